Context: an optimization exercise on an open-source flow, tuned for a short achievable clock period and few clock cycles. The choices shown serve that exercise and are no tape-out recipe. In this exercise RTL edits were held to simulation tests only and were not proved equivalent to the original. Order is by start time. A run may have started before the one above it ended, and the first run may already hold edits. Not every run is shown, and edits may drop behaviour that the tests do not exercise. Power and IR drop assume default switching activity.

<file path="design/flow/run.sh">
#!/bin/bash
# synth_recipe.tcl (not shown) runs the flow's synth.tcl, then flattens the netlist and writes it again
# the make line also repeats each setting of config.mk as NAME=value (left out here)
make -C /OpenROAD-flow-scripts/flow DESIGN_CONFIG=/design/flow/config.mk WORK_HOME=/design/flow/orfs CLKGATE_MAP_FILE= SYNTH_SCRIPT=/design/flow/synth_recipe.tcl finish
</file>
<file path="design/flow/config.mk">
export PLATFORM = sky130hd
export DESIGN_NAME = CPU
export DESIGN_NICKNAME = CPU
export VERILOG_FILES = /design/flow/design.v
export SDC_FILE = /design/flow/constraint.sdc
export NUM_CORES = 4
export LEC_CHECK = 0
export CAP_MARGIN = 20
export CORE_MARGIN = 2
export CORE_UTILIZATION = 30
export SETUP_SLACK_MARGIN = 0.2
export SLEW_MARGIN = 20
</file>
<file path="design/flow/constraint.sdc">
create_clock -name core_clock -period 14.0 [get_ports {clk}]
set_input_delay 2.8000 -clock core_clock [delete_from_list [all_inputs] [get_ports {clk}]]
set_output_delay 2.8000 -clock core_clock [all_outputs]
set_load 0.01 [all_outputs]
</file>
<file path="design/flow/design.v">
`timescale 1ns / 1ps
module Build_imm(
input[31:0] instruction,
output[31:0] imm32
    );
wire [11:0] imm12_I, imm12_S, imm12_SB;
wire [19:0] imm20_U, imm20_UJ;
wire [31:0] imm_I, imm_S, imm_SB, imm_U, imm_UJ;
assign imm12_I = instruction[31:20];
assign imm_I = {{20{imm12_I[11]}}, imm12_I};
assign imm12_S = {instruction[31:25], instruction[11:7]};
assign imm_S = {{20{imm12_S[11]}}, imm12_S};
assign imm12_SB = {instruction[31], instruction[7], instruction[30:25], instruction[11:8]};
assign imm_SB = {{19{imm12_SB[11]}}, imm12_SB, 1'b0};
assign imm20_U = instruction[31:12];
assign imm_U = {imm20_U, 12'b0};
assign imm20_UJ = {instruction[31], instruction[19:12], instruction[20], instruction[30:21]};
assign imm_UJ = {{11{imm20_UJ[19]}}, imm20_UJ, 1'b0};
assign imm32 = (instruction[6:0] == 7'b0000011 ||  
                instruction[6:0] == 7'b0010011) ? imm_I :
               (instruction[6:0] == 7'b0100011) ? imm_S :
               (instruction[6:0] == 7'b1100011) ? imm_SB :
               (instruction[6:0] == 7'b0010111) ? imm_U :
               (instruction[6:0] == 7'b1101111) ? imm_UJ :
               32'h0000_0000;
endmodule
`timescale 1ns / 1ps
module Controller(
    input[21:0] Alu_resultHigh,  
    input [6:0] opcode,
    output Branch,
    output MemRead,
    output MemtoReg,
    output[1:0] ALUOp,
    output MemWrite,
    output ALUSrc,
    output RegWrite,
    output MemOrIOtoReg,  
    output IORead_singal,  
    output IOWrite_singal  
    );
    parameter LW_OP = 7'b000_0011;
    parameter SW_OP = 7'b010_0011;
    parameter BR_OP = 7'b110_0011;
    parameter JAL_OP = 7'b110_1111;
    parameter JALR_OP = 7'b110_0111;
    parameter R_TYPE_OP = 7'b011_0011;
    parameter I_TYPE_OP = 7'b001_0011;
    parameter HIGH_ADDR = 22'h3fffff;
    assign IORead_singal = (opcode == LW_OP && Alu_resultHigh == HIGH_ADDR) ? 1'b1 : 1'b0; 
    assign IOWrite_singal = (opcode == SW_OP && Alu_resultHigh == HIGH_ADDR) ? 1'b1 : 1'b0;
    assign MemOrIOtoReg = IORead_singal || IOWrite_singal;
    assign Branch = (opcode == BR_OP || opcode == JAL_OP || opcode == JALR_OP) ? 1'b1 : 1'b0;
    assign MemWrite = (opcode == SW_OP && IOWrite_singal == 1'b0) ? 1'b1 : 1'b0;
    assign MemRead = (opcode == LW_OP && IORead_singal == 1'b0) ? 1'b1 : 1'b0;
    assign MemtoReg = (opcode == LW_OP) ? 1'b1 : 1'b0;
    assign RegWrite = (opcode == R_TYPE_OP || opcode == LW_OP || opcode == I_TYPE_OP) ? 1'b1 : 1'b0;
    assign ALUOp = (opcode == R_TYPE_OP || opcode == I_TYPE_OP) ? 2'b10 :
                   (opcode == LW_OP || opcode == SW_OP || opcode == JALR_OP) ? 2'b00 :
                   (opcode == BR_OP) ? 2'b01 : 2'b11;
    assign ALUSrc = (opcode == LW_OP || opcode == I_TYPE_OP || opcode == SW_OP || opcode == JAL_OP || opcode == JALR_OP) ? 1'b1 : 1'b0;
endmodule
`timescale 1ns / 1ps
module Decoder(
    input clk,
    input reset,
    input[31:0] Instruction,
    input RegWrite,
    input[31:0] data_to_reg,
    input[31:0]next_PC_plus_4,
    output[31:0] imm32,
    output[2:0] funct3,
    output[6:0] funct7,
    output[31:0] read_data1,
    output[31:0] read_data2
    );
    integer i;
    parameter SW_OP = 7'b010_0011;
    parameter BR_OP = 7'b110_0011;
    parameter JAL_OP = 7'b110_1111;
    parameter JALR_OP = 7'b110_0111;
    wire [6:0] opcode;
    wire [4:0] register_address1;
    wire [4:0] register_address2;
    wire [4:0] return_address;
    wire [31:0] load_data;
    reg [31:0] register[0:31];
    assign opcode = Instruction[6:0];
    assign return_address = Instruction[11:7];
    assign register_address1 = Instruction[19:15];
    assign register_address2 = Instruction[24:20];
    assign funct3 = Instruction[14:12];
    assign funct7 = Instruction[31:25];
    Build_imm imm(.instruction(Instruction), .imm32(imm32));
    assign read_data1 = register[register_address1];
    assign read_data2 = register[register_address2];
    assign load_data = (opcode == 7'b000_0011 && funct3 == 3'b100) ? {24'h00_0000,data_to_reg[7:0]} :
                        (opcode == 7'b000_0011 && funct3 == 3'b000) ? {{24{data_to_reg[7]}},data_to_reg[7:0]} :
                        (opcode == JAL_OP) ? next_PC_plus_4 : data_to_reg;
    always@(posedge clk, negedge reset)begin
        if(reset == 1'b0) begin
            for(i=0;i<32;i=i+1) register[i] <= 32'h0000_0000;
        end else if(RegWrite == 1'b1) begin
            register[return_address] <= load_data;
        end else if(opcode == JAL_OP && return_address == 5'b00001)begin
            register[return_address] <= load_data;
        end
    end
endmodule
`timescale 1ns / 1ps
module ALU(
input[31:0] read_data1,
input[31:0] read_data2,
input[31:0] imm32,
input[1:0] ALUOp,
input[2:0] funct3,
input[6:0] funct7,
input ALUSrc,
input[6:0] opcode,
output[31:0] ALU_result,
output zero,
output check
    );
    wire func7;
    wire[3:0] ALUControl;
    wire[31:0] operand2;
    wire blt;
    wire bge;
    wire bltu;
    wire bgeu;
    wire signed [31:0] signed_data1;
    wire signed [31:0] signed_data2;
    wire [31:0]ALU_mux;
    assign func7 = funct7[5];
    assign operand2 = (ALUSrc == 1'b1)? imm32 : read_data2;
    assign ALUControl = (ALUOp == 2'b01 || (ALUOp == 2'b10 && funct3 == 3'b000 && func7 == 1'b1)) ? 4'b0110 :
                        (ALUOp == 2'b00 || (ALUOp == 2'b10 && funct3 == 3'b000)) ? 4'b0010 :
                        (ALUOp == 2'b10 && funct3 == 3'b111) ? 4'b0000 : 
                        (ALUOp == 2'b10 && funct3 == 3'b110) ? 4'b0001 : 
                        4'b1111;
     assign ALU_mux = (ALUControl == 4'b0010) ? read_data1 + operand2 :
                    (ALUControl == 4'b0110) ? read_data1 - operand2 :
                    (ALUControl == 4'b0000) ? read_data1 & operand2 :
                    (ALUControl == 4'b0001) ? read_data1 | operand2 :
                    (opcode == 7'b0010011 && funct3 == 3'b001) ? read_data1 << operand2 :
                    (opcode == 7'b0010011 && funct3 == 3'b101) ? read_data1 >> operand2 :
                    32'h00000000;
     assign signed_data1 = $signed(read_data1);
     assign signed_data2 = $signed(read_data2);
     assign blt  = signed_data1 < signed_data2;
     assign bge  = signed_data1 >= signed_data2;
     assign bltu = read_data1 < read_data2;
     assign bgeu = read_data1 >= read_data2;
     assign check = blt || bge || bltu || bgeu;
     assign zero = ((ALUOp == 2'b01 && ((funct3 == 3'b000 && ALU_mux == 32'h0000_0000) ||  
                (funct3 == 3'b001 && ALU_mux != 32'h0000_0000) ||  
                (funct3 == 3'b100 && blt == 1'b1) ||  
                (funct3 == 3'b101 && bge == 1'b1) ||  
                (funct3 == 3'b110 && bltu == 1'b1) ||  
                (funct3 == 3'b111 && bgeu == 1'b1)))) || 
                opcode == 7'b110_1111 || opcode == 7'b110_0111 ? 1'b1 : 1'b0; 
     assign ALU_result = ((ALUOp == 2'b01 && ((funct3 == 3'b000 && ALU_mux == 32'h0000_0000) || 
                        (funct3 == 3'b001 && ALU_mux != 32'h0000_0000) ||  
                        (funct3 == 3'b100 && blt == 1'b1) ||  
                        (funct3 == 3'b101 && bge == 1'b1) ||  
                        (funct3 == 3'b110 && bltu == 1'b1) ||  
                        (funct3 == 3'b111 && bgeu == 1'b1)))) ||  
                        opcode == 7'b110_1111 ? imm32 : ALU_mux;
endmodule
`timescale 1ns / 1ps
module MemOrIO(
    input button_a,
    input button_b,
    input button_model,
    input MemRead,
    input MemWrite,
    input IORead_singal,
    input IOWrite_singal,
    input[31:0] addr_in,  
    output[31:0] addr_out,  
    input[31:0] mem_read_data,  
    input[15:0] io_read_data,  
    output[31:0] rdata,  
    input[31:0] register_read_data,  
    output [31:0] write_data,
    output LEDCtrl,
    output SwitchCtrl,
    output DigitalCtrl,
    output[15:0] led_data,
    output[1:0] ledaddr
    );
    wire[31:0] WD;
    assign rdata = (IORead_singal && addr_in != 32'hffff_fc74 && addr_in != 32'hffff_fc78 && addr_in != 32'hffff_fc88) ? {16'h0000 ,io_read_data} :  
                    (IORead_singal && addr_in == 32'hffff_fc74) ? {31'b0,button_a} : 
                    (IORead_singal && addr_in == 32'hffff_fc78) ? {31'b0,button_b} :
                    (IORead_singal && addr_in == 32'hffff_fc88) ? {31'b0,button_model} : mem_read_data;
    assign WD = (MemWrite == 1'b1 || IOWrite_singal == 1'b1) ? register_read_data : 32'h0000_0000; 
    assign write_data = WD;
    assign led_data = (IOWrite_singal == 1'b1) ? WD[15:0] : 16'h0000;
    assign LEDCtrl = (IOWrite_singal == 1'b1) ? 1'b1 : 1'b0;
    assign SwitchCtrl = (IORead_singal == 1'b1) ? 1'b1 : 1'b0;
    assign DigitalCtrl = (IOWrite_singal == 1'b1) ? 1'b1 : 1'b0;
    assign addr_out = addr_in;
    assign ledaddr = (addr_in == 32'hffff_fc7c) ? 2'b10 :
                    (addr_in == 32'hffff_fc80) ? 2'b01 :
                    (addr_in == 32'hffff_fc84) ? 2'b11 :
                    2'b00;
endmodule
`timescale 1ns / 1ps
module IOread (
    input           reset,               
    input           ior,                 
    input           switchctrl,          
    input   [15:0]  ioread_data_switch,  
    output  [15:0]  ioread_data          
);
    assign ioread_data = (reset == 1'b0) ? 16'h0 : ioread_data_switch;
endmodule
`timescale 1ns / 1ps
module Leds (
    input			ledrst,
    input			led_clk,
    input			ledcs,
    input	[1:0]	ledaddr,	 
    input	[15:0]	ledwdata,	 
    output	[15:0]	ledout		 
);
    reg [15:0] ledout_design;
    assign ledout = ledout_design;
    always @ (posedge led_clk or negedge ledrst) begin
        if (ledrst == 1'b0)begin
            ledout_design <= 16'h0000;
        end
		else if(ledcs == 1'b1) begin
		    case(ledaddr)
		      2'b10: ledout_design[15:0] <= {ledwdata[7:0], ledout_design[7:0]};
		      2'b01: ledout_design[15:0] <= {ledout_design[15:8],ledwdata[7:0]};
		      2'b11: ledout_design[15:0] <= ledwdata[15:0];
		      default : ledout_design <= ledout_design;
		      endcase
		end else begin
		    ledout_design <= ledout_design;
		end
	end
endmodule
`timescale 1ns / 1ps
module DigitalOut(
input IOWrite_singal,
input clk,
input rst,
input[31:0] digital,
output reg [31:0] digital_tube
);
always@(posedge clk, negedge rst) begin
    if (rst == 1'b0) begin
        digital_tube <= 32'h0000_0000;
    end else if(IOWrite_singal == 1'b1) begin 
        digital_tube <= digital;
    end
end
endmodule
`timescale 1ns / 1ps
module Ana_Instruction(
input clk,
input reset,
input Branch,
input zero,
input[6:0] opcode,
input[31:0] ALU_result,
input[31:0] imem_data,
output[13:0] imem_addr,
output[31:0] Instruction,
output[31:0] next_PC_plus_4
    );
    reg[31:0] PC;
    assign next_PC_plus_4 = PC + 32'h0000_0004;
    assign imem_addr = PC[15:2];
    assign Instruction = imem_data;
    always@(posedge clk, negedge reset)begin
        if(reset == 1'b0)begin
            PC <= 32'h0000_0000;
        end else begin
            if(opcode == 7'b110_0111)begin 
                PC <= (Branch && zero) ? ALU_result : 32'h0000_0000;
            end else begin
                PC <= (Branch && zero) ? PC + ALU_result : PC + 32'h0000_0004;
            end
        end
    end
endmodule
`timescale 1ns / 1ps
module CPU(
input clk,
input reset,                     
input[15:0] io_read_dataP5R1,    
input button_a,
input button_b,
input button_model,
output[15:0] ledF6K2,            
output[31:0] digit,              
output[13:0] imem_addr,          
input[31:0] imem_data,           
output[13:0] dmem_addr,          
output[31:0] dmem_wdata,         
output dmem_we,                  
input[31:0] dmem_rdata           
    );
    wire[1:0] ledaddr;
    wire[15:0] led_input;
    wire[31:0] dagital;
    wire[15:0] io_read_data;
    wire[31:0] Instruction;
    wire[31:0] next_PC_plus_4;
    wire[6:0] opcode;
    wire[1:0] ALUOp;
    wire Branch;
    wire MemRead;
    wire MemtoReg;
    wire MemWrite;
    wire ALUSrc;
    wire RegWrite;
    wire MemOrIOtoReg;
    wire IORead_singal;
    wire IOWrite_singal;
    wire[31:0] data_to_reg;
    wire[31:0] imm32;
    wire[2:0] funct3;
    wire[6:0] funct7;
    wire[31:0] read_data1;
    wire[31:0] read_data2;
    wire zero;
    wire check;
    wire[31:0] ALU_result;
    wire[31:0] mem_addr;
    wire[31:0] mem_data_out;
    wire[31:0] rdata;
    wire[31:0] write_data;
    wire LEDCtrl;
    wire SwitchCtrl;
    wire DigitalCtrl;
    wire[15:0] led_data;
    assign dagital = write_data;
    assign led_input = led_data;
    assign opcode = Instruction[6:0];
    assign data_to_reg = (MemRead == 1'b1 || IORead_singal == 1'b1) ? rdata :
                        (opcode == 7'b0110011 || opcode == 7'b0010011) ? ALU_result : 
                        32'h0000_0000;
    Leds leds(.ledrst(reset),.led_clk(clk),
            .ledcs(LEDCtrl),.ledaddr(ledaddr),
            .ledwdata(led_input),.ledout(ledF6K2));
    DigitalOut digital_out(.IOWrite_singal(IOWrite_singal),
                .clk(clk),.rst(reset),
                .digital(dagital),.digital_tube(digit));
    IOread io_read(.reset(reset),.ior(IORead_singal),
                .switchctrl(SwitchCtrl),.ioread_data_switch(io_read_dataP5R1),
                .ioread_data(io_read_data));
    Ana_Instruction instruction(.clk(clk),.reset(reset),.Branch(Branch),
                        .zero(zero),.opcode(opcode),.ALU_result(ALU_result),
                        .imem_data(imem_data),.imem_addr(imem_addr),
                        .Instruction(Instruction),.next_PC_plus_4(next_PC_plus_4));
    Controller con(.Alu_resultHigh({ALU_result[31:10]}),.opcode(opcode),
                    .Branch(Branch),.MemRead(MemRead),
                    .MemtoReg(MemtoReg),.ALUOp(ALUOp),
                    .MemWrite(MemWrite),.ALUSrc(ALUSrc),
                    .RegWrite(RegWrite),.MemOrIOtoReg(MemOrIOtoReg),
                    .IORead_singal(IORead_singal),.IOWrite_singal(IOWrite_singal));
    Decoder decoder(.clk(clk),.reset(reset),.Instruction(Instruction),
                    .RegWrite(RegWrite),.data_to_reg(data_to_reg),.next_PC_plus_4(next_PC_plus_4),
                    .imm32(imm32),.funct3(funct3),.funct7(funct7),
                    .read_data1(read_data1),.read_data2(read_data2));
    ALU alu(.read_data1(read_data1),.read_data2(read_data2),
            .imm32(imm32),.ALUOp(ALUOp),.funct3(funct3),
            .funct7(funct7), .ALUSrc(ALUSrc),.opcode(opcode),
            .ALU_result(ALU_result),.zero(zero),.check(check));
    MemOrIO mem_or_io(.button_a(button_a),.button_b(button_b),.button_model(button_model),.MemRead(MemRead),.MemWrite(MemWrite),
                    .IORead_singal(IORead_singal),.IOWrite_singal(IOWrite_singal),
                    .addr_in(ALU_result),.addr_out(mem_addr),
                    .mem_read_data(mem_data_out),.io_read_data(io_read_data),
                    .rdata(rdata),.register_read_data(read_data2),
                    .write_data(write_data),.LEDCtrl(LEDCtrl),
                    .SwitchCtrl(SwitchCtrl),.DigitalCtrl(DigitalCtrl),.led_data(led_data),.ledaddr(ledaddr));
    assign dmem_addr = mem_addr[13:0];
    assign dmem_wdata = write_data;
    assign dmem_we = MemWrite;
    assign mem_data_out = dmem_rdata;
endmodule
</file>
==> results.py, run 1 <==
metrics = {
    "sta": {
        "period_minus_slack_ns": 13.71,
        "rsz0062_at_grt": "true",
        "worst_pin_slew_ns": 1.21,
        "max_slew_margin": 0.187,
        "fin_ws_ns": 0.294,
        "drv_slew": 0,
        "clock_skew_ns": 0.0710,
        "setup-violations-final": 0,
        "finalHoldViolations": 0,
        "fmax_ghz": 0.0730,
        "post-route-period-util": 0.979,
    },
    "setup_path": {
        "slowest_stage": "clkdlybuf4s50_1",
        "crit_top_cell": "buf_4",
        "cp.arrival_ns": 10.91,
        "crit_fanout": 18,
        "startpoint_type": "input pin",
        "cp-end-kind": "primary output",
        "max_stage_delay_ns": 0.55,
        "required_ns": 11.20,
        "rrSetupSlack_ns": 2.58,
        "critPathKind": "input pin to primary output",
    },
    "clock_network": {
        "cts.sinks": 1104,
        "clk_path_buf_depth": 3,
        "cts_made_buffers": 138,
        "h-tree-depth": 4,
        "clockRootBuffer": "clkbuf_16",
        "clk_latency_ns": 0.88,
        "cts_tree": "done",
        "clk_pin_slew_ns": 0.06,
    },
    "layout": {
        "syn2layout_area_growth_pct": 32.1,
        "layout_common_cells": "1,564 x buf_4, 1,265 x nand2_1, 1,104 x dfrtp_1",
        "finish.instance_area_um2": 95400,
        "finalNetCount": 10300,
        "final_common_cell": "buf_4",
        "drive_gt1_frac": 0.228,
    },
    "synth": {
        "ys_top_cells_by_area": "dfrtp_1 38%, nand2_1 6.7%, nand3_1 5.3%",
        "synth-async-reset-ratio": 1.00,
        "syn-mean-instance-area_um2": 8.13,
        "synth-main-ff-cell": "dfrtp_1",
        "synth_top_area_frac": 0.383,
        "ys_seq_area_frac": 0.383,
        "synthesis.area_um2": 72200,
        "synth-seq-cells": 1104,
        "ys_warn_count": 5,
        "yosysTopAreaCell": "dfrtp_1",
        "syn-num-nets": 9129,
        "syn-instance-count": 8882,
        "synth_edf_count": 0,
        "yosysUniqueCellTypes": 109,
    },
    "routing": {
        "drt_iter0_markers": 13900,
        "wl_per_cell_um": 37.8,
        "drt-pass1-iter-count": 6,
        "drt-vias-per-instance": 6.49,
        "finalWirelength_um": 506000,
        "drc": 0,
        "ant_nets": 0,
        "num_vias": 86800,
    },
    "power": {
        "powerDensity_nw_per_um2": 89.4,
        "totalPowerFinal_w": 0.00853,
        "leakage_nw": 43.1,
        "ir_drop_v": 0.0000970,
    },
    "global_routing": {
        "track_usage": 0.401,
        "antenna_found_initial": 55,
        "grt_max_degree": 139,
        "grt_overflow_total": 0,
        "grt_pass1_vias": 80900,
        "grt_pass1_wl_um": 687000,
    },
    "worst_hold_path": {
        "hold_class": "flip-flop to flip-flop",
    },
    "floorplan": {
        "core_um2": 240000,
        "rows": 180,
        "die_y_um": 495,
        "dieArea_um2": 245000,
        "start_util": 0.301,
        "io_pins": 194,
        "die_x_um": 495,
    },
    "run_status": {
        "outcome": "complete, no violations",
    },
    "placed_design": {
        "io_buffers": 193,
        "placed_area_um2": 89300,
        "hpwlAfterDp_um": 368000,
        "gp_congestion": 1.07,
        "post-place-ws_ns": -1.95,
    },
    "run": {
        "cap_violations": 0,
    },
}
-- worst paths after layout --
kind	start	end	cells past startpoint
worst max-delay path	imem_data[17]	dmem_addr[6]	38
worst min-delay path	digital_out.digital_tube[7]	digital_out.digital_tube[7]	1
worst max register to register	decoder.register[3][0]	instruction.PC[30]	56
worst min register to register	digital_out.digital_tube[7]	digital_out.digital_tube[7]	1
max in group asynchronous	reset	decoder.register[23][22]	4
min in group asynchronous	reset	decoder.register[1][21]	1
-- through the flow --
step | TNS (ns) | cells | hold slack, ns | utilization
2_1_floorplan | 0 | 8882 | 0.449 | -
3_3_place_gp | -43.84 | 13100 | 0.464 | 0.372
3_5_place_dp | -29.94 | 13100 | 0.466 | 0.372
4_1_cts | 0 | 13300 | 0.479 | 0.394
5_1_grt | 0 | 13300 | 0.492 | 0.397
6_report | 0 | 13400 | 0.473 | 0.398
-- where the power goes --
group | switching [W] | internal, W
registers | 0.0000909 | 0.00323
clock network | 0.00160 | 0.00216
logic | 0.000908 | 0.000527
-- repair_timing --
item / CTS / global route
resized for setup: 109 / 164
hold buffers: 0 / 0
cloned: 3 / 0
setup endpoints to repair: 31 / 25
buffers inserted: 17 / 22
pin swaps: 16 / 37
-- layer usage --
layer,GRT usage,up-vias,share of wire
met5,0.00176,-,0.00041
met4,0.268,30,0.083
met3,0.120,1848,0.12
met2,0.569,6758,0.41
met1,0.523,42700,0.40
li1,-,35400,-
-- layout make-up --
class                           count  area [um2]
Timing Repair Buffer             1929       17000
Tap cell                         3185        3990
Multi-Input combinational cell   6729       41500
Clock inverter                     63         788
Inverter                          147         552
Antenna cell                       41         103
Clock buffer                      182        3830
Sequential cell                  1104       27600
Fill cell                       24400      144000
-- registers in the layout (all words and copies together), names as in the netlist --
name	flops
decoder.register	1024
instruction.PC	32
digital_out.digital_tube	32
leds.ledout_design	16
-- cell families after synthesis --
| group | synth area share |
|---|---|
| AND/OR/NAND/NOR | 0.261 |
| AO/OA/AOI/OAI | 0.243 |
| flip-flops | 0.383 |
| buffers and inverters | 0.0650 |
| adder cells (fa/ha/maj) | 0.0284 |
| multiplexers | 0.0133 |
| XOR/XNOR | 0.00752 |
-- critical path, delay by kind of cell --
kind / cells / cell delay (ns)
AND/OR/NAND/NOR: 10 / 1.62
adder cells (fa/ha/maj): 1 / 0.28
AO/OA/AOI/OAI: 15 / 3.41
buffers and inverters: 12 / 2.75
-- synth_stat cells (88+ instances only) --
cell,n
a22oi_1,187
nor2_1,492
clkbuf_1,587
dfrtp_1,1104
nor3_1,92
a2111oi_0,160
nand2_1,1292
nand4_1,286
buf_2,187
ha_1,159
o31ai_1,487
a21oi_1,306
a221oi_1,88
nand3_1,759
o21ai_0,641
and3_1,544
inv_1,137
Testbench counts, summed over its fixed seeds: cycles 130,013.
==> run 2: changes to the inputs <==
==> design/flow/design.v (replaced) <==
`timescale 1ns / 1ps
module CPU(
input clk,
input reset,                     
input[15:0] io_read_dataP5R1,    
input button_a,
input button_b,
input button_model,
output[15:0] ledF6K2,            
output[31:0] digit,              
output[13:0] imem_addr,          
input[31:0] imem_data,           
output[13:0] dmem_addr,          
output[31:0] dmem_wdata,         
output dmem_we,                  
input[31:0] dmem_rdata           
    );
    localparam OP_LOAD  = 7'b000_0011;
    localparam OP_STORE = 7'b010_0011;
    localparam OP_BR    = 7'b110_0011;
    localparam OP_JAL   = 7'b110_1111;
    localparam OP_JALR  = 7'b110_0111;
    localparam OP_R     = 7'b011_0011;
    localparam OP_I     = 7'b001_0011;
    integer i;
    reg [31:0] pcF;              
    reg        vX;               
    reg [31:0] irX, pcX;
    reg [31:0] linkX;            
    reg [31:0] altX;             
    reg        predTX;           
    reg        hzX;              
    reg [31:0] oh1X, oh2X;       
    reg [31:0] ras;              
    reg [1023:0] rf;             
    reg        mLoad;
    reg [4:0]  mRd;
    reg [2:0]  mF3;
    reg        mIo;
    reg [31:0] mIoVal;
    reg [13:0] dAddr;
    reg [31:0] dWdata;
    reg        dWe;
    reg        ioW;
    reg [1:0]  ioLed;            
    reg [31:0] ioData;
    reg [15:0] led;
    reg [31:0] dig;
    assign imem_addr  = pcF[15:2];
    assign dmem_addr  = dAddr;
    assign dmem_wdata = dWdata;
    assign dmem_we    = dWe;
    assign ledF6K2    = led;
    assign digit      = dig;
    wire [31:0] insF  = imem_data;
    wire [6:0]  opF   = insF[6:0];
    wire isJalF  = opF == OP_JAL;
    wire isJalrF = opF == OP_JALR;
    wire isBrF   = opF == OP_BR;
    wire [31:0] immJF = {{12{insF[31]}}, insF[19:12], insF[20], insF[30:21], 1'b0};
    wire [31:0] immBF = {{20{insF[31]}}, insF[7], insF[30:25], insF[11:8], 1'b0};
    wire [31:0] pc4F  = pcF + 32'd4;
    wire [31:0] tgtJF = pcF + immJF;
    wire [31:0] tgtBF = pcF + immBF;
    wire brTakeF = isBrF & insF[31];
    wire [31:0] predF = isJalF ? tgtJF : brTakeF ? tgtBF : isJalrF ? ras : pc4F;
    wire use1F = opF != OP_JAL;
    wire use2F = (opF == OP_R) | (opF == OP_STORE) | (opF == OP_BR);
    wire [6:0] opX = irX[6:0];
    wire [4:0] rdX = irX[11:7];
    wire [2:0] f3X = irX[14:12];
    wire isLoadX  = opX == OP_LOAD;
    wire isStoreX = opX == OP_STORE;
    wire isBrX    = opX == OP_BR;
    wire isJalX   = opX == OP_JAL;
    wire isJalrX  = opX == OP_JALR;
    wire isRX     = opX == OP_R;
    wire isIX     = opX == OP_I;
    wire stallX = vX & hzX;
    wire exX    = vX & ~hzX;
    reg [31:0] a, b;
    always @* begin
        a = 32'd0;
        b = 32'd0;
        for (i = 0; i < 32; i = i + 1) begin
            a = a | (rf[i*32 +: 32] & {32{oh1X[i]}});
            b = b | (rf[i*32 +: 32] & {32{oh2X[i]}});
        end
    end
    wire [31:0] immIX = {{20{irX[31]}}, irX[31:20]};
    wire [31:0] immSX = {{20{irX[31]}}, irX[31:25], irX[11:7]};
    wire [31:0] op2X = isRX ? b : immIX;
    wire        subX = irX[30];
    wire [31:0] addX = subX ? a - op2X : a + op2X;
    wire        shBig = |irX[31:25];
    wire [31:0] sllX = shBig ? 32'd0 : a << irX[24:20];
    wire [31:0] srlX = shBig ? 32'd0 : a >> irX[24:20];
    reg  [31:0] aluX;
    always @* begin
        case (f3X)
            3'b000: aluX = addX;
            3'b111: aluX = a & op2X;
            3'b110: aluX = a | op2X;
            3'b001: aluX = isIX ? sllX : 32'd0;
            3'b101: aluX = isIX ? srlX : 32'd0;
            default: aluX = 32'd0;
        endcase
    end
    wire [31:0] resX = isJalX ? linkX : aluX;
    wire weX = exX & (isRX | isIX | (isJalX & rdX == 5'd1));
    wire eqX  = a == b;
    wire ltuX = a < b;
    wire ltX  = (a[31] ^ b[31]) ? a[31] : ltuX;
    reg takeX;
    always @* begin
        case (f3X)
            3'b000: takeX = eqX;
            3'b001: takeX = ~eqX;
            3'b100: takeX = ltX;
            3'b101: takeX = ~ltX;
            3'b110: takeX = ltuX;
            3'b111: takeX = ~ltuX;
            default: takeX = 1'b0;
        endcase
    end
    wire redirX = exX & ((isBrX & (takeX ^ predTX)) | (isJalrX & (a != pcF)));
    wire [31:0] redirTgt = isJalrX ? a : altX;
    wire [31:0] memA = a + (isStoreX ? immSX : immIX);
    wire ioA = &memA[31:10];
    wire [31:0] rdM = mIo ? mIoVal : dmem_rdata;
    wire [31:0] ldM = (mF3 == 3'b100) ? {24'd0, rdM[7:0]} :
                      (mF3 == 3'b000) ? {{24{rdM[7]}}, rdM[7:0]} : rdM;
    always @(posedge clk or negedge reset) begin
        if (reset == 1'b0) begin
            pcF <= 32'd0;
            vX <= 1'b0;
            irX <= 32'd0;
            pcX <= 32'd0;
            linkX <= 32'd0;
            altX <= 32'd0;
            predTX <= 1'b0;
            hzX <= 1'b0;
            oh1X <= 32'd0;
            oh2X <= 32'd0;
            ras <= 32'd0;
        end else begin
            if (redirX) begin
                pcF <= redirTgt;
                vX <= 1'b0;
                hzX <= 1'b0;
            end else if (stallX) begin
                hzX <= 1'b0;
            end else begin
                pcF <= predF;
                vX <= 1'b1;
                irX <= insF;
                pcX <= pcF;
                linkX <= pc4F;
                altX <= insF[31] ? pc4F : tgtBF;
                predTX <= insF[31];
                hzX <= exX & isLoadX &
                       ((use1F & insF[19:15] == rdX) | (use2F & insF[24:20] == rdX));
                for (i = 0; i < 32; i = i + 1) begin
                    oh1X[i] <= insF[19:15] == i;
                    oh2X[i] <= insF[24:20] == i;
                end
            end
            if (exX & isJalX & rdX == 5'd1) ras <= linkX;
        end
    end
    always @(posedge clk or negedge reset) begin
        if (reset == 1'b0) begin
            rf <= 1024'd0;
        end else begin
            for (i = 0; i < 32; i = i + 1) begin
                if (weX && rdX == i)
                    rf[i*32 +: 32] <= resX;
                else if (mLoad && mRd == i)
                    rf[i*32 +: 32] <= ldM;
            end
        end
    end
    always @(posedge clk or negedge reset) begin
        if (reset == 1'b0) begin
            mLoad <= 1'b0;
            mRd <= 5'd0;
            mF3 <= 3'd0;
            mIo <= 1'b0;
            mIoVal <= 32'd0;
            dAddr <= 14'd0;
            dWdata <= 32'd0;
            dWe <= 1'b0;
            ioW <= 1'b0;
            ioLed <= 2'd0;
            ioData <= 32'd0;
        end else begin
            mLoad <= exX & isLoadX;
            mRd <= rdX;
            mF3 <= f3X;
            mIo <= ioA;
            mIoVal <= (memA == 32'hffff_fc74) ? {31'd0, button_a} :
                      (memA == 32'hffff_fc78) ? {31'd0, button_b} :
                      (memA == 32'hffff_fc88) ? {31'd0, button_model} :
                      {16'd0, io_read_dataP5R1};
            dAddr <= memA[13:0];
            dWdata <= b;
            dWe <= exX & isStoreX & ~ioA;
            ioW <= exX & isStoreX & ioA;
            ioLed <= (memA == 32'hffff_fc7c) ? 2'b10 :
                     (memA == 32'hffff_fc80) ? 2'b01 :
                     (memA == 32'hffff_fc84) ? 2'b11 : 2'b00;
            ioData <= b;
        end
    end
    always @(posedge clk or negedge reset) begin
        if (reset == 1'b0) begin
            led <= 16'd0;
            dig <= 32'd0;
        end else if (ioW) begin
            dig <= ioData;
            case (ioLed)
                2'b10: led <= {ioData[7:0], led[7:0]};
                2'b01: led <= {led[15:8], ioData[7:0]};
                2'b11: led <= ioData[15:0];
                default: led <= led;
            endcase
        end
    end
endmodule
==> run 2 against run 1 <==
Largest cell class unchanged. Flip-flop and latch count grew 264. Area after synthesis up 18%. Die area increased by 17%. Critical path depth is 19 lower. Total power is 52% higher. Wire length grew 9.6%. Worst hold slack got worse by 0.00072 ns. Global-route usage shrank 3.0 points. Largest power group is now sequential cells. Combinational power rose by 150%. Register-to-register slack better by 2.5 ns.
==> results.py, run 2 <==
metrics = {
    "global_routing": {
        "grt_pass1_vias": 85000,
        "grt_overflow_total": 0,
        "track_usage": 0.371,
        "antenna_found_initial": 40,
        "grt_pass1_wl_um": 743000,
        "grt_max_degree": 175,
    },
    "layout": {
        "largest_register": "rf",
        "finalNetCount": 9744,
        "layout_common_cells": "1,504 x nand2_1, 1,316 x o21ai_0, 1,302 x dfrtp_1",
        "syn2layout_area_growth_pct": 14.7,
        "final_common_cell": "nand2_1",
        "largest_reg_flops": 1024,
        "drive_gt1_frac": 0.123,
    },
    "run_status": {
        "outcome": "complete, no violations",
    },
    "clock_network": {
        "h-tree-depth": 4,
        "cts_resized": 0,
        "clk_pin_slew_ns": 0.07,
        "clockRootBuffer": "clkbuf_16",
        "clk_latency_ns": 0.92,
        "cts_made_buffers": 170,
        "post_cts_buffers": 0,
        "cts_tree": "done",
        "cts.sinks": 1368,
        "clk_path_buf_depth": 4,
        "cts_hold_buf": 0,
    },
    "synth": {
        "ys_warn_count": 1,
        "synth_commonest_cells": "1,527 x nand2_1, 1,368 x dfrtp_1, 1,319 x o21ai_0, 960 x a22oi_1, 858 x o211ai_1",
        "synth-seq-cells": 1368,
        "synthesis.area_um2": 84900,
        "syn-mean-instance-area_um2": 8.67,
        "ys_seq_area_frac": 0.403,
        "yosysUniqueCellTypes": 96,
        "yosysTopAreaCell": "dfrtp_1",
        "syn-num-nets": 10000,
        "synth-async-reset-ratio": 1.00,
        "syn-instance-count": 9788,
        "synth_top_area_frac": 0.403,
        "ys_top_cells_by_area": "dfrtp_1 40%, a22oi_1 8.5%, o21ai_0 7.8%",
        "synth_edf_count": 0,
        "synth_most_common_cell": "nand2_1",
        "synth-main-ff-cell": "dfrtp_1",
    },
    "setup_path": {
        "reg2reg_depth": 19,
        "startpoint_type": "flip-flop",
        "worstReg2RegStart": "oh1X[2]",
        "rrSetupSlack_ns": 5.10,
        "worst-path-buf-inv": 5,
        "reg2reg_to": "linkX[4]",
        "critPathKind": "flip-flop to flip-flop",
        "max_stage_delay_ns": 0.92,
        "crit_top_cell": "buf_4",
        "cpLargestDelayFamily": "simple AND/OR/NAND/NOR gates",
        "cp-end-kind": "flip-flop",
        "crit_fanout": 73,
        "required_ns": 14.72,
        "path_cells": "buf_4 -> a22oi_1 -> nand4_1 -> nor2_1 -> and2_1 -> inv_1 -> ha_1 -> nand4_1 -> nor2_1 -> o211ai_1 -> a41oi_1 -> nor4_1 -> nor3b_2 -> buf_4 -> mux2i_1 -> o221ai_4 -> buf_4 -> buf_4 -> mux2_2",
        "cp.arrival_ns": 9.61,
        "slowest_stage": "nor2_1",
    },
    "floorplan": {
        "rows": 195,
        "core_um2": 282000,
        "die_y_um": 536,
        "io_pins": 194,
        "dieArea_um2": 287000,
        "die_x_um": 536,
        "start_util": 0.301,
    },
    "sta": {
        "post-route-period-util": 0.635,
        "setup-violations-final": 0,
        "fin_ws_ns": 5.10,
        "max_slew_margin": 0.0398,
        "clock_skew_ns": 0.128,
        "period_minus_slack_ns": 8.90,
        "rsz0062_at_grt": "false",
        "finalSetupTns_ns": 0,
        "fmax_ghz": 0.112,
        "finalHoldViolations": 0,
        "drv_slew": 0,
        "worst_pin_slew_ns": 1.44,
    },
    "power": {
        "intPower_w": 0.00817,
        "p_sw_w": 0.00481,
        "powerDensity_nw_per_um2": 133,
        "leakage_nw": 32.5,
        "ir_drop_v": 0.000107,
        "p_seq_frac": 0.367,
        "share_comb_of_total_power": 0.276,
        "p_clk_frac": 0.357,
        "netSwitchingFraction": 0.371,
    },
    "routing": {
        "wl_per_cell_um": 41.3,
        "drt-vias-per-instance": 7.00,
        "ant_nets": 0,
        "drt_iter0_markers": 18900,
        "drc": 0,
        "finalWirelength_um": 554000,
        "drt-pass1-iter-count": 14,
        "num_vias": 94000,
    },
    "placed_design": {
        "post-place-ws_ns": 5.51,
        "io_buffers": 193,
        "gp_congestion": 1.04,
        "hpwlAfterDp_um": 355000,
    },
    "worst_hold_path": {
        "hold_start": "altX[9]",
        "hold_class": "flip-flop to flip-flop",
        "hold_end": "altX[9]",
        "whs_path_depth": 2,
    },
    "run": {
        "cap_violations": 0,
    },
}
run 2: cell types whose count changed in the layout (fill, tap and decap cells not counted), moves of 198 or more:
cell	previous run	this run
nand2_1	1265	1504
o21ai_0	618	1316
and3_1	542	27
nand3_1	756	95
buf_4	1564	337
a22oi_1	186	959
o211ai_1	40	858
dfrtp_1	1104	1302
o31ai_1	484	79
run 2: final cells by class:
| type | count | area, um2 |
|---|---|---|
| inverter | 123 | 462 |
| multi-input combinational | 7299 | 47200 |
| clock buffer | 232 | 4870 |
| clock inverter | 69 | 778 |
| sequential | 1368 | 34300 |
| antenna | 28 | 70.1 |
| timing repair buffer | 553 | 4940 |
| fill | 28500 | 184000 |
| tap | 3743 | 4680 |
run 2: worst max-delay path by stage:
stage / endpoint / start / cells after the start / slack [ns]
2_1_floorplan: rf[127] / irX[3] / 22 / 8.22
3_3_place_gp: altX[5] / oh1X[2] / 19 / 5.41
3_5_place_dp: irX[29] / oh1X[11] / 19 / 5.51
4_1_cts: irX[27] / oh1X[11] / 19 / 5.40
5_1_grt: irX[23] / oh1X[3] / 19 / 5.10
6_report: linkX[4] / oh1X[2] / 19 / 5.10
run 2: kinds of logic (layout without fill, tap and decap cells):
group | count (synthesis) | after routing | synth area share
other cells | 0 | 28 | 0
simple gates | 2610 | 2610 | 0.139
mux | 279 | 279 | 0.0428
compound gates | 4069 | 4069 | 0.318
buf+inv | 1121 | 977 | 0.0547
flops | 1368 | 1368 | 0.403
fa+ha+maj | 169 | 169 | 0.0245
xor+xnor | 172 | 172 | 0.0179
run 2: power by group through the flow:
stage | combinational (W) | clock (W) | sequential, W
after CTS | 0.00343 | 0.00464 | 0.00471
after global routing | 0.00376 | 0.00481 | 0.00475
after detailed placement | 0.00341 | 0 | 0.00478
after global placement | 0.00339 | 0 | 0.00478
final | 0.00358 | 0.00464 | 0.00476
after floorplan | 0.00207 | 0 | 0.00451
run 2: stage by stage:
step                instance area (um2)  hold slack, ns  total power (W)  utilization  cells
floorplan                         84900           0.352          0.00658            -   9788
global placement                  91200           0.456          0.00817        0.324  13100
detailed placement                91400           0.465          0.00819        0.324  13100
CTS                               97100           0.478           0.0128        0.344  13400
global route                      97300           0.501           0.0133        0.345  13400
finish                            97400           0.472           0.0130        0.345  13400
run 2: layer usage:
metal | vias to the layer above | global-route usage | share of wire
met3 | 2326 | 0.153 | 0.15
met5 | - | 0.000833 | 0.00033
met4 | 24 | 0.235 | 0.083
li1 | 36300 | - | -
met1 | 46300 | 0.484 | 0.38
met2 | 8979 | 0.503 | 0.39
run 2: worst reg2reg max path, delay by kind of cell (launching register included):
kind                     cells  cell delay (ns)
multiplexers                 2             0.65
adder cells (fa/ha/maj)      1             0.45
flip-flops                   1             0.74
buffers and inverters        5             2.68
AND/OR/NAND/NOR              7             2.73
AO/OA/AOI/OAI                4             1.46
Testbench counts for the RTL of run 2, summed over its fixed seeds: cycles 135,709.
==> run 3: changes to the inputs <==
--- a/design/flow/design.v
+++ b/design/flow/design.v
@@ -27,9 +27,9 @@
     reg        vX;               
     reg [31:0] irX, pcX;
+    reg [31:0] aX, bX;           
     reg [31:0] linkX;            
     reg [31:0] altX;             
     reg        predTX;           
-    reg        hzX;              
-    reg [31:0] oh1X, oh2X;       
+    reg        hz1X, hz2X;       
     reg [31:0] ras;              
     reg [1023:0] rf;             
@@ -53,18 +53,4 @@
     assign ledF6K2    = led;
     assign digit      = dig;
-    wire [31:0] insF  = imem_data;
-    wire [6:0]  opF   = insF[6:0];
-    wire isJalF  = opF == OP_JAL;
-    wire isJalrF = opF == OP_JALR;
-    wire isBrF   = opF == OP_BR;
-    wire [31:0] immJF = {{12{insF[31]}}, insF[19:12], insF[20], insF[30:21], 1'b0};
-    wire [31:0] immBF = {{20{insF[31]}}, insF[7], insF[30:25], insF[11:8], 1'b0};
-    wire [31:0] pc4F  = pcF + 32'd4;
-    wire [31:0] tgtJF = pcF + immJF;
-    wire [31:0] tgtBF = pcF + immBF;
-    wire brTakeF = isBrF & insF[31];
-    wire [31:0] predF = isJalF ? tgtJF : brTakeF ? tgtBF : isJalrF ? ras : pc4F;
-    wire use1F = opF != OP_JAL;
-    wire use2F = (opF == OP_R) | (opF == OP_STORE) | (opF == OP_BR);
     wire [6:0] opX = irX[6:0];
     wire [4:0] rdX = irX[11:7];
@@ -77,15 +63,8 @@
     wire isRX     = opX == OP_R;
     wire isIX     = opX == OP_I;
-    wire stallX = vX & hzX;
-    wire exX    = vX & ~hzX;
-    reg [31:0] a, b;
-    always @* begin
-        a = 32'd0;
-        b = 32'd0;
-        for (i = 0; i < 32; i = i + 1) begin
-            a = a | (rf[i*32 +: 32] & {32{oh1X[i]}});
-            b = b | (rf[i*32 +: 32] & {32{oh2X[i]}});
-        end
-    end
+    wire stallX = vX & (hz1X | hz2X);
+    wire exX    = vX & ~(hz1X | hz2X);
+    wire [31:0] a = aX;
+    wire [31:0] b = bX;
     wire [31:0] immIX = {{20{irX[31]}}, irX[31:20]};
     wire [31:0] immSX = {{20{irX[31]}}, irX[31:25], irX[11:7]};
@@ -131,4 +110,36 @@
     wire [31:0] ldM = (mF3 == 3'b100) ? {24'd0, rdM[7:0]} :
                       (mF3 == 3'b000) ? {{24{rdM[7]}}, rdM[7:0]} : rdM;
+    wire [31:0] insF  = imem_data;
+    wire [6:0]  opF   = insF[6:0];
+    wire [4:0]  rs1F  = insF[19:15];
+    wire [4:0]  rs2F  = insF[24:20];
+    wire isJalF  = opF == OP_JAL;
+    wire isJalrF = opF == OP_JALR;
+    wire isBrF   = opF == OP_BR;
+    wire [31:0] immJF = {{12{insF[31]}}, insF[19:12], insF[20], insF[30:21], 1'b0};
+    wire [31:0] immBF = {{20{insF[31]}}, insF[7], insF[30:25], insF[11:8], 1'b0};
+    wire [31:0] pc4F  = pcF + 32'd4;
+    wire [31:0] tgtJF = pcF + immJF;
+    wire [31:0] tgtBF = pcF + immBF;
+    wire brTakeF = isBrF & insF[31];
+    wire [31:0] predF = isJalF ? tgtJF : brTakeF ? tgtBF : isJalrF ? ras : pc4F;
+    wire use1F = opF != OP_JAL;
+    wire use2F = (opF == OP_R) | (opF == OP_STORE) | (opF == OP_BR);
+    reg [31:0] rf1F, rf2F;
+    always @* begin
+        rf1F = 32'd0;
+        rf2F = 32'd0;
+        for (i = 0; i < 32; i = i + 1) begin
+            rf1F = rf1F | (rf[i*32 +: 32] & {32{rs1F == i}});
+            rf2F = rf2F | (rf[i*32 +: 32] & {32{rs2F == i}});
+        end
+    end
+    wire fx1 = weX & (rdX == rs1F);
+    wire fx2 = weX & (rdX == rs2F);
+    wire fm1 = mLoad & (mRd == rs1F);
+    wire fm2 = mLoad & (mRd == rs2F);
+    wire [31:0] aF = fx1 ? resX : fm1 ? ldM : rf1F;
+    wire [31:0] bF = fx2 ? resX : fm2 ? ldM : rf2F;
+    wire ldX = exX & isLoadX;
     always @(posedge clk or negedge reset) begin
         if (reset == 1'b0) begin
@@ -137,32 +148,33 @@
             irX <= 32'd0;
             pcX <= 32'd0;
+            aX <= 32'd0;
+            bX <= 32'd0;
             linkX <= 32'd0;
             altX <= 32'd0;
             predTX <= 1'b0;
-            hzX <= 1'b0;
-            oh1X <= 32'd0;
-            oh2X <= 32'd0;
+            hz1X <= 1'b0;
+            hz2X <= 1'b0;
             ras <= 32'd0;
         end else begin
-            if (redirX) begin
+            if (redirX)
                 pcF <= redirTgt;
-                vX <= 1'b0;
-                hzX <= 1'b0;
-            end else if (stallX) begin
-                hzX <= 1'b0;
+            else if (!stallX)
+                pcF <= predF;
+            if (stallX) begin
+                if (hz1X) aX <= ldM;
+                if (hz2X) bX <= ldM;
+                hz1X <= 1'b0;
+                hz2X <= 1'b0;
             end else begin
-                pcF <= predF;
-                vX <= 1'b1;
+                vX <= ~redirX;
                 irX <= insF;
                 pcX <= pcF;
+                aX <= aF;
+                bX <= bF;
                 linkX <= pc4F;
                 altX <= insF[31] ? pc4F : tgtBF;
                 predTX <= insF[31];
-                hzX <= exX & isLoadX &
-                       ((use1F & insF[19:15] == rdX) | (use2F & insF[24:20] == rdX));
-                for (i = 0; i < 32; i = i + 1) begin
-                    oh1X[i] <= insF[19:15] == i;
-                    oh2X[i] <= insF[24:20] == i;
-                end
+                hz1X <= ldX & use1F & (rs1F == rdX);
+                hz2X <= ldX & use2F & (rs2F == rdX);
             end
             if (exX & isJalX & rdX == 5'd1) ras <= linkX;
@@ -195,5 +207,5 @@
             ioData <= 32'd0;
         end else begin
-            mLoad <= exX & isLoadX;
+            mLoad <= ldX;
             mRd <= rdX;
             mF3 <= f3X;
--- a/design/flow/config.mk
+++ b/design/flow/config.mk
@@ -6,7 +6,8 @@
 export NUM_CORES = 4
 export LEC_CHECK = 0
+export ABC_CLOCK_PERIOD_IN_PS = 3000
 export CAP_MARGIN = 20
 export CORE_MARGIN = 2
-export CORE_UTILIZATION = 30
-export SETUP_SLACK_MARGIN = 0.2
+export CORE_UTILIZATION = 40
+export SETUP_SLACK_MARGIN = 5
 export SLEW_MARGIN = 20
==> run 3 against run 2 <==
Setup slack better by 1.8 ns. Critical path depth increased by 4. Total power grew 1.7%. Utilization up 11 points. Worst hold slack got worse by 0.0053 ns. Sequential share of layout area shrank 0.60 points.
==> results.py, run 3 <==
metrics = {
    "clock_network": {
        "cts_hold_buf": 0,
        "post_cts_buffers": 0,
        "clockRootBuffer": "clkbuf_16",
        "cts_resized": 0,
        "clk_path_buf_depth": 3,
        "cts.sinks": 1369,
        "h-tree-depth": 4,
        "cts_tree": "done",
        "cts_made_buffers": 163,
        "clk_pin_slew_ns": 0.06,
        "clk_latency_ns": 0.92,
    },
    "synth": {
        "ys_top_cells_by_area": "dfrtp_1 39%, nand2_1 7.9%, o211ai_1 6.0%",
        "synth_commonest_cells": "1,829 x nand2_1, 1,369 x dfrtp_1, 990 x o21ai_0, 888 x clkbuf_1, 697 x o211ai_1",
        "synth_edf_count": 0,
        "ys_seq_area_frac": 0.393,
        "ys_warn_count": 1,
        "synth_top_area_frac": 0.393,
        "yosysTopAreaCell": "dfrtp_1",
        "synth-seq-cells": 1369,
        "synth-main-ff-cell": "dfrtp_1",
        "syn-instance-count": 10400,
        "synth-async-reset-ratio": 1.00,
        "syn-mean-instance-area_um2": 8.40,
        "syn-num-nets": 10600,
        "synth_most_common_cell": "nand2_1",
        "yosysUniqueCellTypes": 106,
        "synthesis.area_um2": 87100,
    },
    "routing": {
        "num_vias": 97500,
        "drt_iter0_markers": 21200,
        "drt-vias-per-instance": 7.46,
        "drt-pass1-iter-count": 14,
        "finalWirelength_um": 521000,
        "drc": 0,
        "ant_nets": 0,
        "wl_per_cell_um": 39.9,
    },
    "layout": {
        "largest_register": "rf",
        "syn2layout_area_growth_pct": 13.5,
        "final_common_cell": "nand2_1",
        "stdcell_count": 13100,
        "finalNetCount": 10300,
        "drive_gt1_frac": 0.114,
        "largest_reg_flops": 1024,
        "layout_common_cells": "1,806 x nand2_1, 1,363 x dfrtp_1, 989 x o21ai_0",
    },
    "global_routing": {
        "grt_pass1_wl_um": 718000,
        "antenna_found_initial": 52,
        "grt_pass1_vias": 88500,
        "grt_use_met1": 0.549,
        "grt_util_met2": 0.610,
        "grtUsageMet3": 0.235,
        "top_usage_layer": "met2",
        "grt_max_degree": 163,
        "track_usage": 0.456,
        "grt_overflow_total": 0,
    },
    "setup_path": {
        "cp.arrival_ns": 7.76,
        "worst-path-buf-inv": 1,
        "required_ns": 14.70,
        "path_cells": "and4b_1 -> and3_4 -> mux2i_1 -> ha_1 -> o2111a_2 -> and3_1 -> and2_1 -> nor3b_2 -> o21ai_1 -> nand2_1 -> a21boi_1 -> ha_1 -> nand2_1 -> nor2_1 -> a2111oi_0 -> o21ai_0 -> a211oi_1 -> o21bai_1 -> xnor2_1 -> o211ai_1 -> buf_4 -> nand2_1 -> o21ai_0",
        "max_stage_delay_ns": 0.65,
        "cp-end-kind": "flip-flop",
        "critPathKind": "flip-flop to flip-flop",
        "slowest_stage": "and3_4",
        "crit_fanout": 51,
        "cpLargestDelayFamily": "simple AND/OR/NAND/NOR gates",
        "startpoint_type": "flip-flop",
        "crit_top_cell": "nand2_1",
    },
    "sta": {
        "rsz0062_at_grt": "false",
        "max_slew_margin": 0.129,
        "hold_ws_ns": 0.467,
        "clock_skew_ns": 0.0803,
        "worst_pin_slew_ns": 1.31,
        "fin_ws_ns": 6.94,
        "setup-violations-final": 0,
        "drv_slew": 0,
        "finalSetupTns_ns": 0,
        "post-route-period-util": 0.504,
        "fmax_ghz": 0.142,
        "period_minus_slack_ns": 7.06,
        "finalHoldViolations": 0,
    },
    "placed_design": {
        "hpwlAfterDp_um": 320000,
        "io_buffers": 193,
        "post-place-ws_ns": 6.96,
        "gp_congestion": 1.06,
        "place_inst": 12700,
    },
    "floorplan": {
        "dieArea_um2": 222000,
        "die_x_um": 471,
        "start_util": 0.402,
        "io_pins": 194,
        "core_um2": 217000,
        "die_y_um": 471,
        "rows": 171,
    },
    "worst_hold_path": {
        "hold_class": "flip-flop to flip-flop",
    },
    "power": {
        "ir_drop_v": 0.000113,
        "p_sw_w": 0.00483,
        "netSwitchingFraction": 0.366,
        "totalPowerFinal_w": 0.0132,
        "intPower_w": 0.00837,
        "share_comb_of_total_power": 0.277,
        "powerDensity_nw_per_um2": 133,
        "p_clk_frac": 0.359,
        "p_seq_frac": 0.364,
        "leakage_nw": 34.2,
    },
    "run": {
        "cap_violations": 0,
    },
    "run_status": {
        "outcome": "complete, no violations",
    },
}
## run 3: cell types whose count changed after synthesis, sizes merged, moves of 42 or more
cell	before	now
nor3	64	111
o21ai	1356	1652
a22o	39	249
o211ai	858	697
clkbuf	794	888
a211oi	89	47
nand2	1528	1829
a22oi	977	575
nor2	345	443
mux2i	65	136
a21oi	240	336
nand4	270	207
a221oi	63	252
o31ai	82	24
## run 3: power by group through the flow
stage	registers, W	clock network [W]	logic [W]
6_report	0.00481	0.00474	0.00365
5_1_grt	0.00481	0.00488	0.00385
4_1_cts	0.00477	0.00472	0.00350
3_5_place_dp	0.00484	0	0.00348
3_3_place_gp	0.00484	0	0.00345
2_1_floorplan	0.00459	0	0.00223
## run 3: metal layers
layer  wire length, um  vias to the layer above  share of wire
li1                  -                    37800              -
met1            182000                    46500           0.35
met3             86100                     3231           0.17
met4             52100                       46           0.10
met5              1230                        -         0.0024
met2            200000                     9881           0.38
## run 3: worst reg2reg max path, delay by kind of cell (launching register included)
family                   cells  cell delay [ns]
flip-flops                   1             0.42
AND/OR/NAND/NOR              9             2.33
multiplexers                 1             0.42
AO/OA/AOI/OAI                9             2.16
XOR/XNOR                     1             0.61
adder cells (fa/ha/maj)      2             0.67
buffers and inverters        1             0.31
## run 3: path summary, 6_finish.rpt
| kind | startpoint | to | slack, ns | cells after the start |
|---|---|---|---|---|
| setup / recovery | irX[6] | rf[345] | 6.94 | 23 |
| hold / removal | altX[9] | altX[9] | 0.47 | 2 |
| setup reg to reg | irX[6] | rf[345] | 6.94 | 23 |
| hold reg to reg | altX[9] | altX[9] | 0.47 | 2 |
| max in group asynchronous | reset | rf[29] | 9.55 | 3 |
| min in group asynchronous | reset | irX[26] | 1.91 | 1 |
## run 3: area by class of cell
cell class | count | area (um2)
clock buffer | 229 | 4760
multi-input combinational | 7823 | 49700
antenna | 52 | 130
clock inverter | 65 | 1040
fill | 20800 | 118000
inverter | 94 | 353
sequential | 1369 | 34300
timing repair buffer | 576 | 5130
tap | 2854 | 3570
## run 3: kinds of logic (layout without fill, tap and decap cells)
kind of cell    Yosys count  count (layout)  share of synthesized area
simple gates           2953            2953                      0.145
buf+inv                1184             964                     0.0549
mux                     340             340                     0.0508
fa+ha+maj               161             161                     0.0230
flops                  1369            1369                      0.393
xor+xnor                204             204                     0.0206
compound gates         4165            4165                      0.313
other cells               0              52                          0
## run 3: through the flow
step,cell area [um2],utilization
floorplan,87100,-
global placement,92600,0.427
detailed placement,92800,0.428
CTS,98600,0.454
global route,98800,0.455
finish,98900,0.456
Testbench counts for the RTL of run 3, summed over its fixed seeds: cycles 135,709.
==> run 4: changes to the inputs <==
==> design/flow/design.v (replaced) <==
`timescale 1ns / 1ps
module CPU(
input clk,
input reset,                     
input[15:0] io_read_dataP5R1,    
input button_a,
input button_b,
input button_model,
output[15:0] ledF6K2,            
output[31:0] digit,              
output[13:0] imem_addr,          
input[31:0] imem_data,           
output[13:0] dmem_addr,          
output[31:0] dmem_wdata,         
output dmem_we,                  
input[31:0] dmem_rdata           
    );
    localparam OP_LOAD  = 7'b000_0011;
    localparam OP_STORE = 7'b010_0011;
    localparam OP_BR    = 7'b110_0011;
    localparam OP_JAL   = 7'b110_1111;
    localparam OP_JALR  = 7'b110_0111;
    localparam OP_R     = 7'b011_0011;
    localparam OP_I     = 7'b001_0011;
    integer i;
    reg [31:0] pcF;              
    reg [31:0] ras;              
    reg [1023:0] rf;             
    reg        vX;               
    reg [31:0] irX, pcX;
    reg [31:0] aX, bX;           
    reg [31:0] opbX;             
    reg        cinX;             
    reg        sAddX, sAndX, sOrX, sSllX, sSrlX, sLinkX;  
    reg        weXr;             
    reg [31:0] immMX;            
    reg        ldXr, stXr, brXr, jalXr, jalrXr;
    reg [31:0] linkX;            
    reg        hz1X, hz2X;       
    reg        mLoad;            
    reg        mAlu;             
    reg [31:0] mRes;
    reg [4:0]  mRd;
    reg [2:0]  mF3;
    reg        mIo;
    reg [31:0] mIoVal;
    reg [13:0] dAddr;
    reg [31:0] dWdata;
    reg        dWe;
    reg        ioW;
    reg [1:0]  ioLed;            
    reg [31:0] ioData;
    reg [15:0] led;
    reg [31:0] dig;
    assign imem_addr  = pcF[15:2];
    assign dmem_addr  = dAddr;
    assign dmem_wdata = dWdata;
    assign dmem_we    = dWe;
    assign ledF6K2    = led;
    assign digit      = dig;
    wire [4:0] rdX = irX[11:7];
    wire [2:0] f3X = irX[14:12];
    wire stallX = vX & (hz1X | hz2X);
    wire exX    = vX & ~(hz1X | hz2X);
    wire [31:0] a = aX;
    wire [31:0] b = bX;
    wire [31:0] addX = a + opbX + {31'd0, cinX};
    wire [31:0] sllX = a << irX[24:20];
    wire [31:0] srlX = a >> irX[24:20];
    wire [31:0] resX = ({32{sAddX}} & addX) | ({32{sAndX}} & (a & opbX)) |
                       ({32{sOrX}} & (a | opbX)) | ({32{sSllX}} & sllX) |
                       ({32{sSrlX}} & srlX) | ({32{sLinkX}} & linkX);
    wire weX = exX & weXr;
    wire eqX  = a == b;
    wire ltuX = a < b;
    wire ltX  = (a[31] ^ b[31]) ? a[31] : ltuX;
    reg takeX;
    always @* begin
        case (f3X)
            3'b000: takeX = eqX;
            3'b001: takeX = ~eqX;
            3'b100: takeX = ltX;
            3'b101: takeX = ~ltX;
            3'b110: takeX = ltuX;
            3'b111: takeX = ~ltuX;
            default: takeX = 1'b0;
        endcase
    end
    wire [31:0] immBX = {{20{irX[31]}}, irX[7], irX[30:25], irX[11:8], 1'b0};
    wire [31:0] immJX = {{12{irX[31]}}, irX[19:12], irX[20], irX[30:21], 1'b0};
    wire [31:0] tgtX  = pcX + (jalXr ? immJX : immBX);
    wire tgtOk  = tgtX == pcF;
    wire fallOk = linkX == pcF;
    wire jrOk   = a == pcF;
    wire nextOk = jalrXr ? jrOk :
                  jalXr  ? tgtOk :
                  brXr   ? (takeX ? tgtOk : fallOk) : fallOk;
    wire redirX = exX & ~nextOk;
    wire [31:0] redirTgt = jalrXr ? a : (jalXr | (brXr & takeX)) ? tgtX : linkX;
    wire [31:0] memA = a + immMX;
    wire [10:0] lowA = {1'b0, a[9:0]} + {1'b0, immMX[9:0]};
    wire [21:0] hx = a[31:10];
    wire [21:0] hy = immMX[31:10];
    wire [21:0] hk = 22'h3ffffe;     
    wire [21:0] hg = (hx & hy) | ((hx | hy) & ~hk);
    wire ioA0 = &(hx ^ hy);
    wire ioA1 = &((hx ^ hy ^ hk) ~^ {hg[20:0], 1'b0});
    wire ioA  = lowA[10] ? ioA1 : ioA0;
    wire [31:0] rdM = mIo ? mIoVal : dmem_rdata;
    wire [31:0] ldM = (mF3 == 3'b100) ? {24'd0, rdM[7:0]} :
                      (mF3 == 3'b000) ? {{24{rdM[7]}}, rdM[7:0]} : rdM;
    wire        weM = mLoad | mAlu;
    wire [31:0] valM = mLoad ? ldM : mRes;
    wire [31:0] insF  = imem_data;
    wire [6:0]  opF   = insF[6:0];
    wire [4:0]  rs1F  = insF[19:15];
    wire [4:0]  rs2F  = insF[24:20];
    wire [2:0]  f3F   = insF[14:12];
    wire isJalF  = opF == OP_JAL;
    wire isJalrF = opF == OP_JALR;
    wire isBrF   = opF == OP_BR;
    wire isRF    = opF == OP_R;
    wire isIF    = opF == OP_I;
    wire isLdF   = opF == OP_LOAD;
    wire isStF   = opF == OP_STORE;
    wire [15:0] immJF = {insF[15:12], insF[20], insF[30:21], 1'b0};
    wire [15:0] immBF = {{4{insF[31]}}, insF[7], insF[30:25], insF[11:8], 1'b0};
    wire [31:0] pc4F  = pcF + 32'd4;
    wire [15:0] tgtJF = pcF[15:0] + immJF;
    wire [15:0] tgtBF = pcF[15:0] + immBF;
    wire [31:0] predF = isJalF ? {pcF[31:16], tgtJF} :
                        (isBrF & insF[31]) ? {pcF[31:16], tgtBF} :
                        isJalrF ? ras : pc4F;
    wire use1F = opF != OP_JAL;
    wire use2F = isRF | isStF | isBrF;
    reg [31:0] rf1F, rf2F;
    always @* begin
        rf1F = 32'd0;
        rf2F = 32'd0;
        for (i = 0; i < 32; i = i + 1) begin
            rf1F = rf1F | (rf[i*32 +: 32] & {32{rs1F == i}});
            rf2F = rf2F | (rf[i*32 +: 32] & {32{rs2F == i}});
        end
    end
    wire fx1 = weX & (rdX == rs1F);
    wire fx2 = weX & (rdX == rs2F);
    wire fm1 = weM & (mRd == rs1F);
    wire fm2 = weM & (mRd == rs2F);
    wire [31:0] aF = fx1 ? resX : fm1 ? valM : rf1F;
    wire [31:0] bF = fx2 ? resX : fm2 ? valM : rf2F;
    wire subF = (isRF | isIF) & (f3F == 3'b000) & insF[30];
    wire [31:0] immIF = {{20{insF[31]}}, insF[31:20]};
    wire [31:0] immSF = {{20{insF[31]}}, insF[31:25], insF[11:7]};
    wire [31:0] sx = {32{subF}};
    wire [31:0] opbF = ~isRF ? (immIF ^ sx) :
                       fx2 ? (resX ^ sx) : fm2 ? (valM ^ sx) : (rf2F ^ sx);
    wire ldX = exX & ldXr;
    always @(posedge clk or negedge reset) begin
        if (reset == 1'b0) begin
            pcF <= 32'd0;
            ras <= 32'd0;
            vX <= 1'b0;
            irX <= 32'd0;
            pcX <= 32'd0;
            aX <= 32'd0;
            bX <= 32'd0;
            opbX <= 32'd0;
            cinX <= 1'b0;
            sAddX <= 1'b0;
            sAndX <= 1'b0;
            sOrX <= 1'b0;
            sSllX <= 1'b0;
            sSrlX <= 1'b0;
            sLinkX <= 1'b0;
            weXr <= 1'b0;
            immMX <= 32'd0;
            ldXr <= 1'b0;
            stXr <= 1'b0;
            brXr <= 1'b0;
            jalXr <= 1'b0;
            jalrXr <= 1'b0;
            linkX <= 32'd0;
            hz1X <= 1'b0;
            hz2X <= 1'b0;
        end else begin
            if (redirX)
                pcF <= redirTgt;
            else if (!stallX)
                pcF <= predF;
            if (exX & jalXr & rdX == 5'd1) ras <= linkX;
            if (stallX) begin
                if (hz1X) aX <= ldM;
                if (hz2X) bX <= ldM;
                if (hz2X) opbX <= cinX ? ~ldM : ldM;
                hz1X <= 1'b0;
                hz2X <= 1'b0;
            end else begin
                vX <= ~redirX;
                irX <= insF;
                pcX <= pcF;
                aX <= aF;
                bX <= bF;
                opbX <= opbF;
                cinX <= subF;
                sAddX <= (isRF | isIF) & (f3F == 3'b000);
                sAndX <= (isRF | isIF) & (f3F == 3'b111);
                sOrX <= (isRF | isIF) & (f3F == 3'b110);
                sSllX <= isIF & (f3F == 3'b001) & (insF[31:25] == 7'd0);
                sSrlX <= isIF & (f3F == 3'b101) & (insF[31:25] == 7'd0);
                sLinkX <= isJalF;
                weXr <= isRF | isIF | (isJalF & insF[11:7] == 5'd1);
                immMX <= isStF ? immSF : immIF;
                ldXr <= isLdF;
                stXr <= isStF;
                brXr <= isBrF;
                jalXr <= isJalF;
                jalrXr <= isJalrF;
                linkX <= pc4F;
                hz1X <= ldX & use1F & (rs1F == rdX);
                hz2X <= ldX & use2F & (rs2F == rdX);
            end
        end
    end
    always @(posedge clk or negedge reset) begin
        if (reset == 1'b0) begin
            rf <= 1024'd0;
        end else begin
            for (i = 0; i < 32; i = i + 1)
                if (weM && mRd == i)
                    rf[i*32 +: 32] <= valM;
        end
    end
    always @(posedge clk or negedge reset) begin
        if (reset == 1'b0) begin
            mLoad <= 1'b0;
            mAlu <= 1'b0;
            mRes <= 32'd0;
            mRd <= 5'd0;
            mF3 <= 3'd0;
            mIo <= 1'b0;
            mIoVal <= 32'd0;
            dAddr <= 14'd0;
            dWdata <= 32'd0;
            dWe <= 1'b0;
            ioW <= 1'b0;
            ioLed <= 2'd0;
            ioData <= 32'd0;
        end else begin
            mLoad <= ldX;
            mAlu <= weX;
            mRes <= resX;
            mRd <= rdX;
            mF3 <= f3X;
            mIo <= ioA;
            mIoVal <= (lowA[9:0] == 10'h074) ? {31'd0, button_a} :
                      (lowA[9:0] == 10'h078) ? {31'd0, button_b} :
                      (lowA[9:0] == 10'h088) ? {31'd0, button_model} :
                      {16'd0, io_read_dataP5R1};
            dAddr <= memA[13:0];
            dWdata <= b;
            dWe <= exX & stXr & ~ioA;
            ioW <= exX & stXr & ioA;
            ioLed <= (lowA[9:0] == 10'h07c) ? 2'b10 :
                     (lowA[9:0] == 10'h080) ? 2'b01 :
                     (lowA[9:0] == 10'h084) ? 2'b11 : 2'b00;
            ioData <= b;
        end
    end
    always @(posedge clk or negedge reset) begin
        if (reset == 1'b0) begin
            led <= 16'd0;
            dig <= 32'd0;
        end else if (ioW) begin
            dig <= ioData;
            case (ioLed)
                2'b10: led <= {ioData[7:0], led[7:0]};
                2'b01: led <= {led[15:8], ioData[7:0]};
                2'b11: led <= ioData[15:0];
                default: led <= led;
            endcase
        end
    end
endmodule
==> design/flow/flow/run.sh (new file) <==
#!/bin/bash
# Layout flow: the standard ORFS flow (standard.sh, with the standard
# synthesis unchanged), with timing repair asked to reach a 10 ns setup
# margin at the design's clock period, and without the footprint limit on
# resizing. Each step's output goes to its own log file here.
set -euo pipefail
cd "$(dirname "$0")/.."
bash standard.sh synth > flow_synth.log 2>&1
bash standard.sh SETUP_SLACK_MARGIN=10 MATCH_CELL_FOOTPRINT=0 finish > flow_layout.log 2>&1
==> design/flow/standard.sh (new file) <==
#!/bin/bash
# synth_recipe.tcl (not shown) runs the flow's synth.tcl, then flattens the netlist and writes it again
# the make line also repeats each setting of config.mk as NAME=value (left out here)
make -C /OpenROAD-flow-scripts/flow DESIGN_CONFIG=/design/flow/config.mk WORK_HOME=/design/flow/orfs CLKGATE_MAP_FILE= SYNTH_SCRIPT=/design/flow/synth_recipe.tcl "${@:-finish}"
--- a/design/flow/config.mk
+++ b/design/flow/config.mk
@@ -10,4 +10,3 @@
 export CORE_MARGIN = 2
 export CORE_UTILIZATION = 40
-export SETUP_SLACK_MARGIN = 5
 export SLEW_MARGIN = 20
removed: design/flow/run.sh
==> run 4 against run 3 <==
Critical path depth shrank 5. First-iteration DRC count shrank 25%. Global-route usage grew 0.75 points. Via count shrank 9.7%. Clock-buffer cell count grew 6. Critical path type is now input pin to flip-flop. Highest routed layer unchanged.
==> results.py, run 4 <==
metrics = {
    "layout": {
        "nFillCells": 17900,
        "largest_register": "rf",
        "finalNetCount": 10000,
        "utilization": 0.534,
        "drive_gt1_frac": 0.256,
        "layout_common_cells": "1,610 x nand2_1, 1,421 x dfrtp_1, 866 x o21ai_0",
        "syn2layout_area_growth_pct": 32.8,
        "final_common_cell": "nand2_1",
        "finish.instance_area_um2": 108000,
        "largest_reg_flops": 1024,
    },
    "clock_network": {
        "cts_made_buffers": 167,
        "clk_latency_ns": 0.88,
        "clk_path_buf_depth": 3,
        "clk_pin_slew_ns": 0.06,
        "cts_tree": "done",
        "clockRootBuffer": "clkbuf_16",
        "cts.sinks": 1448,
        "h-tree-depth": 4,
    },
    "synth": {
        "synth_commonest_cells": "1,675 x nand2_1, 1,448 x dfrtp_1, 1,311 x o21ai_0, 786 x a22oi_1, 706 x clkbuf_1",
        "ys_top_cells_by_area": "dfrtp_1 45%, o21ai_0 8.1%, nand2_1 7.7%",
        "synth_edf_count": 0,
        "syn-instance-count": 9204,
        "ys_warn_count": 1,
        "synth-seq-cells": 1448,
        "yosysTopAreaCell": "dfrtp_1",
        "synth-async-reset-ratio": 1.00,
        "yosysUniqueCellTypes": 112,
        "syn-num-nets": 9477,
        "synthesis.area_um2": 81300,
        "synth-main-ff-cell": "dfrtp_1",
        "synth_top_area_frac": 0.446,
        "synth_most_common_cell": "nand2_1",
        "syn-mean-instance-area_um2": 8.83,
        "ys_seq_area_frac": 0.446,
    },
    "sta": {
        "hold_ws_ns": 0.416,
        "finalHoldViolations": 0,
        "drv_slew": 0,
        "setup-violations-final": 0,
        "rsz0062_at_grt": "true",
        "fmax_ghz": 0.204,
        "period_minus_slack_ns": 4.91,
        "max_slew_margin": 0.101,
        "finalSetupTns_ns": 0,
        "post-route-period-util": 0.351,
        "worst_pin_slew_ns": 1.35,
        "clock_skew_ns": 0.0484,
    },
    "run_status": {
        "outcome": "complete, no violations",
    },
    "placed_design": {
        "hpwlAfterDp_um": 282000,
        "io_buffers": 193,
        "gp_congestion": 1.05,
        "placed_area_um2": 88200,
    },
    "worst_hold_path": {
        "whs_path_depth": 0,
        "hold_start": "bX[23]",
        "hold_end": "ioData[23]",
        "hold_class": "flip-flop to flip-flop",
    },
    "setup_path": {
        "cpLargestDelayFamily": "simple AND/OR/NAND/NOR gates",
        "required_ns": 14.68,
        "critPathKind": "input pin to flip-flop",
        "path_cells": "buf_6 -> buf_12 -> buf_12 -> or3b_4 -> buf_4 -> nor2_4 -> buf_12 -> buf_4 -> clkbuf_16 -> a22oi_2 -> nand2_2 -> nor4_4 -> nand3_4 -> nand3_4 -> nor2b_1 -> nand4_1 -> o2111ai_1 -> a21oi_1",
        "rrSetupSlack_ns": 9.36,
        "crit_fanout": 6,
        "worstReg2RegStart": "jalXr",
        "cp-end-kind": "flip-flop",
        "cp.arrival_ns": 5.59,
        "crit_cells": 18,
        "reg2reg_depth": 16,
        "slowest_stage": "or3b_4",
        "worst-path-buf-inv": 7,
        "crit_top_cell": "buf_12",
        "max_stage_delay_ns": 0.29,
        "startpoint_type": "input pin",
        "reg2reg_to": "pcF[2]",
    },
    "routing": {
        "drt-pass1-iter-count": 17,
        "wl_per_cell_um": 39.2,
        "num_vias": 88000,
        "drc": 0,
        "drt_iter0_markers": 15800,
        "drt-vias-per-instance": 6.99,
        "ant_nets": 0,
        "finalWirelength_um": 493000,
    },
    "floorplan": {
        "dieArea_um2": 207000,
        "io_pins": 194,
        "start_util": 0.402,
        "rows": 165,
        "die_x_um": 455,
        "die_y_um": 455,
        "core_um2": 202000,
    },
    "global_routing": {
        "grt_pass1_wl_um": 670000,
        "grt_overflow_total": 0,
        "antenna_found_initial": 33,
        "grt_pass1_vias": 81200,
        "grt_max_degree": 157,
        "track_usage": 0.464,
    },
    "run": {
        "cap_violations": 0,
    },
    "power": {
        "powerDensity_nw_per_um2": 129,
        "leakage_nw": 47.7,
        "ir_drop_v": 0.000146,
    },
}
==> run 4: how the worst max path moves through the flow <==
| stage | from | end | slack (ns) |
|---|---|---|---|
| after floorplan | imem_data[8] | pcF[15] | 8.94 |
| after global placement | imem_data[21] | opbX[1] | 6.06 |
| after detailed placement | imem_data[21] | opbX[1] | 6.13 |
| after CTS | dmem_rdata[1] | opbX[1] | 9.27 |
| after global routing | imem_data[23] | opbX[8] | 9.03 |
| final | imem_data[23] | opbX[15] | 9.09 |
==> run 4: worst register-to-register path, cell delays in order, from the launching register on <==
cell and delay, ns:
dfrtp_2 0.38, buf_12 0.15, mux2_2 0.40, ha_1 0.33, a211oi_2 0.28, o21bai_1 0.20, a211oi_2 0.34, o21a_2 0.27
a21oi_2 0.11, a22o_1 0.24, or4bb_1 0.56, nor4_4 0.27, buf_4 0.19, nand4_4 0.23, a21oi_4 0.28, buf_12 0.17
a221oi_2 0.06
==> run 4: cell families (layout without fill, tap and decap cells) <==
| logic type | after synthesis | after routing | share of synthesized area |
|---|---|---|---|
| compound gates | 3122 | 3141 | 0.244 |
| buf+inv | 1002 | 1663 | 0.0479 |
| flops | 1448 | 1448 | 0.446 |
| xor+xnor | 263 | 263 | 0.0297 |
| other cells | 0 | 31 | 0 |
| mux | 329 | 329 | 0.0510 |
| fa+ha+maj | 188 | 188 | 0.0296 |
| simple gates | 2852 | 2854 | 0.152 |
==> run 4: through the flow <==
stage | power [W] | cells | worst slack, ns
after floorplan | 0.00716 | 9204 | 8.94
after global placement | 0.00853 | 11500 | 6.06
after detailed placement | 0.00857 | 11500 | 6.13
after CTS | 0.0136 | 12400 | 9.27
after global routing | 0.0143 | 12600 | 9.03
final | 0.0139 | 12600 | 9.09
==> run 4: area by class of cell <==
type,instances,area [um2],share of cell area
diodes,31,77.6,0.000719
clock inverters,65,865,0.00801
repair buffers,1186,14300,0.132
clock buffers,235,4830,0.0448
well taps,2672,3340,0.0310
multi-input cells,6775,47600,0.441
inverters,177,688,0.00638
flip-flops and latches,1448,36300,0.336
==> run 4: metal layers <==
metal | GRT usage | routed length (um)
met5 | 0.0409 | 1710
met2 | 0.636 | 193000
met3 | 0.218 | 72100
met1 | 0.546 | 172000
met4 | 0.378 | 54300
==> run 4: where the power goes <==
group          internal [W]  switching [W]  leakage, nW
registers           0.00449       0.000508         14.2
logic               0.00168        0.00258         30.8
clock network       0.00266        0.00198         2.76
==> run 4: repair_timing <==
item,CTS,global route
setup endpoints to repair,1671,1172
gates cloned,65,11
gates resized for setup,1441,392
hold buffers,0,0
pin swaps,373,333
setup buffers,532,133
Testbench counts for the RTL of run 4, summed over its fixed seeds: cycles 135,709.
==> run 5: changes to the inputs <==
--- a/design/flow/design.v
+++ b/design/flow/design.v
@@ -37,4 +37,5 @@
     reg        ldXr, stXr, brXr, jalXr, jalrXr;
     reg [31:0] linkX;            
+    reg [31:0] immX;             
     reg        hz1X, hz2X;       
     reg        mLoad;            
@@ -87,8 +88,7 @@
         endcase
     end
-    wire [31:0] immBX = {{20{irX[31]}}, irX[7], irX[30:25], irX[11:8], 1'b0};
-    wire [31:0] immJX = {{12{irX[31]}}, irX[19:12], irX[20], irX[30:21], 1'b0};
-    wire [31:0] tgtX  = pcX + (jalXr ? immJX : immBX);
-    wire tgtOk  = tgtX == pcF;
+    wire [31:0] tgtX  = pcX + immX;
+    wire [31:0] tg = (pcX & immX) | ((pcX | immX) & ~pcF);
+    wire tgtOk  = &((pcX ^ immX ^ pcF) ~^ {tg[30:0], 1'b0});
     wire fallOk = linkX == pcF;
     wire jrOk   = a == pcF;
@@ -127,4 +127,6 @@
     wire [15:0] immBF = {{4{insF[31]}}, insF[7], insF[30:25], insF[11:8], 1'b0};
     wire [31:0] pc4F  = pcF + 32'd4;
+    wire [31:0] immJ32 = {{12{insF[31]}}, insF[19:12], insF[20], insF[30:21], 1'b0};
+    wire [31:0] immB32 = {{20{insF[31]}}, insF[7], insF[30:25], insF[11:8], 1'b0};
     wire [15:0] tgtJF = pcF[15:0] + immJF;
     wire [15:0] tgtBF = pcF[15:0] + immBF;
@@ -147,12 +149,13 @@
     wire fm1 = weM & (mRd == rs1F);
     wire fm2 = weM & (mRd == rs2F);
-    wire [31:0] aF = fx1 ? resX : fm1 ? valM : rf1F;
-    wire [31:0] bF = fx2 ? resX : fm2 ? valM : rf2F;
+    wire [31:0] aF = (fx1 | fm1) ? (fx1 ? resX : valM) : rf1F;
+    wire [31:0] bF = (fx2 | fm2) ? (fx2 ? resX : valM) : rf2F;
     wire subF = (isRF | isIF) & (f3F == 3'b000) & insF[30];
     wire [31:0] immIF = {{20{insF[31]}}, insF[31:20]};
     wire [31:0] immSF = {{20{insF[31]}}, insF[31:25], insF[11:7]};
     wire [31:0] sx = {32{subF}};
-    wire [31:0] opbF = ~isRF ? (immIF ^ sx) :
-                       fx2 ? (resX ^ sx) : fm2 ? (valM ^ sx) : (rf2F ^ sx);
+    wire selRf2 = isRF & ~fx2 & ~fm2;
+    wire [31:0] opbF = selRf2 ? (rf2F ^ sx) :
+                       ~isRF ? (immIF ^ sx) : fx2 ? (resX ^ sx) : (valM ^ sx);
     wire ldX = exX & ldXr;
     always @(posedge clk or negedge reset) begin
@@ -181,10 +184,11 @@
             jalrXr <= 1'b0;
             linkX <= 32'd0;
+            immX <= 32'd0;
             hz1X <= 1'b0;
             hz2X <= 1'b0;
         end else begin
-            if (redirX)
-                pcF <= redirTgt;
-            else if (!stallX)
+            if (redirX | stallX)
+                pcF <= redirX ? redirTgt : pcF;
+            else
                 pcF <= predF;
             if (exX & jalXr & rdX == 5'd1) ras <= linkX;
@@ -217,4 +221,5 @@
                 jalrXr <= isJalrF;
                 linkX <= pc4F;
+                immX <= isJalF ? immJ32 : immB32;
                 hz1X <= ldX & use1F & (rs1F == rdX);
                 hz2X <= ldX & use2F & (rs2F == rdX);
==> design/flow/flow/run.sh (replaced) <==
#!/bin/bash
# Layout flow: the standard ORFS flow (standard.sh, with the standard
# synthesis unchanged) with these changes to how the layout is made:
#  - timing repair aims at a 10 ns setup margin at the design's clock
#    period (that is, as much speed as it can find);
#  - resizing may change a cell's footprint;
#  - the buffer on each input and output port is a buf_8.
# Each step's output goes to its own log file here.
set -euo pipefail
cd "$(dirname "$0")/.."
bash standard.sh synth > flow_synth.log 2>&1
bash standard.sh SETUP_SLACK_MARGIN=10 MATCH_CELL_FOOTPRINT=0 \
  "BUFFER_PORTS_ARGS=-buffer_cell sky130_fd_sc_hd__buf_8" finish > flow_layout.log 2>&1
==> run 5 against run 4 <==
Via count up 0.22%. Non-clock buffer count down 97. Synthesized cell count up 1.3%. Critical path depth down 3. Design area down 0.48%. Combinational power down 7.3%. Largest cell class unchanged. Sequential power about the same. Worst hold slack better by 0.024 ns. Still clean on timing, DRC and antenna. Wire length down 2.4%.
==> results.py, run 5 <==
metrics = {
    "run_status": {
        "outcome": "complete, no violations",
    },
    "routing": {
        "drc": 0,
        "ant_nets": 0,
        "drt_iter0_markers": 16700,
        "finalWirelength_um": 482000,
        "drt-pass1-iter-count": 14,
        "num_vias": 88200,
        "wl_per_cell_um": 38.1,
        "drt-vias-per-instance": 6.98,
    },
    "floorplan": {
        "rows": 167,
        "start_util": 0.401,
        "die_x_um": 459,
        "io_pins": 194,
        "dieArea_um2": 211000,
        "die_y_um": 459,
        "core_um2": 206000,
    },
    "layout": {
        "finalNetCount": 10100,
        "final_common_cell": "nand2_1",
        "largest_register": "rf",
        "syn2layout_area_growth_pct": 29.6,
        "drive_gt1_frac": 0.235,
        "largest_reg_flops": 1024,
        "layout_common_cells": "1,578 x nand2_1, 1,409 x dfrtp_1, 892 x o21ai_0",
        "utilization": 0.520,
    },
    "synth": {
        "yosysUniqueCellTypes": 95,
        "synth_fa_ha_area_frac": 0.0410,
        "synth-async-reset-ratio": 1.00,
        "synth_edf_count": 0,
        "yosysTopAreaCell": "dfrtp_1",
        "post_synth_mux_area_share": 0.0476,
        "synth-seq-cells": 1456,
        "synth-main-ff-cell": "dfrtp_1",
        "yosys.area_share.simple": 0.149,
        "synth_top_family_by_area": "compound AO/OA/AOI/OAI gates",
        "syn-num-nets": 9660,
        "syn-mean-instance-area_um2": 8.88,
        "ys_seq_area_frac": 0.440,
        "ys_top_cells_by_area": "dfrtp_1 44%, a22oi_1 8.6%, o21ai_0 8.0%",
        "synth_top_area_frac": 0.440,
        "syn-instance-count": 9326,
        "synth_commonest_cells": "1,642 x nand2_1, 1,456 x dfrtp_1, 1,320 x o21ai_0, 945 x a22oi_1, 665 x clkbuf_1",
        "synth_compound_area_frac": 0.240,
        "synthesis.area_um2": 82900,
        "ys_warn_count": 1,
        "synth-xor-area-share": 0.0302,
        "synth_most_common_cell": "nand2_1",
    },
    "setup_path": {
        "crit_fanout": 7,
        "reg2reg_depth": 13,
        "cp-end-kind": "flip-flop",
        "reg2reg_to": "opbX[18]",
        "critPathKind": "input pin to flip-flop",
        "startpoint_type": "input pin",
        "crit_end": "opbX[13]",
        "rrSetupSlack_ns": 9.47,
        "cp.arrival_ns": 5.58,
        "worstReg2RegStart": "aX[11]",
        "cp-startpoint": "imem_data[23]",
        "required_ns": 14.76,
    },
    "global_routing": {
        "antenna_found_initial": 37,
        "track_usage": 0.440,
        "grt_overflow_total": 0,
        "grt_max_degree": 166,
        "grt_pass1_wl_um": 653000,
        "grt_pass1_vias": 81400,
    },
    "sta": {
        "drv_slew": 0,
        "rsz0062_at_grt": "true",
        "period_minus_slack_ns": 4.81,
        "post-route-period-util": 0.344,
        "max_slew_margin": 0.134,
        "setup-violations-final": 0,
        "fmax_ghz": 0.208,
        "worst_pin_slew_ns": 1.30,
        "finalSetupTns_ns": 0,
        "clock_skew_ns": 0.0574,
        "finalHoldViolations": 0,
    },
    "clock_network": {
        "clk_latency_ns": 0.89,
        "clockRootBuffer": "clkbuf_16",
        "cts_tree": "done",
        "h-tree-depth": 4,
        "cts_made_buffers": 161,
        "clk_pin_slew_ns": 0.06,
        "cts_hold_buf": 0,
        "clk_path_buf_depth": 3,
        "cts.sinks": 1456,
    },
    "power": {
        "leakage_nw": 47.5,
        "netSwitchingFraction": 0.353,
        "ir_drop_v": 0.000139,
        "p_sw_w": 0.00480,
        "share_comb_of_total_power": 0.290,
        "p_clk_frac": 0.340,
        "powerDensity_nw_per_um2": 127,
        "p_seq_frac": 0.369,
        "intPower_w": 0.00880,
    },
    "placed_design": {
        "io_buffers": 193,
        "gp_congestion": 1.02,
        "hpwlAfterDp_um": 277000,
    },
    "run": {
        "cap_violations": 0,
    },
    "worst_hold_path": {
        "hold_class": "flip-flop to flip-flop",
    },
}
[run 5: cell types whose count changed after synthesis, sizes merged, moves of 49 or more]
cell / previous run / this run
mux2i: 166 / 96
a22o: 133 / 29
nor2: 448 / 388
a22oi: 787 / 945
xor2: 124 / 71
a221oi: 143 / 40
nand4: 217 / 168
and3: 41 / 96
xnor2: 131 / 215
inv: 176 / 250
[run 5: logic make-up (layout without fill, tap and decap cells)]
| family | after synthesis | count (layout) |
|---|---|---|
| buffers and inverters | 1075 | 1633 |
| AOI/OAI and AO/OA | 3162 | 3167 |
| DFF | 1456 | 1456 |
| other | 0 | 35 |
| xor gates and xnor gates | 286 | 286 |
| and+or+nand+nor | 2820 | 2827 |
| muxes | 278 | 279 |
| adders and majority gates | 249 | 249 |
[run 5: area by class of cell]
cell class | instances | area, um2
fill | 18500 | 99000
multi-input combinational | 6808 | 47000
clock buffer | 220 | 4630
antenna | 35 | 87.6
sequential | 1456 | 36500
tap | 2704 | 3380
inverter | 250 | 952
timing repair buffer | 1089 | 13800
clock inverter | 74 | 1040
[run 5: routing by layer]
metal,vias to the layer above,GRT usage,part of all wire
li1,34600,-,-
met1,42300,0.513,0.34
met2,8099,0.609,0.39
met3,3114,0.211,0.15
met4,33,0.361,0.11
met5,-,0.0133,0.0018
[run 5: repair_timing]
item | in CTS | in global routing
endpoints found under the setup margin | 1074 | 941
pin swaps | 339 | 251
setup buffers | 439 | 136
gates resized for setup | 882 | 300
gates cloned | 56 | 11
[run 5: metrics by stage]
step	std cells	setup WS, ns	total power [W]	area, um2	hold slack, ns
floorplan	9326	8.93	0.00697	85700	0.369
global placement	11700	7.18	0.00839	89900	0.419
detailed placement	11700	7.22	0.00843	89900	0.413
CTS	12400	9.41	0.0133	104000	0.437
global route	12600	9.24	0.0140	107000	0.454
finish	12600	9.19	0.0136	107000	0.440
[run 5: worst min-delay path by stage]
stage | to | startpoint | depth (start not counted) | slack (ns)
2_1_floorplan | dWdata[11] | bX[11] | 0 | 0.37
3_3_place_gp | mF3[2] | irX[14] | 0 | 0.42
3_5_place_dp | dWdata[19] | bX[19] | 0 | 0.41
4_1_cts | dWdata[19] | bX[19] | 0 | 0.44
5_1_grt | dWdata[16] | bX[16] | 0 | 0.45
6_report | dWdata[19] | bX[19] | 0 | 0.44
[run 5: power by group through the flow]
stage / Sequential (W) / Combinational, W / Clock [W]
finish: 0.00502 / 0.00395 / 0.00463
global route: 0.00503 / 0.00416 / 0.00479
floorplan: 0.00484 / 0.00213 / 0
global placement: 0.00510 / 0.00329 / 0
detailed placement: 0.00511 / 0.00333 / 0
CTS: 0.00499 / 0.00370 / 0.00463
[run 5: critical path, cell delays in order]
cell      delay (ns)
buf_16          0.13
nor3b_4         0.16
buf_6           0.15
and2_4          0.24
buf_12          0.15
buf_12          0.13
buf_6           0.12
a22oi_2         0.16
nand4_1         0.18
nor4_4          0.36
nand3_2         0.31
o211ai_1        0.19
o21ai_2         0.11
mux2i_1         0.15
a22oi_1         0.20
Testbench counts for the RTL of run 5, summed over its fixed seeds: cycles 135,709.
==> run 6: changes to the inputs <==
--- a/design/flow/design.v
+++ b/design/flow/design.v
@@ -39,7 +39,9 @@
     reg [31:0] immX;             
     reg        hz1X, hz2X;       
+    reg        fwdAX, fwdBX;     
     reg        mLoad;            
     reg        mAlu;             
     reg [31:0] mRes;
+    reg [31:0] mResN;            
     reg [4:0]  mRd;
     reg [2:0]  mF3;
@@ -64,11 +66,12 @@
     wire stallX = vX & (hz1X | hz2X);
     wire exX    = vX & ~(hz1X | hz2X);
-    wire [31:0] a = aX;
-    wire [31:0] b = bX;
-    wire [31:0] addX = a + opbX + {31'd0, cinX};
+    wire [31:0] a = fwdAX ? mRes : aX;
+    wire [31:0] b = fwdBX ? mRes : bX;
+    wire [31:0] opb = fwdBX ? (cinX ? mResN : mRes) : opbX;
+    wire [31:0] addX = a + opb + {31'd0, cinX};
     wire [31:0] sllX = a << irX[24:20];
     wire [31:0] srlX = a >> irX[24:20];
-    wire [31:0] resX = ({32{sAddX}} & addX) | ({32{sAndX}} & (a & opbX)) |
-                       ({32{sOrX}} & (a | opbX)) | ({32{sSllX}} & sllX) |
+    wire [31:0] resX = ({32{sAddX}} & addX) | ({32{sAndX}} & (a & opb)) |
+                       ({32{sOrX}} & (a | opb)) | ({32{sSllX}} & sllX) |
                        ({32{sSrlX}} & srlX) | ({32{sLinkX}} & linkX);
     wire weX = exX & weXr;
@@ -149,13 +152,11 @@
     wire fm1 = weM & (mRd == rs1F);
     wire fm2 = weM & (mRd == rs2F);
-    wire [31:0] aF = (fx1 | fm1) ? (fx1 ? resX : valM) : rf1F;
-    wire [31:0] bF = (fx2 | fm2) ? (fx2 ? resX : valM) : rf2F;
+    wire [31:0] aF = fm1 ? valM : rf1F;
+    wire [31:0] bF = fm2 ? valM : rf2F;
     wire subF = (isRF | isIF) & (f3F == 3'b000) & insF[30];
     wire [31:0] immIF = {{20{insF[31]}}, insF[31:20]};
     wire [31:0] immSF = {{20{insF[31]}}, insF[31:25], insF[11:7]};
     wire [31:0] sx = {32{subF}};
-    wire selRf2 = isRF & ~fx2 & ~fm2;
-    wire [31:0] opbF = selRf2 ? (rf2F ^ sx) :
-                       ~isRF ? (immIF ^ sx) : fx2 ? (resX ^ sx) : (valM ^ sx);
+    wire [31:0] opbF = ~isRF ? (immIF ^ sx) : fm2 ? (valM ^ sx) : (rf2F ^ sx);
     wire ldX = exX & ldXr;
     always @(posedge clk or negedge reset) begin
@@ -187,4 +188,6 @@
             hz1X <= 1'b0;
             hz2X <= 1'b0;
+            fwdAX <= 1'b0;
+            fwdBX <= 1'b0;
         end else begin
             if (redirX | stallX)
@@ -199,4 +202,6 @@
                 hz1X <= 1'b0;
                 hz2X <= 1'b0;
+                fwdAX <= 1'b0;
+                fwdBX <= 1'b0;
             end else begin
                 vX <= ~redirX;
@@ -224,4 +229,6 @@
                 hz1X <= ldX & use1F & (rs1F == rdX);
                 hz2X <= ldX & use2F & (rs2F == rdX);
+                fwdAX <= fx1;
+                fwdBX <= fx2 & use2F;
             end
         end
@@ -241,4 +248,5 @@
             mAlu <= 1'b0;
             mRes <= 32'd0;
+            mResN <= 32'd0;
             mRd <= 5'd0;
             mF3 <= 3'd0;
@@ -255,4 +263,5 @@
             mAlu <= weX;
             mRes <= resX;
+            mResN <= ~resX;
             mRd <= rdX;
             mF3 <= f3X;
==> run 6 against run 5 <==
The flow now stops in global routing (5_1_grt). Synthesized cell count decreased by 0.41%. Area after synthesis increased by 0.43%.
==> results.py, run 6 <==
metrics = {
    "synth": {
        "synth_top_area_frac": 0.448,
        "synth-seq-cells": 1490,
        "synth_most_common_cell": "nand2_1",
        "synth_edf_count": 0,
        "ys_seq_area_frac": 0.448,
        "synth_commonest_cells": "1,636 x nand2_1, 1,490 x dfrtp_1, 1,415 x o21ai_0, 787 x a22oi_1, 728 x clkbuf_1",
        "ys_warn_count": 1,
        "synth-async-reset-ratio": 1.00,
        "ys_top_cells_by_area": "dfrtp_1 45%, o21ai_0 8.5%, nand2_1 7.4%",
        "syn-num-nets": 9622,
        "synth-main-ff-cell": "dfrtp_1",
        "yosysTopAreaCell": "dfrtp_1",
        "synthesis.area_um2": 83200,
        "syn-mean-instance-area_um2": 8.96,
        "syn-instance-count": 9288,
        "yosysUniqueCellTypes": 88,
    },
    "clock_network": {
        "h-tree-depth": 4,
        "clockRootBuffer": "clkbuf_16",
        "clk_path_buf_depth": 3,
        "cts_made_buffers": 167,
        "cts.sinks": 1490,
    },
    "floorplan": {
        "io_pins": 194,
        "die_y_um": 460,
        "rows": 167,
        "die_x_um": 460,
        "start_util": 0.402,
    },
    "run_status": {
        "outcome": "stopped before the end",
        "haltStage": "global routing (5_1_grt)",
        "tool.error": "[ERROR GRT-0232] Routing congestion too high. Check the congestion heatmap in the GUI.",
    },
    "global_routing": {
        "grt_max_degree": 181,
        "grt_overflow_total": 2,
        "track_usage": 0.484,
    },
    "placed_design": {
        "hpwlAfterDp_um": 284000,
        "io_buffers": 193,
        "placed_area_um2": 90100,
        "place_inst": 11600,
        "gp_congestion": 1.15,
    },
}
[run 6: kinds of logic after synthesis]
| group | Yosys count | share of synthesized area |
|---|---|---|
| adder cells (fa/ha/maj) | 249 | 0.0408 |
| AND/OR/NAND/NOR | 2648 | 0.137 |
| XOR/XNOR | 293 | 0.0308 |
| buffers and inverters | 1047 | 0.0484 |
| AO/OA/AOI/OAI | 3182 | 0.243 |
| multiplexers | 379 | 0.0515 |
| flip-flops | 1490 | 0.448 |
[run 6: timing repair]
item,4_1_cts
buffers inserted,490
resized for setup,1040
hold buffers,0
setup endpoints to repair,1983
gates cloned,78
pin swaps,354
[run 6: how the worst max path moves through the flow]
| stage | from | cells past startpoint | end |
|---|---|---|---|
| after CTS | fwdAX | 18 | mResN[30] |
| after detailed placement | imem_data[20] | 11 | opbX[3] |
| after global placement | imem_data[20] | 11 | opbX[3] |
| after floorplan | imem_data[20] | 13 | opbX[15] |
[run 6: per-stage QoR]
stage | setup slack, ns | hold WS, ns
floorplan | 9.37 | 0.415
global placement | 7.49 | 0.464
detailed placement | 7.41 | 0.476
CTS | 9.60 | 0.488
[run 6: power by group through the flow]
stage | logic, W | clock network [W] | registers [W]
4_1_cts | 0.00411 | 0.00493 | 0.00514
3_5_place_dp | 0.00346 | 0 | 0.00527
3_3_place_gp | 0.00343 | 0 | 0.00526
2_1_floorplan | 0.00215 | 0 | 0.00493
[run 6: metal layers]
metal  global-route usage  GRT overflow
met5                0.157             0
met1                0.522             0
met4                0.437             0
met3                0.291             0
met2                0.639             2
Testbench counts for the RTL of run 6, summed over its fixed seeds: cycles 135,709.

-- port drivers added, routing unchanged --
How much do the figures lean on ideal ports? The routed layouts below were timed once more, with nothing changed but the port constraints.
Step 1 (the two cells are an assumption about what drives the block):
set clk [get_ports {clk}]
set_driving_cell -lib_cell sky130_fd_sc_hd__clkbuf_16 $clk
set_driving_cell -lib_cell sky130_fd_sc_hd__buf_2 [delete_from_list [all_inputs] $clk]
Step 2, shift: input delay + t, output delay - t, t = (earliest + latest rising clock arrival at the registers) / 2. This alone moves slack from input paths to output paths.
Three values: ideal ports, drivers, drivers and shift; two values: the first two.
run | t, ns | setup slack, ns | clock arrival spread, ns | slew at the worst register clock pin (ns)
run 1 | 0.946 | 0.294 / 0.240 / -0.444 | 0.071 / 0.071 | 0.07 / 0.07
run 2 | 0.956 | 5.103 / 5.103 / 5.103 | 0.129 / 0.129 | 0.07 / 0.07
run 3 | 0.972 | 6.938 / 6.938 / 6.402 | 0.081 / 0.081 | 0.07 / 0.07
run 4 | 0.961 | 9.090 / 8.976 / 8.015 | 0.053 / 0.053 | 0.07 / 0.07
run 5 | 0.956 | 9.188 / 9.047 / 8.091 | 0.060 / 0.060 | 0.07 / 0.07
Met with ideal ports but missed after step 2: setup timing in run 1. The setup slack of run 5, which loses most, moves by -0.141 ns with the drivers and by -1.097 ns with both steps.
